From an optimization exercise on the open Yosys and OpenROAD flow, aimed at small area; shortcuts taken in it are not production practice.
At most, simulation tests tie the RTL to the original design; equivalence was not proved.
Runs are listed by start time; runs that overlapped did not see each other's results, and the first one shown may already differ from the original design.
Some runs may be left out. An edit can pass the tests and still lose a function that they never use.
No functional check of the RTL was part of runs 5 and 6.
The clock port is modelled as an ideal driver; clocking choices that lean on that would not hold on a real chip.
No activity file was given, so power comes from the tool's default toggle rates.

==> flow/design.v <==
module lfsr(R, clk, rst_n, seed);
input clk, rst_n, seed;
reg out;
output reg [7:0]R;
reg [4:0]clk_count;
always @ (posedge clk)
begin
	if(!rst_n)
	begin
		out <= 1'b0;
		clk_count <= 5'd0;
		R <= 8'd0;
	end
	else
	begin
	if(clk_count <= 10) 
	begin	
		out <= seed;
		clk_count <= clk_count + 1'b1;
	end
	else out <= R[7] + R[6];
	R[0]<=out;
	R[1]<=R[0];
	R[2]<=R[1];
	R[3]<=R[2];
	R[4]<=R[3];
	R[5]<=R[4];
	R[6]<=R[5];
	R[7]<=R[6];
	end
end
endmodule 
module cmp(
	input [7:0]datain,
	input [7:0]random_number,
	input random_btn,
	input clk,
	input rst_n,
	output big,
	output smal,
	output match_n,
	output [7:0]xx
);
reg [7:0] key;
reg btn_q;
always @ (posedge clk)
begin
	if(!rst_n)
	begin
		key<=8'b10101010;
		btn_q<=1'b0;
	end
	else
	begin
		btn_q<=random_btn;
		if(random_btn && !btn_q)
			key<=random_number;
	end
end
assign xx=key;
assign smal=(datain<key);
assign big=(datain>key);
assign match_n=~(datain==key);
endmodule
module time_counter(
    rst_n,
    clk,        
    min_h,      
    min_l,
    sec_h,      
    sec_l,
    display_flag
    );
    parameter   CLK_CYCLE = 20;                                        
    parameter   T0        = 40;                                 
    parameter   T0_VAL    = T0/CLK_CYCLE-1;                            
    input                   rst_n;                                     
    input                   clk;                                       
    output reg  [2:0]       min_h;                   
    output reg  [3:0]       min_l;                                     
    output reg  [2:0]       sec_h;                                    
    output reg  [3:0]       sec_l;                                     
    output                  display_flag;  
    wire 					delay_1ms;                            
    reg [15:0]  cnt;
    always@(posedge clk)
    begin
        if(rst_n == 1'b0)
            cnt <= (0);
        else if(cnt < T0_VAL)
            cnt <= cnt + 1'b1;
        else
            cnt <= (0);
    end
    assign  delay_1ms = (cnt == T0_VAL);                              
    assign  display_flag = delay_1ms;                                 
    reg         [9:0]       mse;
    always@(posedge clk)
    begin
        if(rst_n == 1'b0)
            mse <= (0);
        else
        begin
            if(delay_1ms == 1'b1)
            begin
                if(mse < 10'd999)
                    mse <= mse + 1'b1;
                else
                    mse <= (0);
            end
        end
    end
    wire    sec_l_flag = ((mse == 10'd999) && (delay_1ms == 1'b1));      
    always@(posedge clk)
    begin
        if(rst_n == 1'b0)
            sec_l <= 0;
        else
        begin
            if(sec_l_flag == 1'b1)
            begin
                if(sec_l < 4'd9)
                    sec_l <= sec_l + 1'b1;
                else
                    sec_l <= 0;
            end
        end
    end
    wire    sec_h_flag = ((sec_l == 4'd9) && (sec_l_flag == 1'b1));  
    always@(posedge clk)
    begin
        if(rst_n == 1'b0)
            sec_h <= 0;
        else
        begin
            if(sec_h_flag == 1'b1)
            begin
                if(sec_h < 3'd5)
                    sec_h <= sec_h + 1'b1;
                else
                    sec_h <= 0;
                end
        end
    end
    wire    min_l_flag = ((sec_h == 3'd5) && (sec_h_flag == 1'b1));  
    always@(posedge clk)
    begin
        if(rst_n == 1'b0)
            min_l <= 0;
        else
        begin
            if(min_l_flag == 1'b1)
            begin
                if(min_l < 4'd9)
                    min_l <= min_l + 1'b1;
                else
                    min_l <= 0;
            end
        end
    end
    wire    min_h_flag = ((min_l == 4'd9) && (min_l_flag == 1'b1)); 
    always@(posedge clk)
    begin
        if(rst_n == 1'b0)
            min_h <= 0;
        else
        begin
            if(min_h_flag == 1'b1)
            begin
                if(min_h < 3'd5)
                    min_h <= min_h + 1'b1;
                else
                    min_h <= 0;
            end
        end
    end
endmodule
module display(
    rst_n,
    clk,
    min_h,      
    min_l,
    sec_h,      
    sec_l,
    display_flag,
    seg,
    sel
    );
    input                   rst_n;                                      
    input                   clk;                                        
    input       [2:0]       min_h;                                      
    input       [3:0]       min_l;                                      
    input       [2:0]       sec_h;                                      
    input       [3:0]       sec_l;                                      
    input                   display_flag;                               
    output reg  [7:0]       seg;                                        
    output reg  [3:0]       sel;                                        
    function [7:0]  seg_data;
        input   [3:0]       din;                                        
        input               dp;                                         
        begin
            case(din)
            4'd0 : seg_data = {dp,7'b0111111};
            4'd1 : seg_data = {dp,7'b0000110};
            4'd2 : seg_data = {dp,7'b1011011};
            4'd3 : seg_data = {dp,7'b1001111};
            4'd4 : seg_data = {dp,7'b1100110};
            4'd5 : seg_data = {dp,7'b1101101};
            4'd6 : seg_data = {dp,7'b1111101};
            4'd7 : seg_data = {dp,7'b0000111};
            4'd8 : seg_data = {dp,7'b1111111};
            4'd9 : seg_data = {dp,7'b1101111};
            default: seg_data = {dp,7'b0000000};
            endcase
        end
    endfunction
	wire flag;
	assign flag=(min_l>=3'b010);	 
    reg         [1:0]       cnt;                                        
    always @(posedge clk)
    begin
        if(rst_n == 1'b0)
            cnt <= (0);
        else if(display_flag == 1'b1)
            cnt <= cnt + 1'b1;
        else
            cnt <= cnt;
    end
    always @(posedge clk)
    begin
        if(rst_n == 1'b0)
        begin
            seg <= (0);
            sel <= (0);
        end
		else if(flag==1'b1)  
			begin
				case(cnt)
					2'b00 :                                                     
					begin
						seg <= {1'b1,7'b0111001};
						sel <= 4'b0111;
					end
					2'b01 :                                                     
					begin
						seg <= {1'b1,7'b1011000};
						sel <= 4'b1011;
					end
					2'b10 :                                                     
					begin
						seg <= {1'b1,7'b0111110};
						sel <= 4'b1101;
					end
					2'b11 :                                                     
					begin
						seg <= {1'b1,7'b1110001};
						sel <= 4'b1110;
					end
				endcase
			end
        else
        begin
            case(cnt)
            2'b00 :                                                     
            begin
                seg <= seg_data(sec_l,1'b1);
                sel <= 4'b0111;
            end
            2'b01 :                                                     
            begin
                seg <= seg_data({1'b0,sec_h},1'b0);
                sel <= 4'b1011;
            end
            2'b10 :                                                     
            begin
                seg <= seg_data(min_l,1'b1);
                sel <= 4'b1101;
            end
            2'b11 :                                                     
            begin
                seg <= seg_data({1'b0,min_h},1'b0);
                sel <= 4'b1110;
            end
            endcase
        end
    end
endmodule
module timera(
	clk,
	rst_n,
	seg,
	sel
);
	input clk;
	input rst_n;
	output [7:0]seg;
	output [3:0]sel;
	wire  [2:0]       min_h;
	wire  [3:0]       min_l;
	wire  [2:0]       sec_h;
	wire  [3:0]       sec_l;
	wire              display_flag;
	time_counter t(
		.clk(clk),
		.rst_n(rst_n),
		.min_h(min_h),
		.min_l(min_l),
		.sec_h(sec_h),
		.sec_l(sec_l),
		.display_flag(display_flag)
	);
	display d(
		.rst_n(rst_n),
		.clk(clk),
		.min_h(min_h),      
		.min_l(min_l),
		.sec_h(sec_h),      
		.sec_l(sec_l),
		.display_flag(display_flag),
		.seg(seg),
		.sel(sel)
	);
endmodule 
module Led_Top
(
	input clk,rst_n,
	output[3:0] ledOut
);
	wire[3:0] isStart;
	wire[55:0] SetMSTimes;
	wire[3:0] isDone;
	Led_Control Led_Control 
	(
		.clk(clk),
		.rst_n(rst_n),
		.isDone(isDone),
		.isStart(isStart),
		.SetMSTimes(SetMSTimes)
	);
	genvar gi;
	generate
		for(gi=0;gi<4;gi=gi+1) begin : g_drv
			Led_Driver Led_Driver
			(
				.clk(clk),
				.rst_n(rst_n),
				.StartSig(isStart[gi]),
				.setMSTimes(SetMSTimes),
				.DoneSig(isDone[gi]),
				.ledOut(ledOut[gi])
			);
		end
	endgenerate
endmodule
module Led_Control
(
	input clk,rst_n,
	input[3:0] isDone,
	output[3:0] isStart,
	output[55:0] SetMSTimes
);
	reg[3:0] i,j,k;
	reg[3:0] regStart;
	reg[13:0] regSetMSTimes[3:0];
	always@(posedge clk)
		if(!rst_n)    
			begin 
				i<=4'd0;
				j<=4'd0;
				k<=4'd0;
				regStart<=4'b0000;
				regSetMSTimes[0]<=14'd0;
				regSetMSTimes[1]<=14'd0;
				regSetMSTimes[2]<=14'd0;
				regSetMSTimes[3]<=14'd0;
			end
		else
			case(i)
				0:SerialLight(14'd500,14'd500,14'd500,14'd500);
				1:PipeLineLight(14'd500,14'd500,14'd500,14'd500);
				2:ParallelPipeLineLight(14'd500,14'd500,14'd500,14'd500);
				3:i<=4'd0;     
			endcase
	assign isStart=regStart;
	assign SetMSTimes={regSetMSTimes[3],regSetMSTimes[2],regSetMSTimes[1],regSetMSTimes[0]};
	task SerialLight
	(
		input[13:0] serialSetMSTimes0,serialSetMSTimes1,
						serialSetMSTimes2,serialSetMSTimes3
	);
		case(j)
				0:
					begin
						regSetMSTimes[0]<=serialSetMSTimes0;
						regSetMSTimes[1]<=serialSetMSTimes1;
						regSetMSTimes[2]<=serialSetMSTimes2;
						regSetMSTimes[3]<=serialSetMSTimes3;
						regStart[0]<=1'b1;
						j<=j+1'b1;
					end
				1:
					if(isDone[0])
						begin
							regStart[0]<=1'b0;
							regStart[1]<=regStart[0];
							j<=j+1'b1;
						end
				2:
					if(isDone[1])
						begin
							regStart[1]<=1'b0;
							regStart[2]<=regStart[1];
							j<=j+1'b1;
						end
				3:
					if(isDone[2])
						begin
							regStart[2]<=1'b0;
							regStart[3]<=regStart[2];
							j<=j+1'b1;
						end
				4:
					if(isDone[3])
						begin
							regStart[3]<=1'b0;
							k<=k+1'b1;
							if(k==4'd3)
								begin
									k<=4'd0;
									j<=j+1'b1;
								end
							else
								begin
									regStart[0]<=regStart[3];
									j<=4'd1;   
								end				
						end
				5:
					begin
						j<=4'd0;
						i<=i+1'b1;
					end
			endcase
	endtask
	task PipeLineLight
	(
		input[13:0] PipeLineSetMSTimes0,PipeLineSetMSTimes1,
						PipeLineSetMSTimes2,PipeLineSetMSTimes3
	);
		case(j)
				0:
					begin
						regSetMSTimes[0]<=PipeLineSetMSTimes0;
						regSetMSTimes[1]<=PipeLineSetMSTimes1;
						regSetMSTimes[2]<=PipeLineSetMSTimes2;
						regSetMSTimes[3]<=PipeLineSetMSTimes3;
						regStart[0]<=1'b1;
						j<=j+1'b1;
					end
				1:
					if(isDone[0])
						begin
							regStart[0]<=1'b1;
							regStart[1]<=regStart[0];
							regStart[2]<=regStart[1];
							regStart[3]<=regStart[2];
							k<=k+1'b1;
							if(k==4'd2)
								begin
									k<=4'd0;
									j<=j+1'b1;
								end
							else
								j<=j;
						end
				2:
					if(isDone[3])
						begin
							regStart[0]<=1'b0;
							regStart[1]<=regStart[0];
							regStart[2]<=regStart[1];
							regStart[3]<=regStart[2];
							k<=k+1'b1;
							if(k==4'd3)
								begin
									k<=4'd0;
									j<=j+1'b1;
								end
							else
								j<=j;
						end
				3:
					begin
						j<=4'd0;
						i<=i+1'b1;
					end
			endcase
	endtask
	task ParallelPipeLineLight
	(
		input[13:0] PipeLineSetMSTimes0,PipeLineSetMSTimes1,
						PipeLineSetMSTimes2,PipeLineSetMSTimes3
	);
		case(j)
				0:
					begin
						regSetMSTimes[0]<=PipeLineSetMSTimes0;
						regSetMSTimes[1]<=PipeLineSetMSTimes1;
						regSetMSTimes[2]<=PipeLineSetMSTimes2;
						regSetMSTimes[3]<=PipeLineSetMSTimes3;
						regStart[0]<=1'b1;
						regStart[2]<=1'b1;
						j<=j+1'b1;
					end
				1:
					if(isDone[0])
						begin
							regStart[0]<=1'b1;
							regStart[1]<=regStart[0];
							regStart[2]<=1'b1;
							regStart[3]<=regStart[2];
							k<=k+1'b1;
							if(k==4'd0)
								begin
									k<=4'd0;
									j<=j+1'b1;
								end
							else
								j<=j;
						end
				2:
					if(isDone[1])
						begin
							regStart[0]<=1'b0;
							regStart[1]<=regStart[0];
							regStart[2]<=1'b0;
							regStart[3]<=regStart[2];
							k<=k+1'b1;
							if(k==4'd1)
								begin
									k<=4'd0;
									j<=j+1'b1;
								end
							else
								j<=j;
						end
				3:
					begin
						j<=4'd0;
						i<=i+1'b1;
					end
			endcase
	endtask
endmodule
module Led_Driver
(
	input clk,rst_n,
	input StartSig,
	input[55:0] setMSTimes,
	output DoneSig,
	output ledOut
);
	wire[13:0] halrSetMSTimes;
	wire timerOut;
	Led_Driver_Control Led_Driver_Control
	(
		.clk(clk),
		.rst_n(rst_n),
		.StartSig(StartSig),
		.setMSTimes(setMSTimes),
		.timerOut(timerOut),
		.DoneSig(DoneSig),
		.halrSetMSTimes(halrSetMSTimes)
	);
	Timer Timer							   
	(										   
		.clk(clk),						   
		.rst_n(rst_n),					   
		.StartSig(StartSig),
		.setMSTimes(halrSetMSTimes),  
		.timerOut(timerOut)
	);
	Led_Interface Led_Interface
	(
		.clk(clk),
		.rst_n(rst_n),
		.StartSig(StartSig),
		.timerIn(timerOut),
		.ledOut(ledOut)
	);
endmodule
module Led_Driver_Control
(
	input clk,rst_n,
	input StartSig,
	input[13:0] setMSTimes,
	input timerOut,
	output DoneSig,
	output[13:0] halrSetMSTimes
);
	reg countTimerOut;
	always@(posedge clk)   
		if(!rst_n)
			countTimerOut<=1'b0;
		else if(StartSig)
			begin
				if(timerOut && (countTimerOut==1'b1) )
					countTimerOut<=1'b0;
				else if(timerOut)
					countTimerOut<=countTimerOut+1'b1;
			end
		else
			countTimerOut<=1'b0;
	assign DoneSig=(StartSig && timerOut && (countTimerOut==1'b1) )?1'b1:1'b0;	
	assign halrSetMSTimes=setMSTimes>>1;
endmodule
module Timer
(
	input clk,rst_n,
	input[13:0] setMSTimes,
	input StartSig,
	output timerOut
);
	wire MSOut;
	MSTimer MSTimer
	(
		.clk(clk),
		.rst_n(rst_n),
		.StartSig(StartSig),
		.MSOut(MSOut)
	);
	NMSTimer NMSTimer
	(
		.clk(clk),
		.rst_n(rst_n),
		.setMSTimes(setMSTimes),
		.StartSig(StartSig),
		.MSIn(MSOut),
		.NMSOut(timerOut)
	);
endmodule
module MSTimer
(
	input clk,rst_n,
	input StartSig,
	output MSOut
);
	reg[15:0] countMS;
	always@(posedge clk)
		if(!rst_n)
			countMS<=16'd0;
		else if(StartSig)
			begin
				if(countMS == 16'd1)
					countMS<=16'd0;
				else
					countMS<=countMS+1'b1;
			end
		else
			countMS<=16'd0;
	assign MSOut=(StartSig && (countMS == 16'd1) )?1'b1:1'b0;
endmodule
module NMSTimer
(
	input clk,rst_n,
	input MSIn,
	input StartSig,
	input[13:0] setMSTimes,
	output NMSOut
);
	reg[13:0] countNMS;   	
	always@(posedge clk) 
		if(!rst_n)
			countNMS<=14'd0;
		else if(StartSig)
			begin
				if(MSIn && (countNMS==(setMSTimes-1'd1) ) )   
					countNMS<=14'd0;								 	 
				else if(MSIn)
					countNMS<=countNMS+1'b1;
			end
		else
			countNMS<=14'd0;
	assign NMSOut=(StartSig && MSIn && (countNMS==(setMSTimes-1'd1) ) )?1'b1:1'b0;
endmodule
module Led_Interface
(
	input clk,rst_n,
	input StartSig,
	input timerIn,
	output ledOut
);
	reg regLedOut;
	always@(posedge clk)
		if(!rst_n)
			regLedOut<=1'b0;
		else if(StartSig)
			begin
				if(timerIn)
					regLedOut<=~regLedOut;
			end
		else
			regLedOut<=1'b0;
	assign ledOut=regLedOut;
endmodule 
module final_top(
	input clk,
	input rst_n,
	input [7:0] datain,
	input random_btn,
	output big,
	output smal,
	output [7:0] seg,
	output [3:0] sel,
	output [3:0] led_out,
	output [7:0]key
);
wire match_n;
wire timer_rst_n;
wire led_rst_n;
wire [7:0]random_number;
wire [7:0] xx;
assign key=xx;
lfsr r(
	.R(random_number),
	.clk(clk),
	.rst_n(rst_n),
	.seed(1'b1)
);
cmp c(
	.datain(datain),
	.big(big),
	.smal(smal),
	.rst_n(rst_n),
	.match_n(match_n),
	.random_number(random_number),
	.random_btn(random_btn),
	.clk(clk),
	.xx(xx)
);
assign timer_rst_n = rst_n & match_n;
assign led_rst_n = rst_n & ~match_n;
timera t(
	.rst_n(timer_rst_n),
	.clk(clk),
	.seg(seg),
	.sel(sel)
);
Led_Top l(clk,led_rst_n,led_out);
endmodule
==> flow/run.sh <==
#!/bin/bash
# synth_recipe.tcl (not shown) runs the flow's synth.tcl, then flattens the netlist and writes it again
# the make line also repeats each setting of config.mk as NAME=value (left out here)
make -C /OpenROAD-flow-scripts/flow DESIGN_CONFIG=/design/flow/config.mk WORK_HOME=/design/flow/orfs CLKGATE_MAP_FILE= SYNTH_SCRIPT=/design/flow/synth_recipe.tcl finish
==> flow/config.mk <==
export PLATFORM = sky130hd
export DESIGN_NAME = final_top
export DESIGN_NICKNAME = final_top
export VERILOG_FILES = /design/flow/design.v
export SDC_FILE = /design/flow/constraint.sdc
export NUM_CORES = 4
export LEC_CHECK = 0
export CAP_MARGIN = 20
export CORE_MARGIN = 2
export CORE_UTILIZATION = 40
export SLEW_MARGIN = 20
==> flow/constraint.sdc <==
create_clock -name core_clock -period 10.0 [get_ports {clk}]
set_input_delay 2.0000 -clock core_clock [delete_from_list [all_inputs] [get_ports {clk}]]
set_output_delay 2.0000 -clock core_clock [all_outputs]
set_load 0.01 [all_outputs]
==> reports/metrics.yaml, run 1 <==
run_status:
  outcome: "complete, no violations"
logic_synthesis:
  yosysMostFrequentCell: "dfxtp_1"
  syn_avg_cell_area_um2: 8.72
  yosysTopAreaCellShare: 0.418
  yosysTopAreaCell: "dfxtp_1"
  synth_common_cells: "250 x dfxtp_1, 206 x nor2_1, 119 x nand2_1"
  netlist_area_mm2: 0.0120
  yosysSeqAreaShare: 0.418
  synth_area_leaders: "dfxtp_1 42%, ha_1 8.0%, nor2_1 6.5%"
  synthDistinctLibCells: 76
  synth_warnings: 11
  synth_edf_count: 0
  synth-seq-cells: 250
  synthFlopType: "dfxtp_1"
  synthArstFlopShare: 0
  synth_cells: 1373
timing:
  clock_skew_ns: 0.0220
  worst_slew_pin_slew_ns: 0.964
  setup_viol: 0
  relSlewSlack: 0.351
  slew_viol_final: 0
  rsz0062_at_grt: "no"
  setup_tns_ns: 0
  clock.fmax_ghz: 0.158
  holdWs_ns: 0.439
  fin_crit_ns: 6.33
  min_period_over_period: 0.633
  hold_viol: 0
critical_path:
  cp.required_ns: 8.00
  ff2ff_setup_slack_ns: 6.72
  reg2reg_from: "l.Led_Control.regSetMSTimes[0][2]"
  path_common_cell: "o21a_1"
  critPathMaxStageDelay_ns: 0.47
  cp.arrival_ns: 4.33
  cp_cell_sequence: "clkdlybuf4s50_1 -> ha_1 -> nor2b_1 -> o21a_1 -> o21a_1 -> o21a_1 -> o21ai_0 -> a21oi_1 -> o21ba_2 -> clkdlybuf4s50_1"
  start_kind: "input port"
  endpoint: "big"
  crit_path_start: "datain[1]"
  reg2reg_depth: 7
  critPathCaptureType: "output port"
  r2r-end: "l.Led_Control.k[2]"
  slowest_stage: "clkdlybuf4s50_1"
  crit_fanout: 2
  critPathKind: "input port to output port"
place:
  io_buffers: 36
  dpl.cell_count: 1777
  dp_hpwl_um: 16600
  gp_congestion: 0.821
run:
  drv_cap: 0
clocking:
  tritoncts: "yes"
  hold_buffers: 0
  clock_path_buffers: 3
  cts_sinks: 250
  cts_buffers: 30
  cts.repair.resized: 0
  clk_pin_slew_ns: 0.05
  htree_levels: 1
  cts_root_buffer: "clkbuf_16"
  clock_latency_ns: 0.56
  post_cts_buffers: 0
final_layout:
  fin_cells: 1833
  fillCellCount: 2937
  area_growth_pct: 14.9
  diodes: 0
  fin_nets: 1507
  layout-drive-gt1-share: 0.0568
routing:
  wl_um: 23700
  ant_nets: 0
  drtPass1Iterations: 5
  route.detailed.drc: 0
  num_vias: 9343
  avgViaCountPerCell: 5.10
  wl_per_cell_um: 13.0
  drtIter0Drc: 552
floorplan:
  fp.dieW_um: 177
  core-area_mm2: 0.0296
  row_count: 63
  initial_utilization: 0.405
  ios: 37
  dieHeight_um: 177
  die_area_mm2: 0.0313
global_route:
  grt_max_degree: 26
  grtUsageMet1: 0.197
  met3_usage: 0.0271
  busiest_layer: "met2"
  antenna_found_initial: 0
  grt_pass1_wl_um: 40800
  grtUsageMet2: 0.260
  grt_overflow_total: 0
  grtUsageTotal: 0.153
  grt_pass1_vias: 8794
pwr:
  power_density_mw_per_mm2: 155
  leakagePower_nw: 5.06
  ir_drop_uv: 110
worst_hold_path:
  hold_path_class: "register to register"
## how the worst min path moves through the flow
stage | start | endpoint | slack [ns] | depth (start not counted)
floorplan | r.out | r.R[0] | 0.41 | 1
global placement | r.out | r.R[0] | 0.42 | 1
detailed placement | r.out | r.R[0] | 0.43 | 1
CTS | r.out | r.R[0] | 0.44 | 1
global route | r.out | r.R[0] | 0.47 | 1
finish | r.out | r.R[0] | 0.44 | 1
## per-layer routing
layer  vias up  wire [µm]
met5         -          0
met4         0        625
li1       4867          -
met2       124      10900
met3        44        919
met1      4308      11300
## kinds of logic after synthesis
logic type               share of synthesized area
other                                     0.000313
buffers and inverters                       0.0350
multiplexers                                0.0171
flip-flops                                   0.418
AND/OR/NAND/NOR                              0.252
XOR/XNOR                                    0.0885
AO/OA/AOI/OAI                                0.108
adder cells (fa/ha/maj)                     0.0805
## where the power goes
| group | total (mW) | switching (mW) | internal (mW) |
|---|---|---|---|
| Clock | 1.09 | 0.422 | 0.665 |
| Combinational | 0.0406 | 0.0204 | 0.0202 |
| Sequential | 1.01 | 0.00363 | 1.01 |
## per-stage QoR
stage	util	area, µm²	setup slack [ns]	total power, mW
floorplan	-	12000	4.69	1.05
global placement	0.431	12700	3.68	1.07
detailed placement	0.431	12700	3.66	1.07
CTS	0.465	13700	3.64	2.17
global route	0.465	13800	3.50	2.21
finish	0.465	13800	3.67	2.14
## worst max-delay path: cells and delay by family
family                     cells  cell delay [ns]
AOI/OAI and AO/OA              6             0.95
adders and majority gates      1             0.33
buffers and inverters          2             0.92
and+or+nand+nor                1             0.14
## placed cells by master, fill, tap and decap left out, types with 8 or more instances in the layout
master / instances
clkdlybuf4s50_1: 36
conb_1: 13
nor4_1: 18
xnor2_1: 53
and3_1: 26
nor4b_1: 11
o21ai_0: 45
clkbuf_1: 10
nor2_1: 206
nand4_1: 35
nand2_1: 119
and2_1: 21
clkbuf_16: 31
nor3_1: 26
or3_1: 21
dfxtp_1: 250
a211oi_1: 9
nand3_1: 56
inv_1: 67
a31oi_1: 9
a21oi_1: 45
ha_1: 77
xor2_1: 68
or2_2: 8
o211ai_1: 9
and4_1: 11
mux2i_1: 16
## layout make-up
class | count | area, µm² | area share
Clock buffer | 47 | 896 | 0.0651
Clock inverter | 9 | 105 | 0.00764
Inverter | 68 | 255 | 0.0186
Multi-Input combinational cell | 1030 | 6620 | 0.481
Sequential cell | 250 | 5000 | 0.364
Tap cell | 390 | 488 | 0.0355
Timing Repair Buffer | 39 | 383 | 0.0278
==> inputs of run 2 (changes only) <==
==> flow/design.v (replaced) <==
module final_top(
	input clk,
	input rst_n,
	input [7:0] datain,
	input random_btn,
	output big,
	output smal,
	output [7:0] seg,
	output [3:0] sel,
	output [3:0] led_out,
	output [7:0] key
);
reg [7:0] R;
reg       out;
reg       npre;
reg       e8;
always @(posedge clk)
	if (!rst_n) begin
		R <= 8'd0; out <= 1'b0; npre <= 1'b0; e8 <= 1'b0;
	end else begin
		R <= {R[6:0], out};
		out <= ~npre | (R[7] ^ R[6]);
		npre <= npre | e8;
		e8 <= R[7];
	end
reg [7:0] k;
reg       bq;
always @(posedge clk)
	if (!rst_n) begin
		k <= 8'hAA; bq <= 1'b0;
	end else begin
		bq <= random_btn;
		if (random_btn & ~bq) k <= R;
	end
assign key  = k;
assign big  = datain > k;
assign smal = datain < k;
wire match = (datain == k);
reg       rf;
reg       tc;
reg [1:0] dc;
reg [7:0] mh;
reg [3:0] sl;
reg [2:0] sh;
reg [3:0] ml;
reg [2:0] mt;
always @(posedge clk) rf <= ~rst_n | match;
wire t_ms  = tc & (dc == 2'd3);
wire c_sl  = t_ms & (mh == 8'd249);
wire c_sh  = c_sl & (sl == 4'd9);
wire c_ml  = c_sh & (sh == 3'd5);
wire c_mt  = c_ml & (ml == 4'd9);
always @(posedge clk)
	if (rf) begin
		tc <= 1'b0; dc <= 2'd0; mh <= 8'd0;
		sl <= 4'd0; sh <= 3'd0; ml <= 4'd0; mt <= 3'd0;
	end else begin
		tc <= ~tc;
		if (tc) dc <= dc + 2'd1;
		if (t_ms) mh <= (mh == 8'd249) ? 8'd0 : mh + 8'd1;
		if (c_sl) sl <= (sl == 4'd9) ? 4'd0 : sl + 4'd1;
		if (c_sh) sh <= (sh == 3'd5) ? 3'd0 : sh + 3'd1;
		if (c_ml) ml <= (ml == 4'd9) ? 4'd0 : ml + 4'd1;
		if (c_mt) mt <= (mt == 3'd5) ? 3'd0 : mt + 3'd1;
	end
reg [3:0] dig;
always @*
	case (dc)
		2'd0: dig = sl;
		2'd1: dig = {1'b0, sh};
		2'd2: dig = ml;
		default: dig = {1'b0, mt};
	endcase
wire w = dig[3], x = dig[2], y = dig[1], z = dig[0];
wire [6:0] s7;
assign s7[0] = w | y | (x & z) | (~x & ~z);
assign s7[1] = ~x | (~y & ~z) | (y & z);
assign s7[2] = x | ~y | z;
assign s7[3] = w | (~x & ~z) | (y & ~z) | (~x & y) | (x & ~y & z);
assign s7[4] = (~x & ~z) | (y & ~z);
assign s7[5] = w | (~y & ~z) | (x & ~y) | (x & ~z);
assign s7[6] = w | (x & ~y) | (~x & y) | (y & ~z);
wire bomb = ml[3] | ml[2] | ml[1];
wire [6:0] bp;
assign bp[0] = ~dc[1] ^ dc[0];
assign bp[1] = dc[1] & ~dc[0];
assign bp[2] = dc[1] & ~dc[0];
assign bp[3] = ~(dc[1] & dc[0]);
assign bp[4] = 1'b1;
assign bp[5] = ~(dc[0] & ~dc[1]);
assign bp[6] = dc[0];
wire [7:0] seg_d = bomb ? {1'b1, bp} : {~dc[0], s7};
wire [3:0] sel_d = {~(dc == 2'd3), ~(dc == 2'd2), ~(dc == 2'd1), ~(dc == 2'd0)};
assign seg = rf ? 8'd0 : seg_d;
assign sel = rf ? 4'd0 : {sel_d[0], sel_d[1], sel_d[2], sel_d[3]};
reg [4:0] s;
reg       half;
reg [8:0] sub;
wire lrun = rst_n & match;
wire sub_end = (sub == 9'd499);
always @(posedge clk)
	if (!lrun) begin
		s <= 5'd0; half <= 1'b0; sub <= 9'd511;
	end else if (sub_end) begin
		half <= ~half;
		if (half) begin
			s <= (s == 5'd25) ? 5'd0 : s + 5'd1;
			sub <= (s == 5'd15 || s == 5'd22) ? 9'd510 : (s == 5'd25) ? 9'd509 : 9'd0;
		end else
			sub <= 9'd0;
	end else
		sub <= sub + 9'd1;
reg [3:0] sv;
always @* begin
	case (s)
		5'd16: sv = 4'b0001;
		5'd17: sv = 4'b0011;
		5'd18: sv = 4'b0111;
		5'd19: sv = 4'b1111;
		5'd20: sv = 4'b1110;
		5'd21: sv = 4'b1100;
		5'd22: sv = 4'b1000;
		5'd23: sv = 4'b0101;
		5'd24: sv = 4'b1111;
		5'd25: sv = 4'b1010;
		default: sv = 4'b0001 << s[1:0];
	endcase
end
assign led_out = sv & {4{half}};
endmodule
==> reports/metrics.yaml, run 2 <==
run_status:
  outcome: "complete, no violations"
logic_synthesis:
  synth-seq-cells: 61
  synthFlopType: "dfxtp_1"
  synth_compound_gate_area_share: 0.171
  synth_simple_gate_area_share: 0.247
  yosysMostFrequentCell: "dfxtp_1"
  synth_top_family_by_area: "simple AND/OR/NAND/NOR gates"
  syn_avg_cell_area_um2: 8.49
  netlist_area_mm2: 0.00323
  yosysSeqAreaShare: 0.378
  synth_common_cells: "61 x dfxtp_1, 35 x nor2_1, 28 x nand2_1"
  synth_area_leaders: "dfxtp_1 38%, ha_1 7.4%, nor2_1 4.1%"
  synthDistinctLibCells: 52
  synth_fa_ha_area_frac: 0.0768
  synth_edf_count: 0
  synthArstFlopShare: 0
  synth_xor_area_frac: 0.0597
  synth_cells: 380
  yosysTopAreaCellShare: 0.378
  synth_warnings: 1
  synthMuxAreaShare: 0.0221
  yosysTopAreaCell: "dfxtp_1"
clocking:
  htree_levels: 3
  hold_buffers: 0
  clock_latency_ns: 0.33
  cts_buffers: 9
  clk_pin_slew_ns: 0.07
  tritoncts: "yes"
  clock_path_buffers: 2
  cts.repair.resized: 0
  post_cts_buffers: 0
  cts_root_buffer: "clkbuf_8"
  cts_sinks: 61
timing:
  setup_viol: 0
  fin_crit_ns: 5.97
  rsz0062_at_grt: "no"
  worst_slew_pin_slew_ns: 0.816
  setup_tns_ns: 0
  min_period_over_period: 0.597
  worst_slack_ns: 4.03
  clock.fmax_ghz: 0.167
  clock_skew_ns: 0.00831
  slew_viol_final: 0
  hold_viol: 0
  relSlewSlack: 0.455
final_layout:
  ff_latch_area_mm2: 0.00122
  fillCellCount: 770
  layout-drive-gt1-share: 0.0528
  diodes: 0
  area_growth_pct: 20.4
  multi_input_area_mm2: 0.00186
  layout_commonest_cell: "dfxtp_1"
  fin_nets: 442
  largest_register_ffs: 9
  finish.utilization: 0.500
  top_register: "sub"
  layout_common_cells: "61 x dfxtp_1, 36 x clkdlybuf4s50_1, 35 x nor2_1"
critical_path:
  crit_fanout: 2
  reg2reg_depth: 6
  critPathMaxStageDelay_ns: 0.53
  cp.arrival_ns: 3.97
  start_kind: "input port"
  reg2reg_from: "dc[0]"
  slowest_stage: "clkdlybuf4s50_1"
  critPathKind: "input port to output port"
  cp_cell_sequence: "clkdlybuf4s50_1 -> ha_1 -> a21o_1 -> a21o_1 -> a21oi_1 -> o21a_1 -> clkdlybuf4s50_1"
  cp_top_family: "buffers and inverters"
  crit_path_start: "datain[5]"
  ff2ff_setup_slack_ns: 7.51
  path_buf_inv: 2
  critPathCaptureType: "output port"
  cp_num_cells: 7
  cp.required_ns: 8.00
global_route:
  grt_overflow_total: 0
  grt_pass1_wl_um: 11300
  grt_max_degree: 30
  grt_pass1_vias: 2591
  antenna_found_initial: 0
  grtUsageTotal: 0.160
floorplan:
  dieHeight_um: 93.8
  initial_utilization: 0.415
  ios: 37
  die_area_mm2: 0.00880
  fp.dieW_um: 93.8
  row_count: 32
  core-area_mm2: 0.00777
routing:
  drtPass1Iterations: 4
  wl_um: 6370
  drtIter0Drc: 95
  route.detailed.drc: 0
  num_vias: 2709
  wl_per_cell_um: 12.3
  ant_nets: 0
  avgViaCountPerCell: 5.22
place:
  gp_congestion: 0.804
  dp_hpwl_um: 4540
  io_buffers: 36
  dp_slack_ns: 4.03
worst_hold_path:
  hp-start: "e8"
  holdPathStages: 1
  hold_path_class: "register to register"
pwr:
  ir_drop_uv: 80.6
  total_power_uw: 548
  leakagePower_nw: 1.44
  power_density_mw_per_mm2: 141
run:
  drv_cap: 0
## run 2: changes by cell type after synthesis, sizes merged, moves of 42 or more
| cell | change |
|---|---|
| dfxtp | -189 |
| nor2 | -171 |
| nand2 | -91 |
| ha | -58 |
| xor2 | -57 |
| inv | -46 |
| xnor2 | -42 |
## run 2: cell families after synthesis
logic type / after synthesis
compound gates: 85
xor+xnor: 22
flops: 61
simple gates: 147
fa+ha+maj: 20
buf+inv: 38
mux: 7
## run 2: layout make-up
cell class	instances	area share
well taps	102	0.0329
inverters	22	0.0213
repair buffers	37	0.0947
flip-flops and latches	61	0.314
clock inverters	3	0.0174
clock buffers	13	0.0409
multi-input cells	281	0.479
## run 2: per-layer routing
metal / GRT usage / vias to the layer above / share of wire
met5: 0 / - / 0
li1: - / 1407 / -
met4: 0.0435 / 0 / 0.011
met2: 0.263 / 38 / 0.46
met1: 0.203 / 1257 / 0.49
met3: 0.0465 / 7 / 0.037
## run 2: power breakdown
part | leakage [nW] | total, mW | switching [mW] | internal (mW)
sequential | 0.495 | 0.251 | 0.00397 | 0.247
clock | 0.110 | 0.247 | 0.0923 | 0.154
combinational | 0.836 | 0.0501 | 0.0241 | 0.0260
## run 2: path summary, 6_finish.rpt
path                 to
setup / recovery   smal
hold / removal     npre
setup reg to reg  mt[1]
hold reg to reg    npre
## run 2: stage by stage
step,cell area (µm²),hold slack (ns),instances
floorplan,3230,0.405,380
global placement,3660,0.411,503
detailed placement,3660,0.420,503
CTS,3880,0.436,519
global route,3880,0.460,519
finish,3880,0.429,519
==> inputs of run 3 (changes only) <==
--- a/flow/design.v
+++ b/flow/design.v
@@ -36,30 +36,57 @@
 assign big  = datain > k;
 assign smal = datain < k;
 wire match = (datain == k);
-reg       rf;
+reg rf, lf, p;
+wire trun = rst_n & ~match;
+wire lrun = rst_n & match;
+always @(posedge clk) begin
+	rf <= ~trun;
+	lf <= lrun;
+	p  <= rf;
+end
+wire lm = lf & p;
 reg       tc;
 reg [1:0] dc;
-reg [7:0] mh;
+reg [6:0] Y;
+reg       b;
 reg [3:0] sl;
 reg [2:0] sh;
 reg [3:0] ml;
 reg [2:0] mt;
-always @(posedge clk) rf <= ~rst_n | match;
-wire t_ms  = tc & (dc == 2'd3);
-wire c_sl  = t_ms & (mh == 8'd249);
-wire c_sh  = c_sl & (sl == 4'd9);
-wire c_ml  = c_sh & (sh == 3'd5);
-wire c_mt  = c_ml & (ml == 4'd9);
+wire t4   = tc & (dc == 2'd3);
+wire W    = t4 & (Y == 7'd124);
+wire inc  = W & (lm ^ b);
+wire s15  = (sh[1:0] == 2'd1) & (sl == 4'd5);
+wire s22  = (sh[1:0] == 2'd2) & (sl == 4'd2);
+wire s25  = (sh[1:0] == 2'd2) & (sl == 4'd5);
+wire lend = lm & W & ~b;
+wire g2   = lend & (s15 | s22);
+wire g3   = lend & s25;
+wire gap  = g2 | g3;
+wire c_sh = inc & (sl == 4'd9);
+wire c_ml = c_sh & (sh == 3'd5);
+wire c_mt = c_ml & (ml == 4'd9);
+wire keep = ~rf | (lrun & lm);
+wire l2   = lrun & lf & ~p;
 always @(posedge clk)
-	if (rf) begin
-		tc <= 1'b0; dc <= 2'd0; mh <= 8'd0;
+	if (!keep) begin
+		tc <= l2; dc <= 2'd0; Y <= 7'd0; b <= 1'b0;
 		sl <= 4'd0; sh <= 3'd0; ml <= 4'd0; mt <= 3'd0;
 	end else begin
-		tc <= ~tc;
-		if (tc) dc <= dc + 2'd1;
-		if (t_ms) mh <= (mh == 8'd249) ? 8'd0 : mh + 8'd1;
-		if (c_sl) sl <= (sl == 4'd9) ? 4'd0 : sl + 4'd1;
-		if (c_sh) sh <= (sh == 3'd5) ? 3'd0 : sh + 3'd1;
+		tc <= gap ? g3 : ~tc;
+		if (gap) dc <= {1'b1, g2};
+		else if (tc) dc <= dc + 2'd1;
+		if (gap) Y <= 7'd124;
+		else if (t4) Y <= W ? 7'd0 : Y + 7'd1;
+		if (W) b <= lm ? gap : ~b;
+		if (inc) begin
+			if (lm & s25) begin
+				sl <= 4'd0; sh <= 3'd0;
+			end else begin
+				sl <= (sl == 4'd9) ? 4'd0 : sl + 4'd1;
+				if (c_sh) sh <= (sh == 3'd5) ? 3'd0 : sh + 3'd1;
+			end
+		end
 		if (c_ml) ml <= (ml == 4'd9) ? 4'd0 : ml + 4'd1;
 		if (c_mt) mt <= (mt == 3'd5) ? 3'd0 : mt + 3'd1;
 	end
@@ -93,38 +120,11 @@
 wire [3:0] sel_d = {~(dc == 2'd3), ~(dc == 2'd2), ~(dc == 2'd1), ~(dc == 2'd0)};
 assign seg = rf ? 8'd0 : seg_d;
 assign sel = rf ? 4'd0 : {sel_d[0], sel_d[1], sel_d[2], sel_d[3]};
-reg [4:0] s;
-reg       half;
-reg [8:0] sub;
-wire lrun = rst_n & match;
-wire sub_end = (sub == 9'd499);
-always @(posedge clk)
-	if (!lrun) begin
-		s <= 5'd0; half <= 1'b0; sub <= 9'd511;
-	end else if (sub_end) begin
-		half <= ~half;
-		if (half) begin
-			s <= (s == 5'd25) ? 5'd0 : s + 5'd1;
-			sub <= (s == 5'd15 || s == 5'd22) ? 9'd510 : (s == 5'd25) ? 9'd509 : 9'd0;
-		end else
-			sub <= 9'd0;
-	end else
-		sub <= sub + 9'd1;
-reg [3:0] sv;
-always @* begin
-	case (s)
-		5'd16: sv = 4'b0001;
-		5'd17: sv = 4'b0011;
-		5'd18: sv = 4'b0111;
-		5'd19: sv = 4'b1111;
-		5'd20: sv = 4'b1110;
-		5'd21: sv = 4'b1100;
-		5'd22: sv = 4'b1000;
-		5'd23: sv = 4'b0101;
-		5'd24: sv = 4'b1111;
-		5'd25: sv = 4'b1010;
-		default: sv = 4'b0001 << s[1:0];
-	endcase
-end
-assign led_out = sv & {4{half}};
+wire [3:0] sv;
+assign sv[0] = (~sl[0] & ~sl[1] & ~sh[0] & ~sh[1]) | (sl[0] & sl[1] & sh[1]) | (~sl[0] & sl[1] & sh[0]) | (sl[1] & sl[2] & sh[0]) | (sl[3] & sh[0]) | (~sl[0] & sl[2] & sh[1]);
+assign sv[1] = (~sl[0] & ~sl[1] & sh[1]) | (sl[0] & ~sl[1] & ~sh[0] & ~sh[1]) | (sl[0] & sl[1] & sh[0]) | (sl[3] & sh[0]) | (sl[2] & sh[1]);
+assign sv[2] = (~sl[0] & sl[1] & ~sh[0] & ~sh[1]) | (~sl[0] & ~sl[1] & sh[0]) | (sl[3] & sh[0]) | (~sl[1] & ~sl[2] & sh[1]) | (sl[0] & ~sl[2] & sh[1]) | (~sl[0] & sl[2] & sh[1]);
+assign sv[3] = (~sl[1] & sh[1]) | (~sl[0] & sh[1]) | (sl[0] & sl[1] & ~sh[0] & ~sh[1]) | (sl[0] & ~sl[1] & sh[0]);
+wire half = ~b & (Y[6] | ((Y[5:1] == 5'b11111) & (Y[0] | dc[1])));
+assign led_out = sv & {4{half & lm}};
 endmodule
==> reports/metrics.yaml, run 3 <==
global_route:
  grtUsageTotal: 0.173
  grt_pass1_vias: 2240
  antenna_found_initial: 0
  grt_max_degree: 24
  grt_overflow_total: 0
  grt_pass1_wl_um: 10700
run:
  drv_cap: 0
routing:
  wl_per_cell_um: 14.0
  ant_nets: 0
  drtIter0Drc: 90
  wl_um: 6450
  route.detailed.drc: 0
  num_vias: 2399
  drtPass1Iterations: 4
  avgViaCountPerCell: 5.22
final_layout:
  layout_commonest_cell: "dfxtp_1"
  diodes: 0
  layout_common_cells: "48 x dfxtp_1, 36 x clkdlybuf4s50_1, 31 x nand2_1"
  finish.utilization: 0.496
  fin_nets: 389
  fin_area_mm2: 0.00339
  area_growth_pct: 18.8
  layout-drive-gt1-share: 0.0687
  reg.largest.list: "R x8, k x8, Y x7"
  fillCellCount: 684
logic_synthesis:
  syn_avg_cell_area_um2: 8.46
  synthDistinctLibCells: 59
  yosysSeqAreaShare: 0.337
  synth_cells: 337
  synth_edf_count: 0
  yosysTopAreaCellShare: 0.337
  yosysTopAreaCell: "dfxtp_1"
  synth_area_leaders: "dfxtp_1 34%, ha_1 6.6%, nand2_1 4.1%"
  synth_common_cells: "48 x dfxtp_1, 31 x nand2_1, 26 x nor2_1"
  synthFlopType: "dfxtp_1"
  yosysMostFrequentCell: "dfxtp_1"
  synth_warnings: 1
  netlist_area_mm2: 0.00285
  synth-seq-cells: 48
  synthArstFlopShare: 0
place:
  gp_congestion: 0.807
  place_area_mm2: 0.00325
  dp_hpwl_um: 4770
  dp_slack_ns: 4.01
  io_buffers: 36
timing:
  holdWs_ns: 0.433
  relSlewSlack: 0.447
  setup_tns_ns: 0
  setup_viol: 0
  clock_skew_ns: 0.0104
  min_period_over_period: 0.597
  clock.fmax_ghz: 0.168
  rsz0062_at_grt: "no"
  hold_viol: 0
  worst_slack_ns: 4.03
  slew_viol_final: 0
  fin_crit_ns: 5.97
  worst_slew_pin_slew_ns: 0.827
worst_hold_path:
  hold_path_class: "register to register"
clocking:
  cts_root_buffer: "clkbuf_8"
  post_cts_buffers: 0
  cts.repair.resized: 0
  htree_levels: 2
  hold_buffers: 0
  cts_sinks: 48
  clock_path_buffers: 2
  clk_pin_slew_ns: 0.09
  tritoncts: "yes"
  clock_latency_ns: 0.31
  cts_buffers: 5
pwr:
  p_seq_frac: 0.482
  switching_power_uw: 95.6
  sw_frac_of_total: 0.230
  power_density_mw_per_mm2: 123
  leakagePower_nw: 1.26
  p_comb_frac: 0.110
  pwr-share-clk: 0.408
  cell_internal_pwr_uw: 320
  ir_drop_uv: 73.6
floorplan:
  initial_utilization: 0.417
  fp.dieW_um: 88.4
  die_area_mm2: 0.00782
  ios: 37
  row_count: 30
  core-area_mm2: 0.00683
  dieHeight_um: 88.4
critical_path:
  cp.required_ns: 8.00
  cp.arrival_ns: 3.97
  critPathKind: "input port to output port"
  critPathCaptureType: "output port"
  start_kind: "input port"
  crit_fanout: 2
run_status:
  outcome: "complete, no violations"
## run 3: changes by cell type after synthesis, sizes merged, moves of 4 or more
| cell | previous run | this run |
|---|---|---|
| dfxtp | 61 | 48 |
| nor2 | 35 | 28 |
| xor2 | 11 | 5 |
| a21oi | 24 | 19 |
| or3 | 7 | 2 |
| a31oi | 3 | 7 |
| ha | 19 | 15 |
| nand3 | 16 | 12 |
| nor4 | 6 | 2 |
| xnor2 | 11 | 7 |
## run 3: worst max-delay path, stage by stage
cell and delay [ns]:
clkdlybuf4s50_1 0.40, ha_1 0.31, a21o_1 0.16, a21o_1 0.17, a21oi_1 0.23, o21a_1 0.17, clkdlybuf4s50_1 0.53
## run 3: area by class of cell
type | count | area (µm²) | area share
multi-input combinational | 250 | 1720 | 0.508
timing repair buffer | 37 | 368 | 0.109
inverter | 21 | 78.8 | 0.0233
clock buffer | 5 | 68.8 | 0.0203
tap | 96 | 120 | 0.0355
sequential | 48 | 961 | 0.284
clock inverter | 3 | 68.8 | 0.0203
## run 3: cell families after synthesis
group	synth area share
flops	0.337
xor+xnor	0.0369
buf+inv	0.0610
fa+ha+maj	0.0693
compound gates	0.215
simple gates	0.249
mux	0.0320
## run 3: per-stage QoR
| step | instances | total power [mW] |
|---|---|---|
| 6_report | 460 | 0.415 |
| 3_5_place_dp | 452 | 0.251 |
| 3_3_place_gp | 452 | 0.250 |
| 4_1_cts | 460 | 0.421 |
| 2_1_floorplan | 337 | 0.228 |
| 5_1_grt | 460 | 0.434 |
## run 3: power by group through the flow
stage	clock [mW]	sequential (mW)	combinational [mW]
2_1_floorplan	0	0.203	0.0253
3_3_place_gp	0	0.204	0.0457
3_5_place_dp	0	0.204	0.0462
4_1_cts	0.174	0.200	0.0465
5_1_grt	0.182	0.201	0.0512
6_report	0.169	0.200	0.0458
## run 3: final timing paths
kind,cells after the start,slack (ns),end,start
setup / recovery,7,4.03,smal,datain[5]
hold / removal,1,0.43,npre,e8
setup reg to reg,6,7.73,mt[2],dc[0]
hold reg to reg,1,0.43,npre,e8
## run 3: layer usage
layer | GRT usage | share of wire | wire length (µm)
met5 | 0 | 0 | 0
met4 | 0.0468 | 0.0081 | 52
met3 | 0.0317 | 0.024 | 156
met2 | 0.290 | 0.48 | 3100
met1 | 0.229 | 0.49 | 3140
==> inputs of run 4 (changes only) <==
==> flow/flow/run.sh (new file) <==
#!/bin/bash
set -o pipefail
cp standard.sh standard_copy.sh.txt 2>/dev/null
cat standard.sh > standard_sh.log
export BUFFER_PORTS_ARGS="-buffer_cell sky130_fd_sc_hd__buf_1"
export CTS_ARGS="-sink_clustering_enable -repair_clock_nets -dont_use_dummy_load"
bash standard.sh > flow_standard.log 2>&1
==> flow/standard.sh (new file) <==
#!/bin/bash
# synth_recipe.tcl (not shown) runs the flow's synth.tcl, then flattens the netlist and writes it again
# the make line also repeats each setting of config.mk as NAME=value (left out here)
make -C /OpenROAD-flow-scripts/flow DESIGN_CONFIG=/design/flow/config.mk WORK_HOME=/design/flow/orfs CLKGATE_MAP_FILE= SYNTH_SCRIPT=/design/flow/synth_recipe.tcl "${@:-finish}"
removed: flow/run.sh
==> reports/metrics.yaml, run 4 <==
logic_synthesis:
  synth_xor_area_frac: 0.0369
  synth_edf_count: 0
  synthDistinctLibCells: 59
  yosysTopAreaCell: "dfxtp_1"
  synthMuxAreaShare: 0.0320
  synth_simple_gate_area_share: 0.249
  synth-seq-cells: 48
  synth_cells: 337
  yosysTopAreaCellShare: 0.337
  synth_warnings: 1
  synth_fa_ha_area_frac: 0.0693
  synthFlopType: "dfxtp_1"
  yosysSeqAreaShare: 0.337
  synth_top_family_by_area: "simple AND/OR/NAND/NOR gates"
  synth_area_leaders: "dfxtp_1 34%, ha_1 6.6%, nand2_1 4.1%"
  synth_compound_gate_area_share: 0.215
  synth_common_cells: "48 x dfxtp_1, 31 x nand2_1, 26 x nor2_1"
  yosysMostFrequentCell: "dfxtp_1"
  synthArstFlopShare: 0
  netlist_area_mm2: 0.00285
  syn_avg_cell_area_um2: 8.46
final_layout:
  fin_nets: 389
  layout_commonest_cell: "dfxtp_1"
  finish.utilization: 0.453
  layout-drive-gt1-share: 0.0609
  layout_common_cells: "48 x dfxtp_1, 36 x buf_1, 31 x nand2_1"
  reg.largest.list: "R x8, k x8, Y x7"
  area_growth_pct: 8.51
  diodes: 0
clocking:
  clock_latency_ns: 0.30
  cts_buffers: 5
  tritoncts: "yes"
  cts_sinks: 48
  clock_path_buffers: 2
  htree_levels: 2
  cts_root_buffer: "clkbuf_8"
  post_cts_buffers: 0
  cts.repair.resized: 0
  clk_pin_slew_ns: 0.09
  hold_buffers: 0
timing:
  worst_slew_pin_slew_ns: 0.755
  fin_crit_ns: 5.24
  relSlewSlack: 0.495
  rsz0062_at_grt: "no"
  slew_viol_final: 0
  setup_tns_ns: 0
  clock_skew_ns: 0.0186
  clock.fmax_ghz: 0.191
  setup_viol: 0
  min_period_over_period: 0.524
  holdWs_ns: 0.432
  hold_viol: 0
critical_path:
  cp_cell_sequence: "buf_1 -> ha_1 -> a21o_1 -> a21o_1 -> a21oi_1 -> o21a_1 -> buf_1"
  critPathCaptureType: "output port"
  cp.required_ns: 8.00
  slowest_stage: "ha_1"
  critPathKind: "input port to output port"
  critPathMaxStageDelay_ns: 0.30
  crit_fanout: 2
  start_kind: "input port"
  cp.arrival_ns: 3.24
floorplan:
  initial_utilization: 0.417
  dieHeight_um: 88.4
  fp.dieW_um: 88.4
  row_count: 30
  core-area_mm2: 0.00683
  die_area_mm2: 0.00782
  ios: 37
pwr:
  power_density_mw_per_mm2: 109
  ir_drop_uv: 57.5
  leakagePower_nw: 1.14
routing:
  drtPass1Iterations: 4
  num_vias: 2422
  drtIter0Drc: 121
  wl_um: 6030
  wl_per_cell_um: 13.2
  avgViaCountPerCell: 5.30
  ant_nets: 0
  route.detailed.drc: 0
global_route:
  grt_pass1_wl_um: 10300
  grt_overflow_total: 0
  grt_max_degree: 23
  antenna_found_initial: 0
  grt_pass1_vias: 2199
  grtUsageTotal: 0.164
place:
  dp_hpwl_um: 4520
  gp_congestion: 0.810
  io_buffers: 36
run_status:
  outcome: "complete, no violations"
run:
  drv_cap: 0
worst_hold_path:
  hold_path_class: "register to register"
## run 4: path summary, 6_finish.rpt
kind	slack, ns	to	cells past startpoint	startpoint
max	4.76	smal	7	datain[5]
min	0.43	npre	1	e8
max reg2reg	7.70	dc[0]	8	k[7]
min reg2reg	0.43	npre	1	e8
## run 4: cell type report
| type | instances | area, µm² |
|---|---|---|
| timing repair buffer | 37 | 143 |
| sequential | 48 | 961 |
| inverter | 21 | 78.8 |
| fill | 698 | 3740 |
| multi-input combinational | 250 | 1720 |
| tap | 96 | 120 |
| clock buffer | 5 | 68.8 |
## run 4: cell families (layout without fill, tap and decap cells)
| kind of cell | Yosys count | count (layout) |
|---|---|---|
| AND/OR/NAND/NOR | 127 | 127 |
| AO/OA/AOI/OAI | 86 | 86 |
| flip-flops | 48 | 48 |
| buffers and inverters | 39 | 63 |
| adder cells (fa/ha/maj) | 16 | 16 |
| XOR/XNOR | 12 | 12 |
| multiplexers | 9 | 9 |
## run 4: report_power, final
part           switching, mW  internal [mW]
Sequential           0.00480          0.195
Combinational         0.0214         0.0138
Clock                 0.0580         0.0452
## run 4: worst max-delay path, delay by kind of cell
kind / cells / cell delay [ns]
buffers and inverters: 2 / 0.22
adders and majority gates: 1 / 0.30
AOI/OAI and AO/OA: 4 / 0.73
## run 4: routing by layer
| metal | part of all wire | vias up | track usage |
|---|---|---|---|
| li1 | - | 1241 | - |
| met1 | 0.48 | 1115 | 0.227 |
| met2 | 0.48 | 59 | 0.265 |
| met3 | 0.034 | 7 | 0.0289 |
| met4 | 0.0073 | 0 | 0.0441 |
| met5 | 0 | - | 0 |
## run 4: metrics by stage
step                cell area (µm²)  total power, mW  setup WS, ns  cells
floorplan                      2850            0.228          5.06    337
global placement               3030            0.240          4.73    452
detailed placement             3030            0.240          4.74    452
CTS                            3090            0.344          4.73    457
global route                   3090            0.358          4.63    457
finish                         3090            0.338          4.76    457
==> inputs of run 5 (changes only) <==
==> flow/design.v (replaced) <==
module final_top(
	input clk,
	input rst_n,
	input [7:0] datain,
	input random_btn,
	output big,
	output smal,
	output [7:0] seg,
	output [3:0] sel,
	output [3:0] led_out,
	output [7:0] key
);
reg [7:0] R;
reg       out;
reg       npre;
reg       e8;
always @(posedge clk)
	if (!rst_n) begin
		R <= 8'd0; out <= 1'b0; npre <= 1'b0; e8 <= 1'b0;
	end else begin
		R <= {R[6:0], out};
		out <= ~npre | (R[7] ^ R[6]);
		npre <= npre | e8;
		e8 <= R[7];
	end
reg [7:0] k;
reg       bq;
always @(posedge clk)
	if (!rst_n) begin
		k <= 8'hAA; bq <= 1'b0;
	end else begin
		bq <= random_btn;
		if (random_btn & ~bq) k <= R;
	end
assign key  = k;
assign big  = datain > k;
assign smal = datain < k;
wire match = (datain == k);
reg rf, lf;
always @(posedge clk) begin
	rf <= ~rst_n | match;
	lf <= rst_n & match;
end
reg       tc;
reg [1:0] dc;
reg [6:0] Y;
reg       b;
reg [3:0] sl;
reg [2:0] sh;
reg [3:0] ml;
reg [2:0] mt;
reg [3:0] dig;
always @*
	case (dc)
		2'd0: dig = sl;
		2'd1: dig = {1'b0, sh};
		2'd2: dig = ml;
		default: dig = {1'b0, mt};
	endcase
wire [3:0] sl_n, ml_n; wire [2:0] sh_n, mt_n;
assign sl_n[0] = (~sl[0]);
assign sl_n[1] = (sl[0] & ~sl[1] & ~sl[3]) | (~sl[0] & sl[1]);
assign sl_n[2] = (sl[0] & sl[1] & ~sl[2]) | (~sl[1] & sl[2]) | (~sl[0] & sl[2]);
assign sl_n[3] = (~sl[0] & sl[3]) | (sl[0] & sl[1] & sl[2]);
assign ml_n[0] = (~ml[0]);
assign ml_n[1] = (ml[0] & ~ml[1] & ~ml[3]) | (~ml[0] & ml[1]);
assign ml_n[2] = (ml[0] & ml[1] & ~ml[2]) | (~ml[1] & ml[2]) | (~ml[0] & ml[2]);
assign ml_n[3] = (~ml[0] & ml[3]) | (ml[0] & ml[1] & ml[2]);
assign sh_n[0] = (~sh[0]);
assign sh_n[1] = (sh[0] & ~sh[1] & ~sh[2]) | (~sh[0] & sh[1]);
assign sh_n[2] = (sh[0] & sh[1]) | (~sh[0] & sh[2]);
assign mt_n[0] = (~mt[0]);
assign mt_n[1] = (mt[0] & ~mt[1] & ~mt[2]) | (~mt[0] & mt[1]);
assign mt_n[2] = (mt[0] & mt[1]) | (~mt[0] & mt[2]);
wire sl9 = (sl[0] & sl[3]);
wire ml9 = (ml[0] & ml[3]);
wire sh5 = (sh[0] & sh[2]);
wire s15 = (sl[0] & ~sl[1] & sl[2] & sh[0]);
wire s22 = (~sl[0] & sl[1] & sh[1]);
wire s25 = (sl[0] & sl[2] & sh[1]);
wire [3:0] sv;
assign sv[0] = (~sl[0] & ~sl[1] & ~sh[0] & ~sh[1]) | (sl[0] & sl[1] & sh[1]) | (~sl[0] & sl[1] & sh[0]) | (sl[1] & sl[2] & sh[0]) | (sl[3] & sh[0]) | (~sl[0] & sl[2] & sh[1]);
assign sv[1] = (~sl[0] & ~sl[1] & sh[1]) | (sl[0] & ~sl[1] & ~sh[0] & ~sh[1]) | (sl[0] & sl[1] & sh[0]) | (sl[3] & sh[0]) | (sl[2] & sh[1]);
assign sv[2] = (~sl[0] & sl[1] & ~sh[0] & ~sh[1]) | (~sl[0] & ~sl[1] & sh[0]) | (sl[3] & sh[0]) | (~sl[0] & ~sl[1] & sh[1]) | (sl[0] & ~sl[2] & sh[1]);
assign sv[3] = (~sl[1] & sh[1]) | (~sl[0] & sh[1]) | (sl[0] & sl[1] & ~sh[0] & ~sh[1]) | (sl[0] & ~sl[1] & sh[0]);
wire bomb = (ml[1]) | (ml[2]) | (ml[3]);
wire [6:0] s7;
assign s7[0] = (~dig[0] & ~dig[2]) | (dig[1]) | (dig[0] & dig[2]) | (dig[3]);
assign s7[1] = (~dig[2]) | (~dig[0] & ~dig[1]) | (dig[0] & dig[1]);
assign s7[2] = (~dig[1]) | (dig[0]) | (dig[2]);
assign s7[3] = (~dig[0] & ~dig[2]) | (dig[1] & ~dig[2]) | (dig[0] & ~dig[1] & dig[2]) | (~dig[0] & dig[1]) | (dig[3]);
assign s7[4] = (~dig[0] & ~dig[2]) | (~dig[0] & dig[1]);
assign s7[5] = (~dig[0] & ~dig[1]) | (~dig[1] & dig[2]) | (~dig[0] & dig[2]) | (dig[3]);
assign s7[6] = (dig[1] & ~dig[2]) | (~dig[1] & dig[2]) | (dig[3]) | (~dig[0] & dig[1]);
wire t4   = tc & (dc == 2'd3);
wire W    = t4 & (Y == 7'd124);
wire inc  = W & (lf ^ b);
wire lend = lf & W & ~b;
wire g2   = lend & (s15 | s22);
wire g3   = lend & s25;
wire gap  = g2 | g3;
wire c_sh = inc & sl9;
wire c_ml = c_sh & sh5;
wire c_mt = c_ml & ml9;
wire keep = rst_n & (match ? lf : ~rf);
always @(posedge clk)
	if (!keep) begin
		tc <= 1'b0; dc <= 2'd0; Y <= 7'd0; b <= 1'b0;
		sl <= 4'd0; sh <= 3'd0; ml <= 4'd0; mt <= 3'd0;
	end else begin
		tc <= gap ? g3 : ~tc;
		if (gap) dc <= {1'b1, g2};
		else if (tc) dc <= dc + 2'd1;
		if (gap) Y <= 7'd124;
		else if (t4) Y <= W ? 7'd0 : Y + 7'd1;
		if (W) b <= lf ? gap : ~b;
		if (inc) begin
			if (lf & s25) begin
				sl <= 4'd0; sh <= 3'd0;
			end else begin
				sl <= sl_n;
				if (c_sh) sh <= sh_n;
			end
		end
		if (c_ml) ml <= ml_n;
		if (c_mt) mt <= mt_n;
	end
wire [6:0] bp;
assign bp[0] = ~dc[1] ^ dc[0];
assign bp[1] = dc[1] & ~dc[0];
assign bp[2] = dc[1] & ~dc[0];
assign bp[3] = ~(dc[1] & dc[0]);
assign bp[4] = 1'b1;
assign bp[5] = ~(dc[0] & ~dc[1]);
assign bp[6] = dc[0];
wire [7:0] seg_d = bomb ? {1'b1, bp} : {~dc[0], s7};
wire [3:0] sel_d = {~(dc == 2'd0), ~(dc == 2'd1), ~(dc == 2'd2), ~(dc == 2'd3)};
assign seg = rf ? 8'd0 : seg_d;
assign sel = rf ? 4'd0 : sel_d;
wire half = ~b & (Y[6] | ((Y[5:1] == 5'b11111) & (Y[0] | dc[1])));
assign led_out = sv & {4{half & lf}};
endmodule
==> flow/flow/run.sh (replaced) <==
#!/bin/bash
export BUFFER_PORTS_ARGS="-buffer_cell sky130_fd_sc_hd__buf_1"
export CTS_ARGS="-sink_clustering_enable -sink_clustering_size 50 -sink_clustering_max_diameter 300 -repair_clock_nets -dont_use_dummy_load -buf_list sky130_fd_sc_hd__clkbuf_8"
bash standard.sh > flow_standard.log 2>&1
==> reports/metrics.yaml, run 5 <==
timing:
  worst_slack_ns: 4.75
  holdWs_ns: 0.445
  worst_slew_pin_slew_ns: 0.746
  clock.fmax_ghz: 0.191
  setup_viol: 0
  slew_viol_final: 0
  hold_viol: 0
  relSlewSlack: 0.501
  fin_crit_ns: 5.25
  clock_skew_ns: 0.0207
  min_period_over_period: 0.525
  setup_tns_ns: 0
  rsz0062_at_grt: "no"
logic_synthesis:
  synthArstFlopShare: 0
  synthFlopType: "dfxtp_1"
  syn_avg_cell_area_um2: 8.21
  netlist_area_mm2: 0.00265
  synth_common_cells: "47 x dfxtp_1, 39 x nand2_1, 25 x nor2_1"
  synth_area_leaders: "dfxtp_1 35%, ha_1 8.0%, nand2_1 5.5%"
  synth_warnings: 1
  synth-seq-cells: 47
  yosysTopAreaCellShare: 0.355
  yosysSeqAreaShare: 0.355
  synthDistinctLibCells: 49
  synth_edf_count: 0
  synth_cells: 323
  yosysTopAreaCell: "dfxtp_1"
  yosysMostFrequentCell: "dfxtp_1"
global_route:
  antenna_found_initial: 0
  grt_max_degree: 26
  grt_overflow_total: 0
  grt_pass1_wl_um: 9460
  grt_pass1_vias: 2115
  grtUsageTotal: 0.160
final_layout:
  area_growth_pct: 9.91
  layout-drive-gt1-share: 0.0456
  layout_commonest_cell: "dfxtp_1"
  diodes: 0
  fillCellCount: 659
  ff_latch_area_um2: 941
  multi_input_area_mm2: 0.00160
  fin_nets: 381
  fin_cells: 428
  fin_area_mm2: 0.00292
  reg.largest.list: "R x8, k x8, Y x7"
  layout_common_cells: "47 x dfxtp_1, 39 x nand2_1, 36 x buf_1"
place:
  dpl.cell_count: 423
  place_area_mm2: 0.00285
  gp_congestion: 0.760
  io_buffers: 36
  dp_hpwl_um: 4130
  dp_slack_ns: 4.75
floorplan:
  ios: 37
  row_count: 29
  dieHeight_um: 85.4
  fp.dieW_um: 85.4
  initial_utilization: 0.415
  core-area_mm2: 0.00639
  die_area_mm2: 0.00730
critical_path:
  critPathCaptureType: "output port"
  reg2reg_depth: 6
  cp.arrival_ns: 3.25
  critPathKind: "input port to output port"
  crit_fanout: 2
  start_kind: "input port"
  r2r-end: "mt[1]"
  ff2ff_setup_slack_ns: 7.64
  cp.required_ns: 8.00
  reg2reg_from: "dc[0]"
routing:
  route.detailed.drc: 0
  wl_per_cell_um: 13.1
  wl_um: 5600
  ant_nets: 0
  avgViaCountPerCell: 5.33
  drtPass1Iterations: 5
  num_vias: 2281
  drtIter0Drc: 106
pwr:
  ir_drop_uv: 72.6
  power_density_mw_per_mm2: 111
  leakagePower_nw: 1.07
clocking:
  hold_buffers: 0
  htree_levels: 2
  cts_root_buffer: "clkbuf_8"
  cts_sinks: 47
  clock_latency_ns: 0.31
  cts.repair.resized: 0
  cts_buffers: 5
  tritoncts: "yes"
  clk_pin_slew_ns: 0.09
  post_cts_buffers: 0
  clock_path_buffers: 2
run:
  drv_cap: 0
worst_hold_path:
  hold_path_class: "register to register"
  holdPathStages: 1
  min_to: "npre"
  hp-start: "e8"
run_status:
  outcome: "complete, no violations"
==> run 5: area by class of cell <==
class,instances,share of cell area
Tap cell,77,0.0330
Clock buffer,5,0.0236
Inverter,19,0.0245
Timing Repair Buffer,37,0.0489
Multi-Input combinational cell,243,0.547
Sequential cell,47,0.323
==> run 5: per-layer routing <==
layer / vias up / global-route usage / share of wire
met3: 5 / 0.0331 / 0.040
met4: 0 / 0.0491 / 0.011
li1: 1190 / - / -
met1: 1046 / 0.206 / 0.48
met2: 40 / 0.269 / 0.47
met5: - / 0 / 0
==> run 5: worst max path at each step <==
stage	cells after the start	from	to	slack [ns]
2_1_floorplan	5	datain[5]	smal	5.06
3_3_place_gp	7	datain[5]	smal	4.76
3_5_place_dp	7	datain[5]	smal	4.75
4_1_cts	7	datain[5]	smal	4.75
5_1_grt	7	datain[5]	smal	4.68
6_report	7	datain[5]	smal	4.75
==> run 5: through the flow <==
stage                      util  power, mW
after floorplan               -      0.215
after global placement    0.446      0.224
after detailed placement  0.446      0.225
after CTS                 0.457      0.328
after global routing      0.457      0.341
final                     0.457      0.323
==> run 5: power by group <==
part	switching (mW)	internal, mW
logic	0.0162	0.0106
registers	0.00281	0.190
clock network	0.0582	0.0452
==> run 5: worst max-delay path, cell delays in order <==
cell and delay [ns]:
buf_1 0.07, ha_1 0.30, a21o_1 0.16, a21o_1 0.17, a21oi_1 0.25, o21a_1 0.16
buf_1 0.14
==> run 5: cell families (layout without fill, tap and decap cells) <==
kind of cell,Yosys count,count (layout),synth area share
mux,8,8,0.0307
compound gates,76,76,0.183
fa+ha+maj,17,17,0.0802
xor+xnor,13,13,0.0458
flops,47,47,0.355
buf+inv,33,61,0.0467
simple gates,129,129,0.258
==> inputs of run 6 (changes only) <==
==> flow/flow/run.sh (replaced) <==
#!/bin/bash
export BUFFER_PORTS_ARGS="-buffer_cell sky130_fd_sc_hd__buf_1"
export CTS_ARGS="-sink_clustering_enable -sink_clustering_size 50 -sink_clustering_max_diameter 300 -repair_clock_nets -dont_use_dummy_load -buf_list sky130_fd_sc_hd__clkbuf_16 -root_buf sky130_fd_sc_hd__clkbuf_16"
bash standard.sh > flow_standard.log 2>&1
==> reports/metrics.yaml, run 6 <==
place:
  dp_hpwl_um: 4130
  gp_congestion: 0.760
  io_buffers: 36
clocking:
  htree_levels: 2
  cts_buffers: 5
  tritoncts: "yes"
  cts_root_buffer: "clkbuf_16"
  post_cts_buffers: 0
  clock_path_buffers: 2
  clock_latency_ns: 0.29
  cts.repair.resized: 0
  cts_sinks: 47
  hold_buffers: 0
  clk_pin_slew_ns: 0.07
critical_path:
  reg2reg_from: "dc[0]"
  cp.arrival_ns: 3.25
  cp.required_ns: 8.00
  r2r-end: "mt[1]"
  critPathCaptureType: "output port"
  critPathKind: "input port to output port"
  start_kind: "input port"
  crit_fanout: 2
  reg2reg_depth: 6
  ff2ff_setup_slack_ns: 7.64
global_route:
  grt_pass1_vias: 2101
  grt_max_degree: 26
  grt_overflow_total: 0
  antenna_found_initial: 0
  grt_pass1_wl_um: 9460
  grtUsageTotal: 0.160
timing:
  hold_viol: 0
  rsz0062_at_grt: "no"
  fin_crit_ns: 5.25
  setup_viol: 0
  clock.fmax_ghz: 0.191
  slew_viol_final: 0
  setup_tns_ns: 0
  relSlewSlack: 0.505
  worst_slew_pin_slew_ns: 0.741
  clock_skew_ns: 0.0160
  min_period_over_period: 0.525
run_status:
  outcome: "complete, no violations"
worst_hold_path:
  hold_path_class: "register to register"
  min_to: "npre"
  hp-start: "e8"
  holdPathStages: 1
pwr:
  leakagePower_nw: 1.10
  pwr-share-clk: 0.406
  cell_internal_pwr_uw: 289
  switching_power_uw: 81.3
  p_comb_frac: 0.072
  ir_drop_uv: 96.8
  power_density_mw_per_mm2: 125
  sw_frac_of_total: 0.219
  total_power_uw: 371
  p_seq_frac: 0.521
final_layout:
  area_growth_pct: 12.0
  reg.largest.list: "R x8, k x8, Y x7"
  fillCellCount: 651
  diodes: 0
  layout_commonest_cell: "dfxtp_1"
  layout_common_cells: "47 x dfxtp_1, 39 x nand2_1, 36 x buf_1"
  layout-drive-gt1-share: 0.0456
  fin_nets: 381
routing:
  drtIter0Drc: 94
  route.detailed.drc: 0
  drtPass1Iterations: 4
  ant_nets: 0
  avgViaCountPerCell: 5.29
  num_vias: 2263
  wl_per_cell_um: 13.0
  wl_um: 5560
logic_synthesis:
  syn_avg_cell_area_um2: 8.21
  yosysTopAreaCell: "dfxtp_1"
  synth_cells: 323
  synth_warnings: 1
  yosysTopAreaCellShare: 0.355
  synthArstFlopShare: 0
  synthFlopType: "dfxtp_1"
  synth-seq-cells: 47
  synthDistinctLibCells: 49
  synth_edf_count: 0
  yosysMostFrequentCell: "dfxtp_1"
  yosysSeqAreaShare: 0.355
  synth_area_leaders: "dfxtp_1 35%, ha_1 8.0%, nand2_1 5.5%"
  netlist_area_mm2: 0.00265
  synth_common_cells: "47 x dfxtp_1, 39 x nand2_1, 25 x nor2_1"
floorplan:
  die_area_mm2: 0.00730
  ios: 37
  fp.dieW_um: 85.4
  dieHeight_um: 85.4
  initial_utilization: 0.415
  row_count: 29
  core-area_mm2: 0.00639
run:
  drv_cap: 0
## run 6: kinds of logic after synthesis
family | share of synthesized area
adder cells (fa/ha/maj) | 0.0802
flip-flops | 0.355
multiplexers | 0.0307
buffers and inverters | 0.0467
AO/OA/AOI/OAI | 0.183
AND/OR/NAND/NOR | 0.258
XOR/XNOR | 0.0458
## run 6: how the worst max path moves through the flow
stage / startpoint / to / slack, ns / cells after the start
floorplan: datain[5] / smal / 5.06 / 5
global placement: datain[5] / smal / 4.76 / 7
detailed placement: datain[5] / smal / 4.75 / 7
CTS: datain[5] / smal / 4.75 / 7
global route: datain[5] / smal / 4.68 / 7
finish: datain[5] / smal / 4.75 / 7
## run 6: final cells by class
cell class              instances  area [µm²]  share of cell area
clock buffers                   5         125              0.0421
inverters                      19        71.3              0.0240
multi-input cells             243        1600               0.537
flip-flops and latches         47         941               0.317
well taps                      77        96.3              0.0324
repair buffers                 37         143              0.0480
## run 6: critical path, stage by stage
cell and delay, ns:
buf_1 0.07, ha_1 0.30, a21o_1 0.16, a21o_1 0.17, a21oi_1 0.25, o21a_1 0.16, buf_1 0.14
## run 6: layer usage
metal | global-route usage | routed length [µm]
met1 | 0.208 | 2720
met2 | 0.268 | 2590
met3 | 0.0360 | 178
met4 | 0.0447 | 65
met5 | 0 | 0
## run 6: power by group through the flow
stage	Clock [mW]	Sequential (mW)	Combinational (mW)
2_1_floorplan	0	0.197	0.0179
3_3_place_gp	0	0.197	0.0269
3_5_place_dp	0	0.197	0.0272
4_1_cts	0.156	0.193	0.0272
5_1_grt	0.167	0.194	0.0304
6_report	0.151	0.193	0.0267
## run 6: per-stage QoR
stage          setup WS [ns]  cell area [µm²]  std cells   util  hold WS, ns
2_1_floorplan           5.06             2650        323      -        0.405
3_3_place_gp            4.76             2850        423  0.446        0.412
3_5_place_dp            4.75             2850        423  0.446        0.421
4_1_cts                 4.75             2970        428  0.465        0.444
5_1_grt                 4.68             2970        428  0.465        0.460
6_report                4.75             2970        428  0.465        0.438
==> inputs of run 7 (changes only) <==
--- a/flow/design.v
+++ b/flow/design.v
@@ -10,15 +10,16 @@
 	output [3:0] led_out,
 	output [7:0] key
 );
-reg [7:0] R;
+reg [7:0] Rx;
+wire [7:0] R = Rx ^ 8'h55;
 reg       out;
 reg       npre;
 reg       e8;
 always @(posedge clk)
 	if (!rst_n) begin
-		R <= 8'd0; out <= 1'b0; npre <= 1'b0; e8 <= 1'b0;
+		Rx <= 8'h55; out <= 1'b0; npre <= 1'b0; e8 <= 1'b0;
 	end else begin
-		R <= {R[6:0], out};
+		Rx <= {R[6:0], out} ^ 8'h55;
 		out <= ~npre | (R[7] ^ R[6]);
 		npre <= npre | e8;
 		e8 <= R[7];
@@ -92,10 +93,11 @@
 assign s7[4] = (~dig[0] & ~dig[2]) | (~dig[0] & dig[1]);
 assign s7[5] = (~dig[0] & ~dig[1]) | (~dig[1] & dig[2]) | (~dig[0] & dig[2]) | (dig[3]);
 assign s7[6] = (dig[1] & ~dig[2]) | (~dig[1] & dig[2]) | (dig[3]) | (~dig[0] & dig[1]);
-wire t4   = tc & (dc == 2'd3);
-wire W    = t4 & (Y == 7'd124);
-wire inc  = W & (lf ^ b);
-wire lend = lf & W & ~b;
+wire tick = tc | lf;
+wire t4   = tick & (dc == 2'd3);
+wire W    = t4 & (Y == 7'd80);
+wire inc  = W & b & ~(lf & tc);
+wire lend = lf & inc;
 wire g2   = lend & (s15 | s22);
 wire g3   = lend & s25;
 wire gap  = g2 | g3;
@@ -108,12 +110,12 @@
 		tc <= 1'b0; dc <= 2'd0; Y <= 7'd0; b <= 1'b0;
 		sl <= 4'd0; sh <= 3'd0; ml <= 4'd0; mt <= 3'd0;
 	end else begin
-		tc <= gap ? g3 : ~tc;
-		if (gap) dc <= {1'b1, g2};
-		else if (tc) dc <= dc + 2'd1;
-		if (gap) Y <= 7'd124;
-		else if (t4) Y <= W ? 7'd0 : Y + 7'd1;
-		if (W) b <= lf ? gap : ~b;
+		tc <= lf ? (gap | (tc & ~W)) : ~tc;
+		if (gap) dc <= {g2, g3};
+		else if (tick) dc <= dc + 2'd1;
+		if (gap) Y <= 7'd80;
+		else if (t4) Y <= W ? 7'd0 : {Y[5:0], ~(Y[6] ^ Y[5])};
+		if (W) b <= ~b | gap;
 		if (inc) begin
 			if (lf & s25) begin
 				sl <= 4'd0; sh <= 3'd0;
@@ -123,7 +125,7 @@
 			end
 		end
 		if (c_ml) ml <= ml_n;
-		if (c_mt) mt <= mt_n;
+		if (c_mt) mt <= (mt == 3'd5) ? 3'd0 : mt + 3'd1;
 	end
 wire [6:0] bp;
 assign bp[0] = ~dc[1] ^ dc[0];
@@ -137,6 +139,5 @@
 wire [3:0] sel_d = {~(dc == 2'd0), ~(dc == 2'd1), ~(dc == 2'd2), ~(dc == 2'd3)};
 assign seg = rf ? 8'd0 : seg_d;
 assign sel = rf ? 4'd0 : sel_d;
-wire half = ~b & (Y[6] | ((Y[5:1] == 5'b11111) & (Y[0] | dc[1])));
-assign led_out = sv & {4{half & lf}};
+assign led_out = sv & {4{b & ~tc & lf}};
 endmodule
==> flow/flow/run.sh (replaced) <==
#!/bin/bash
# Layout flow: the standard flow (standard.sh, ORFS) with these changes:
#  - synthesis: the same script (synth_recipe.tcl), but the final ABC mapping
#    is area-oriented (flow/area_abc.tcl: the smallest result of the ABC
#    scripts flow/abc_*.script) instead of the speed script with buffering
#    and sizing, and adders are left to ABC instead of half/full-adder cells.
#    The registers (mapped by dfflibmap before ABC) are untouched; the flow
#    checks that they match the standard synthesis's (names and cell types)
#    and falls back to the standard synthesis if they do not.
#  - port buffers are buf_1 cells;
set -e
here=$(pwd)
{
  head -1 synth_recipe.tcl
  echo "source $here/flow/area_abc.tcl"
  tail -n +2 synth_recipe.tcl
} > area_synth.tcl
export AREA_ABC_SCRIPTS="$(ls $here/flow/abc_*.script | tr '\n' ' ')"
export BUFFER_PORTS_ARGS="-buffer_cell sky130_fd_sc_hd__buf_1"
export MANUAL_CTS_DIR="$here/flow"
export PRE_CTS_TCL="$here/flow/pre_cts.tcl"

# reference: the standard synthesis, for its registers
sed -e "s|WORK_HOME=[^ ]*|WORK_HOME=$here/orfs_ref|" standard.sh > ref_standard.sh
bash ref_standard.sh synth > flow_ref_synth.log 2>&1
sed -e "s|SYNTH_SCRIPT=[^ ]*|SYNTH_SCRIPT=$here/area_synth.tcl ADDER_MAP_FILE=|" standard.sh > area_standard.sh
bash area_standard.sh synth > flow_synth.log 2>&1
regs() { grep -E '^ *sky130_fd_sc_hd__(df|edf|sdf)[a-z0-9_]* ' "$1" | sort; }
res=orfs/results/sky130hd/final_top/base
if ! diff <(regs orfs_ref/results/sky130hd/final_top/base/1_2_yosys.v) <(regs $res/1_2_yosys.v) > flow_regs_diff.log; then
  echo "registers differ from the standard synthesis: using the standard synthesis" | tee -a flow_synth.log
  cp orfs_ref/results/sky130hd/final_top/base/1_2_yosys.v $res/1_2_yosys.v
  touch $res/1_2_yosys.v
fi
bash area_standard.sh > flow_standard.log 2>&1
==> flow/flow/abc_b1.script (new file) <==
strash
&get -n
&fraig -x
&put
scorr
dc2
strash
&get -n
&dch -f
&nf -R 1000
&put
==> flow/flow/abc_b2.script (new file) <==
strash
&get -n
&fraig -x
&put
scorr
dc2
strash
dch -f
map -a
==> flow/flow/abc_b3.script (new file) <==
strash
&get -n
&fraig -x
&put
scorr
dc2
strash
&get -n
&syn2
&synch2
&dch -f
&nf -R 1000
&put
==> flow/flow/abc_c1.script (new file) <==
strash
&get -n
&fraig -x
&put
scorr
dc2
strash
&get -n
&syn2
&dch -f
&nf -R 1000
&put
==> flow/flow/abc_c2.script (new file) <==
strash
&get -n
&fraig -x
&put
scorr
dc2
strash
&get -n
&synch2
&dch -f
&nf -R 1000
&put
==> flow/flow/abc_c4.script (new file) <==
strash
&get -n
&fraig -x
&put
scorr
dc2
strash
&get -n
&syn2
&synch2
&dch -f
&nf -R 1000
&put
&get -n
&syn2
&synch2
&dch -f
&nf -R 1000
&put
==> flow/flow/abc_c5.script (new file) <==
strash
&get -n
&fraig -x
&put
scorr
dc2
strash
dch -f
amap
==> flow/flow/abc_c8.script (new file) <==
strash
&get -n
&fraig -x
&put
scorr
dc2
strash
&get -n
&syn2
&synch2
&put
dch -f
amap
==> flow/flow/abc_c9.script (new file) <==
strash
&get -n
&fraig -x
&put
scorr
dc2
strash
dch -f
amap
strash
dch -f
amap
==> flow/flow/area_abc.tcl (new file) <==
# Sourced by the synthesis script after its first line: replaces ORFS's final
# ABC mapping (speed script, with buffering and gate sizing for a 10 ps
# target) by area-oriented mapping.  ABC is run with each script listed in
# AREA_ABC_SCRIPTS on the same netlist and the smallest result is kept.  Only
# combinational logic changes: the registers were mapped before this step.
proc abc {args} {
  foreach opt {-script -D -constr} {
    set i [lsearch -exact $args $opt]
    if { $i >= 0 } { set args [lreplace $args $i [expr {$i + 1}]] }
  }
  set i [lsearch -exact $args -liberty]
  set lib [lindex $args [expr {$i + 1}]]
  yosys design -save area_abc_in
  set best_area ""
  set best_script ""
  foreach script $::env(AREA_ABC_SCRIPTS) {
    yosys design -load area_abc_in
    yosys abc -script $script -D 10000 {*}$args
    set rpt $::env(OBJECTS_DIR)/area_abc_stat.txt
    yosys tee -q -o $rpt stat -liberty $lib
    set fp [open $rpt r]
    set txt [read $fp]
    close $fp
    if { ![regexp {Chip area for module[^:]*:\s*([0-9.]+)} $txt -> area] } { continue }
    puts "area_abc: [file tail $script] $area"
    if { $best_area eq "" || $area < $best_area } {
      set best_area $area
      set best_script $script
      yosys design -save area_abc_best
    }
  }
  puts "area_abc: kept [file tail $best_script] ($best_area)"
  yosys design -load area_abc_best
}
==> flow/flow/manual_cts.tcl (new file) <==
# Manual clock tree: the clock port drives (through an optional root buffer)
# ngroups leaf buffers, each driving a group of registers (groups
# are stripes of equal size along the longer side of the sinks' bounding box).
proc manual_cts {ngroups leaf_cell root_cell} {
  set block [ord::get_db_block]
  set db [ord::get_db]
  set net [$block findNet clk]
  set sinks {}
  foreach iterm [$net getITerms] {
    set bb [[$iterm getInst] getBBox]
    lappend sinks [list $iterm [expr {([$bb xMin] + [$bb xMax]) / 2}] [expr {([$bb yMin] + [$bb yMax]) / 2}]]
  }
  set xs [lmap s $sinks {lindex $s 1}]
  set ys [lmap s $sinks {lindex $s 2}]
  set w [expr {[tcl::mathfunc::max {*}$xs] - [tcl::mathfunc::min {*}$xs]}]
  set h [expr {[tcl::mathfunc::max {*}$ys] - [tcl::mathfunc::min {*}$ys]}]
  set key [expr {$w >= $h ? 1 : 2}]
  set sinks [lsort -integer -index $key $sinks]
  set n [llength $sinks]
  if { $root_cell ne "" } {
    set root [odb::dbInst_create $block [$db findMaster $root_cell] clkbuf_root]
    set rootnet [odb::dbNet_create $block clknet_root]
    $rootnet setSigType CLOCK
    [$root findITerm A] connect $net
    [$root findITerm X] connect $rootnet
    set skip [list clk clknet_root]
  } else {
    set rootnet $net
    set skip [list clk]
  }
  set rx 0; set ry 0
  for {set g 0} {$g < $ngroups} {incr g} {
    set lo [expr {$g * $n / $ngroups}]
    set hi [expr {($g + 1) * $n / $ngroups - 1}]
    set buf [odb::dbInst_create $block [$db findMaster $leaf_cell] clkbuf_leaf_$g]
    set lnet [odb::dbNet_create $block clknet_leaf_$g]
    $lnet setSigType CLOCK
    set sx 0; set sy 0; set m 0
    foreach s [lrange $sinks $lo $hi] {
      set it [lindex $s 0]
      $it disconnect
      $it connect $lnet
      set sx [expr {$sx + [lindex $s 1]}]; set sy [expr {$sy + [lindex $s 2]}]; incr m
    }
    [$buf findITerm A] connect $rootnet
    [$buf findITerm X] connect $lnet
    set cx [expr {$sx / $m}]; set cy [expr {$sy / $m}]
    $buf setLocation $cx $cy
    $buf setPlacementStatus PLACED
    set rx [expr {$rx + $cx}]; set ry [expr {$ry + $cy}]
    lappend skip clknet_leaf_$g
  }
  if { $root_cell ne "" } {
    $root setLocation [expr {$rx / $ngroups}] [expr {$ry / $ngroups}]
    $root setPlacementStatus PLACED
  }
  puts "manual clock tree: clk -> $root_cell -> $ngroups x $leaf_cell -> $n registers"
  set_cts_config -skip_nets $skip
}
==> flow/flow/pre_cts.tcl (new file) <==
# Sourced by ORFS's cts.tcl before clock_tree_synthesis (PRE_CTS_TCL).
source $::env(MANUAL_CTS_DIR)/manual_cts.tcl
manual_cts 3 sky130_fd_sc_hd__clkbuf_8 ""
==> reports/metrics.yaml, run 7 <==
run_status:
  outcome: "complete, no violations"
logic_synthesis:
  synth_common_cells: "69 x nor2_1, 47 x dfxtp_1, 43 x clkinv_1"
  syn_avg_cell_area_um2: 7.45
  synthFlopType: "dfxtp_1"
  synth_warnings: 1
  synth_cells: 286
  netlist_area_mm2: 0.00213
  yosysSeqAreaShare: 0.442
  synth_edf_count: 0
  synthDistinctLibCells: 29
  synth_area_leaders: "dfxtp_1 44%, nor2_1 12%, clkinv_1 7.6%"
  yosysTopAreaCellShare: 0.442
  yosysMostFrequentCell: "nor2_1"
  synthArstFlopShare: 0
  yosysTopAreaCell: "dfxtp_1"
  synth-seq-cells: 47
place:
  dp_slack_ns: 4.76
  place_area_mm2: 0.00236
  io_buffers: 36
  dpl.cell_count: 393
  gp_congestion: 0.841
  dp_hpwl_um: 3650
global_route:
  grt_max_degree: 22
  antenna_found_initial: 0
  grt_pass1_wl_um: 8270
  grtUsageTotal: 0.159
  grt_pass1_vias: 1856
  grt_overflow_total: 0
timing:
  slew_viol_final: 0
  worst_slack_ns: 4.75
  setup_viol: 0
  clock_skew_ns: 0.00223
  rsz0062_at_grt: "no"
  holdWs_ns: 0.385
  worst_slew_pin_slew_ns: 0.773
  min_period_over_period: 0.525
  hold_viol: 0
  relSlewSlack: 0.483
  setup_tns_ns: 0
  fin_crit_ns: 5.25
  clock.fmax_ghz: 0.190
routing:
  num_vias: 2084
  route.detailed.drc: 0
  drtIter0Drc: 79
  drtPass1Iterations: 4
  wl_um: 4830
  wl_per_cell_um: 12.2
  ant_nets: 0
  avgViaCountPerCell: 5.26
critical_path:
  critPathMaxStageDelay_ns: 0.30
  slowest_stage: "a311oi_1"
  reg2reg_from: "dc[0]"
  critPathCaptureType: "output port"
  cp.arrival_ns: 3.25
  start_kind: "input port"
  ff2ff_setup_slack_ns: 6.11
  path_common_cell: "buf_1"
  reg2reg_depth: 15
  r2r-end: "mt[2]"
  critPathKind: "input port to output port"
  cp_cell_sequence: "buf_1 -> clkinv_1 -> a22oi_1 -> o22ai_1 -> a311oi_1 -> a211o_1 -> a21oi_1 -> nor2b_1 -> buf_1"
  cp.required_ns: 8.00
  crit_fanout: 2
floorplan:
  row_count: 26
  initial_utilization: 0.415
  dieHeight_um: 77.0
  fp.dieW_um: 77.0
  ios: 37
  die_area_mm2: 0.00593
  core-area_mm2: 0.00514
final_layout:
  layout-drive-gt1-share: 0.0123
  fin_nets: 339
  area_growth_pct: 12.7
  finish.utilization: 0.467
  fin_cells: 396
  layout_commonest_cell: "nor2_1"
  reg.largest.list: "Rx x8, k x8, Y x7"
  fin_area_mm2: 0.00240
  diodes: 0
  layout_common_cells: "69 x nor2_1, 47 x dfxtp_1, 43 x clkinv_1"
pwr:
  power_density_mw_per_mm2: 126
  total_power_uw: 302
  leakagePower_nw: 0.740
  ir_drop_uv: 61.6
worst_hold_path:
  hp-start: "out"
  hold_path_class: "register to register"
  min_to: "Rx[0]"
  holdPathStages: 1
run:
  drv_cap: 0
clocking:
  post_cts_buffers: 0
  clock_latency_ns: 0.15
  clk_pin_slew_ns: 0.09
  cts.repair.resized: 0
  hold_buffers: 0
-- run 7: cell types whose count changed in the layout (fill, tap and decap cells not counted), sizes merged, moves of 7 or more --
cell    delta
nand4      -9
inv       -19
o22ai      +7
ha        -17
a21oi     -10
nand2     -18
xnor2      -7
and2      -14
clkinv    +43
nor2      +44
nand3      -9
mux2i      -7
-- run 7: worst max-delay path by stage --
stage	end	slack, ns	startpoint	depth (start not counted)
after floorplan	big	4.96	datain[1]	7
after global placement	big	4.78	datain[1]	9
after detailed placement	big	4.76	datain[1]	9
after CTS	big	4.75	datain[1]	9
after global routing	big	4.61	datain[1]	9
final	big	4.75	datain[1]	9
-- run 7: per-layer routing --
layer | up-vias | GRT usage | part of all wire
met5 | - | 0 | 0
met4 | 0 | 0.0250 | 0.018
met3 | 8 | 0.0106 | 0.037
met2 | 42 | 0.271 | 0.43
met1 | 931 | 0.226 | 0.51
li1 | 1103 | - | -
-- run 7: critical path, delay by kind of cell --
kind	cells	cell delay [ns]
compound gates	5	0.81
buf+inv	3	0.30
simple gates	1	0.13
-- run 7: power breakdown --
part | switching, mW | total, mW | internal, mW | leakage (nW)
registers | 0.00361 | 0.195 | 0.191 | 0.382
logic | 0.0211 | 0.0326 | 0.0116 | 0.336
clock network | 0.0472 | 0.0751 | 0.0278 | 0.0216
total | 0.0719 | 0.302 | 0.230 | 0.740
-- run 7: cell type report --
class | count | area [µm²]
fillers | 554 | 2740
multi-input cells | 196 | 1030
flip-flops and latches | 47 | 941
inverters | 43 | 161
repair buffers | 37 | 143
well taps | 70 | 87.6
plain buffers | 3 | 41.3
-- run 7: cells by family after synthesis --
| family | synth area share |
|---|---|
| and+or+nand+nor | 0.223 |
| buffers and inverters | 0.0757 |
| AOI/OAI and AO/OA | 0.260 |
| DFF | 0.442 |
==> inputs of run 8 (changes only) <==
==> flow/flow/pre_cts.tcl (replaced) <==
# Sourced by ORFS's cts.tcl before clock_tree_synthesis (PRE_CTS_TCL).
source $::env(MANUAL_CTS_DIR)/manual_cts.tcl
manual_cts 4 sky130_fd_sc_hd__clkbuf_4 ""
--- a/flow/config.mk
+++ b/flow/config.mk
@@ -7,5 +7,6 @@
 export LEC_CHECK = 0
 export CAP_MARGIN = 20
 export CORE_MARGIN = 2
-export CORE_UTILIZATION = 40
+export CORE_UTILIZATION = 65
+export PLACE_DENSITY = 0.8
 export SLEW_MARGIN = 20
==> reports/metrics.yaml, run 8 <==
critical_path:
  cp.arrival_ns: 3.25
  cp_cell_sequence: "buf_1 -> clkinv_1 -> a22oi_1 -> o22ai_1 -> a311oi_1 -> a211o_1 -> a21oi_1 -> nor2b_1 -> buf_1"
  critPathMaxStageDelay_ns: 0.29
  reg2reg_depth: 15
  cp.required_ns: 8.00
  crit_fanout: 2
  reg2reg_from: "dc[0]"
  r2r-end: "mt[1]"
  path_common_cell: "buf_1"
  critPathCaptureType: "output port"
  critPathKind: "input port to output port"
  cp_top_family: "compound AO/OA/AOI/OAI gates"
  ff2ff_setup_slack_ns: 6.14
  slowest_stage: "a311oi_1"
  path_buf_inv: 3
  start_kind: "input port"
pwr:
  ir_drop_uv: 93.6
  leakagePower_nw: 0.737
  power_density_mw_per_mm2: 123
logic_synthesis:
  synthFlopType: "dfxtp_1"
  netlist_area_mm2: 0.00213
  synth_common_cells: "69 x nor2_1, 47 x dfxtp_1, 43 x clkinv_1"
  synthMuxAreaShare: 0
  synthDistinctLibCells: 29
  synth-seq-cells: 47
  synth_edf_count: 0
  yosysTopAreaCell: "dfxtp_1"
  syn_avg_cell_area_um2: 7.45
  yosysMostFrequentCell: "nor2_1"
  synth_warnings: 1
  synthArstFlopShare: 0
  synth_simple_gate_area_share: 0.223
  synth_top_family_by_area: "compound AO/OA/AOI/OAI gates"
  synth_compound_gate_area_share: 0.260
  yosysSeqAreaShare: 0.442
  synth_area_leaders: "dfxtp_1 44%, nor2_1 12%, clkinv_1 7.6%"
  synth_xor_area_frac: 0
  synth_cells: 286
  synth_fa_ha_area_frac: 0
  yosysTopAreaCellShare: 0.442
timing:
  clock_skew_ns: 0.0160
  setup_tns_ns: 0
  slew_viol_final: 0
  fin_crit_ns: 5.25
  min_period_over_period: 0.525
  hold_viol: 0
  worst_slew_pin_slew_ns: 0.700
  worst_slack_ns: 4.75
  rsz0062_at_grt: "no"
  relSlewSlack: 0.532
  setup_viol: 0
  clock.fmax_ghz: 0.191
  holdWs_ns: 0.375
run_status:
  outcome: "complete, no violations"
global_route:
  grtUsageTotal: 0.253
  grt_overflow_total: 0
  grt_pass1_wl_um: 7550
  antenna_found_initial: 0
  grt_max_degree: 22
  grt_pass1_vias: 1810
routing:
  drtPass1Iterations: 4
  route.detailed.drc: 0
  num_vias: 2151
  drtIter0Drc: 214
  ant_nets: 0
  wl_um: 4490
  wl_per_cell_um: 12.1
  avgViaCountPerCell: 5.80
clocking:
  cts.repair.resized: 0
  hold_buffers: 0
  clk_pin_slew_ns: 0.12
  post_cts_buffers: 0
  clock_latency_ns: 0.18
floorplan:
  die_area_mm2: 0.00375
  ios: 37
  dieHeight_um: 61.3
  row_count: 20
  initial_utilization: 0.692
  core-area_mm2: 0.00308
  fp.dieW_um: 61.3
final_layout:
  fin_area_mm2: 0.00236
  layout_common_cells: "69 x nor2_1, 47 x dfxtp_1, 43 x clkinv_1"
  fillCellCount: 267
  layout-drive-gt1-share: 0.0153
  diodes: 0
  fin_nets: 340
  area_growth_pct: 10.7
  reg.largest.list: "Rx x8, k x8, Y x7"
  layout_commonest_cell: "nor2_1"
worst_hold_path:
  hp-start: "Rx[3]"
  holdPathStages: 1
  hold_path_class: "register to register"
  min_to: "Rx[4]"
place:
  dp_hpwl_um: 3480
  io_buffers: 36
  gp_congestion: 0.902
  dp_slack_ns: 4.76
  place_area_mm2: 0.00233
run:
  drv_cap: 0
[run 8: kinds of logic (layout without fill, tap and decap cells)]
logic type             count (synthesis)  after routing
flip-flops                            47             47
AO/OA/AOI/OAI                         82             82
buffers and inverters                 43             84
AND/OR/NAND/NOR                      114            114
[run 8: worst max-delay path by stage]
stage / from / end / slack (ns) / depth (start not counted)
floorplan: datain[1] / big / 4.96 / 7
global placement: datain[1] / big / 4.78 / 9
detailed placement: datain[1] / big / 4.76 / 9
CTS: datain[1] / big / 4.75 / 9
global route: datain[1] / big / 4.63 / 9
finish: datain[1] / big / 4.75 / 9
[run 8: where the power goes]
part	switching (mW)	total (mW)	internal (mW)
clock network	0.0446	0.0639	0.0193
registers	0.00354	0.195	0.191
logic	0.0209	0.0325	0.0116
[run 8: metrics by stage]
step | power, mW | cells | util
after floorplan | 0.220 | 286 | -
after global placement | 0.231 | 367 | 0.757
after detailed placement | 0.231 | 367 | 0.757
after CTS | 0.279 | 371 | 0.766
after global routing | 0.304 | 371 | 0.766
final | 0.291 | 371 | 0.766
[run 8: worst register-to-register path: cells and delay by family, from the launching register on]
kind	cells	cell delay (ns)
AND/OR/NAND/NOR	9	1.94
buffers and inverters	4	0.79
AO/OA/AOI/OAI	2	0.61
flip-flops	1	0.42
[run 8: area by class of cell]
class | instances | area [µm²] | share of cell area
multi-input combinational | 196 | 1030 | 0.436
inverter | 43 | 161 | 0.0684
timing repair buffer | 37 | 143 | 0.0605
sequential | 47 | 941 | 0.399
tap | 44 | 55.1 | 0.0233
buffer | 4 | 30.0 | 0.0127
[run 8: per-layer routing]
metal / vias up / GRT usage / routed length, µm / part of all wire
li1: 1105 / - / - / -
met1: 964 / 0.353 / 2110 / 0.47
met2: 73 / 0.442 / 2080 / 0.46
met3: 9 / 0.0105 / 219 / 0.049
met4: 0 / 0.0466 / 84 / 0.019
met5: - / 0 / 0 / 0
==> inputs of run 9 (changes only) <==
==> flow/flow/abc_d1.script (new file) <==
strash
&get -n
&fraig -x
&put
scorr
dc2
strash
&get -n
&deepsyn -T 20
&put
dch -f
amap
==> flow/flow/abc_e1.script (new file) <==
strash
&get -n
&fraig -x
&put
scorr
dc2
strash
&get -n
&deepsyn -T 60
&put
dch -f
amap
==> flow/flow/abc_e2.script (new file) <==
strash
&get -n
&fraig -x
&put
scorr
dc2
strash
&get -n
&deepsyn -T 20 -S 7
&put
dch -f
amap
==> flow/flow/abc_e3.script (new file) <==
strash
&get -n
&fraig -x
&put
scorr
dc2
strash
&get -n
&deepsyn -T 20 -S 42
&put
dch -f
amap
==> flow/flow/pre_cts.tcl (replaced) <==
# Sourced by ORFS's cts.tcl before clock_tree_synthesis (PRE_CTS_TCL).
source $::env(MANUAL_CTS_DIR)/manual_cts.tcl
manual_cts 3 sky130_fd_sc_hd__clkbuf_8 ""
--- a/flow/config.mk
+++ b/flow/config.mk
@@ -7,6 +7,5 @@
 export LEC_CHECK = 0
 export CAP_MARGIN = 20
 export CORE_MARGIN = 2
-export CORE_UTILIZATION = 65
-export PLACE_DENSITY = 0.8
+export CORE_UTILIZATION = 40
 export SLEW_MARGIN = 20
==> reports/metrics.yaml, run 9 <==
floorplan:
  fp.dieW_um: 75.2
  dieHeight_um: 75.2
  die_area_mm2: 0.00565
  ios: 37
  row_count: 25
  core-area_mm2: 0.00482
  initial_utilization: 0.421
global_route:
  grt_overflow_total: 0
  grt_max_degree: 17
  grtUsageTotal: 0.163
  grt_pass1_wl_um: 7560
  grt_pass1_vias: 1698
  antenna_found_initial: 0
place:
  place_area_mm2: 0.00224
  dp_hpwl_um: 3590
  gp_congestion: 0.866
  io_buffers: 36
  dpl.cell_count: 368
logic_synthesis:
  synth_cells: 265
  synth_edf_count: 0
  synthDistinctLibCells: 29
  synthFlopType: "dfxtp_1"
  synth_common_cells: "49 x nor2_1, 47 x dfxtp_1, 44 x clkinv_1"
  synth_area_leaders: "dfxtp_1 46%, nor2_1 9.1%, clkinv_1 8.2%"
  netlist_area_mm2: 0.00203
  synth-seq-cells: 47
  yosysSeqAreaShare: 0.464
  syn_avg_cell_area_um2: 7.64
  yosysTopAreaCell: "dfxtp_1"
  synthArstFlopShare: 0
  yosysTopAreaCellShare: 0.464
  yosysMostFrequentCell: "nor2_1"
  synth_warnings: 1
timing:
  min_period_over_period: 0.512
  hold_viol: 0
  relSlewSlack: 0.522
  clock.fmax_ghz: 0.195
  setup_viol: 0
  holdWs_ns: 0.372
  worst_slew_pin_slew_ns: 0.711
  rsz0062_at_grt: "no"
  slew_viol_final: 0
  clock_skew_ns: 0.0120
  setup_tns_ns: 0
  fin_crit_ns: 5.12
final_layout:
  ff_latch_area_um2: 941
  layout_commonest_cell: "nor2_1"
  layout-drive-gt1-share: 0.00987
  fin_nets: 317
  fillCellCount: 497
  area_growth_pct: 12.8
  fin_cells: 371
  multi_input_area_um2: 920
  reg.largest.list: "Rx x8, k x8, Y x7"
  layout_common_cells: "49 x nor2_1, 47 x dfxtp_1, 44 x clkinv_1"
  diodes: 0
  fin_area_mm2: 0.00229
critical_path:
  crit_fanout: 2
  start_kind: "input port"
  cp.arrival_ns: 3.12
  critPathKind: "input port to output port"
  reg2reg_depth: 17
  cp.required_ns: 8.00
  critPathCaptureType: "output port"
clocking:
  clock_latency_ns: 0.16
  hold_buffers: 0
  clk_pin_slew_ns: 0.10
  post_cts_buffers: 0
  cts.repair.resized: 0
routing:
  drtIter0Drc: 84
  wl_per_cell_um: 12.4
  route.detailed.drc: 0
  ant_nets: 0
  drtPass1Iterations: 4
  wl_um: 4610
  avgViaCountPerCell: 5.18
  num_vias: 1922
pwr:
  power_density_mw_per_mm2: 130
  total_power_uw: 296
  leakagePower_nw: 0.726
  ir_drop_uv: 69.7
worst_hold_path:
  holdPathStages: 1
  hold_path_class: "register to register"
run_status:
  outcome: "complete, no violations"
run:
  drv_cap: 0
-- run 9: cell types whose count changed after synthesis, moves of 3 or more --
cell,delta
a211oi_1,-3
o22a_1,+3
a311oi_1,-3
o21a_1,+3
a22oi_1,-4
or2_0,+3
a22o_1,+3
nor2_1,-20
-- run 9: report_power, final --
part	switching, mW	internal, mW
Clock	0.0479	0.0278
Combinational	0.0169	0.00925
Sequential	0.00351	0.191
Total	0.0684	0.228
-- run 9: final cells by class --
type                    instances  share of cell area
plain buffers                   3              0.0181
well taps                      67              0.0367
repair buffers                 36              0.0591
inverters                      44              0.0722
flip-flops and latches         47               0.412
multi-input cells             174               0.402
-- run 9: cells by family (layout without fill, tap and decap cells) --
kind of cell | after synthesis | after routing | synth area share
and+or+nand+nor | 99 | 99 | 0.208
AOI/OAI and AO/OA | 75 | 75 | 0.246
DFF | 47 | 47 | 0.464
buffers and inverters | 44 | 83 | 0.0815
-- run 9: worst paths after layout --
check / slack [ns] / from / end
max: 4.88 / datain[2] / big
min: 0.37 / out / Rx[0]
max reg2reg: 6.66 / dc[0] / mt[1]
min reg2reg: 0.37 / out / Rx[0]
-- run 9: layer usage --
metal / GRT usage / part of all wire / up-vias / routed length (µm)
met5: 0 / 0 / - / 0
met4: 0.0351 / 0.012 / 0 / 55
met3: 0.0107 / 0.028 / 6 / 129
met2: 0.265 / 0.46 / 37 / 2110
met1: 0.238 / 0.50 / 868 / 2310
li1: - / - / 1011 / -
-- run 9: through the flow --
step           worst slack (ns)   util
6_report                   4.88  0.475
3_5_place_dp               4.92  0.466
5_1_grt                    4.71  0.475
4_1_cts                    4.91  0.475
2_1_floorplan              5.00      -
3_3_place_gp               4.95  0.466
-- run 9: worst max-delay path: stages --
cell	delay (ns)
buf_1	0.08
a22o_1	0.24
o21ai_0	0.25
clkinv_1	0.09
o21ai_0	0.24
nor2_1	0.07
buf_1	0.14
==> inputs of run 10 (changes only) <==
==> flow/flow/abc_ds11.script (new file) <==
strash
&get -n
&fraig -x
&put
scorr
dc2
strash
&get -n
&deepsyn -T 25 -S 11
&put
dch -f
amap -F 3 -A 10
==> flow/flow/abc_ds23.script (new file) <==
strash
&get -n
&fraig -x
&put
scorr
dc2
strash
&get -n
&deepsyn -T 25 -S 23
&put
dch -f
amap -F 3 -A 10
==> flow/flow/abc_ds37.script (new file) <==
strash
&get -n
&fraig -x
&put
scorr
dc2
strash
&get -n
&deepsyn -T 25 -S 37
&put
dch -f
amap -F 3 -A 10
==> flow/flow/abc_ds53.script (new file) <==
strash
&get -n
&fraig -x
&put
scorr
dc2
strash
&get -n
&deepsyn -T 25 -S 53
&put
dch -f
amap -F 3 -A 10
==> flow/flow/abc_ds71.script (new file) <==
strash
&get -n
&fraig -x
&put
scorr
dc2
strash
&get -n
&deepsyn -T 25 -S 71
&put
dch -f
amap -F 3 -A 10
==> flow/flow/abc_ds89.script (new file) <==
strash
&get -n
&fraig -x
&put
scorr
dc2
strash
&get -n
&deepsyn -T 25 -S 89
&put
dch -f
amap -F 3 -A 10
==> reports/metrics.yaml, run 10 <==
final_layout:
  fin_nets: 317
  fin_area_mm2: 0.00228
  layout_commonest_cell: "nor2_1"
  diodes: 0
  fin_cells: 371
  area_growth_pct: 12.9
  layout_common_cells: "58 x nor2_1, 49 x clkinv_1, 47 x dfxtp_1"
  reg.largest.list: "Rx x8, k x8, Y x7"
  layout-drive-gt1-share: 0.00987
logic_synthesis:
  synth_area_leaders: "dfxtp_1 47%, nor2_1 11%, clkinv_1 9.1%"
  synth_cells: 265
  synth-seq-cells: 47
  synth_warnings: 1
  synth_edf_count: 0
  synthFlopType: "dfxtp_1"
  yosysTopAreaCellShare: 0.466
  synth_common_cells: "58 x nor2_1, 49 x clkinv_1, 47 x dfxtp_1"
  yosysMostFrequentCell: "nor2_1"
  synthDistinctLibCells: 29
  synthArstFlopShare: 0
  netlist_area_mm2: 0.00202
  yosysSeqAreaShare: 0.466
  yosysTopAreaCell: "dfxtp_1"
  syn_avg_cell_area_um2: 7.63
pwr:
  power_density_mw_per_mm2: 129
  total_power_uw: 294
  ir_drop_uv: 82.3
  leakagePower_nw: 0.729
critical_path:
  reg2reg_depth: 16
  crit_path_start: "datain[7]"
  start_kind: "input port"
  critPathKind: "input port to output port"
  critPathCaptureType: "output port"
  r2r-end: "mt[1]"
  crit_fanout: 2
  ff2ff_setup_slack_ns: 6.23
  reg2reg_from: "dc[0]"
  cp_top_family: "compound AO/OA/AOI/OAI gates"
  cp_cell_sequence: "buf_1 -> nand2_1 -> o21ai_0 -> a211oi_1 -> nand2_1 -> a221oi_1 -> nor2_1 -> buf_1"
  critPathMaxStageDelay_ns: 0.32
  slowest_stage: "a211oi_1"
  cp.arrival_ns: 3.16
  path_buf_inv: 2
  cp.required_ns: 8.00
timing:
  fin_crit_ns: 5.16
  clock.fmax_ghz: 0.194
  hold_viol: 0
  clock_skew_ns: 0.00820
  slew_viol_final: 0
  relSlewSlack: 0.651
  worst_slew_pin_slew_ns: 0.524
  holdWs_ns: 0.391
  setup_viol: 0
  rsz0062_at_grt: "no"
  min_period_over_period: 0.516
  setup_tns_ns: 0
global_route:
  grt_overflow_total: 0
  grt_pass1_vias: 1698
  grt_pass1_wl_um: 7440
  grt_max_degree: 17
  grtUsageTotal: 0.162
  antenna_found_initial: 0
routing:
  drtIter0Drc: 74
  wl_um: 4420
  drtPass1Iterations: 4
  num_vias: 1932
  route.detailed.drc: 0
  wl_per_cell_um: 11.9
  avgViaCountPerCell: 5.21
  ant_nets: 0
clocking:
  post_cts_buffers: 0
  hold_buffers: 0
  clock_latency_ns: 0.16
  clk_pin_slew_ns: 0.09
  cts.repair.resized: 0
run:
  drv_cap: 0
worst_hold_path:
  hp-start: "out"
  holdPathStages: 1
  hold_path_class: "register to register"
  min_to: "Rx[0]"
floorplan:
  fp.dieW_um: 75.1
  dieHeight_um: 75.1
  initial_utilization: 0.422
  die_area_mm2: 0.00564
  core-area_mm2: 0.00479
  row_count: 25
  ios: 37
place:
  io_buffers: 36
  place_area_mm2: 0.00224
  gp_congestion: 0.887
  dpl.cell_count: 368
  dp_hpwl_um: 3500
run_status:
  outcome: "complete, no violations"
run 10: power by group:
part	internal [mW]	leakage (nW)	total (mW)	switching (mW)
Sequential	0.191	0.382	0.194	0.00334
Clock	0.0278	0.0216	0.0732	0.0454
Combinational	0.00949	0.326	0.0272	0.0177
run 10: stage by stage:
step | setup WS, ns | util
floorplan | 5.12 | -
global placement | 5.00 | 0.468
detailed placement | 4.75 | 0.468
CTS | 4.74 | 0.477
global route | 4.67 | 0.477
finish | 4.84 | 0.477
run 10: worst max path at each step:
stage | endpoint | slack (ns) | depth (start not counted)
6_report | big | 4.84 | 8
3_3_place_gp | big | 5.00 | 8
4_1_cts | sh[1] | 4.74 | 13
2_1_floorplan | big | 5.12 | 6
3_5_place_dp | sh[1] | 4.75 | 13
5_1_grt | sh[1] | 4.67 | 13
run 10: area by class of cell:
class / count / area, µm²
buffer: 3 / 41.3
multi-input combinational: 169 / 896
inverter: 49 / 184
tap: 67 / 83.8
fill: 508 / 2500
sequential: 47 / 941
timing repair buffer: 36 / 135
run 10: kinds of logic (layout without fill, tap and decap cells):
group,count (synthesis),count (layout),synth area share
AND/OR/NAND/NOR,98,98,0.200
AO/OA/AOI/OAI,71,71,0.243
flip-flops,47,47,0.466
buffers and inverters,49,88,0.0910
run 10: worst register-to-register path, delay by kind of cell, from the launching register on:
family / cells / cell delay (ns)
AND/OR/NAND/NOR: 9 / 2.01
buffers and inverters: 5 / 0.70
AO/OA/AOI/OAI: 2 / 0.55
flip-flops: 1 / 0.42
run 10: routing by layer:
metal | share of wire | track usage | up-vias
met2 | 0.47 | 0.298 | 69
met1 | 0.45 | 0.211 | 859
met4 | 0.012 | 0.0218 | 0
li1 | - | - | 1000
met5 | 0 | 0 | -
met3 | 0.064 | 0.0134 | 4
==> inputs of run 11 (changes only) <==
==> flow/flow/abc_dt17.script (new file) <==
strash
&get -n
&fraig -x
&put
scorr
dc2
strash
&get -n
&deepsyn -T 40 -S 17
&put
dch -f
amap -F 3 -A 10
==> flow/flow/abc_dt29.script (new file) <==
strash
&get -n
&fraig -x
&put
scorr
dc2
strash
&get -n
&deepsyn -T 40 -S 29
&put
dch -f
amap -F 3 -A 10
==> flow/flow/abc_dt3.script (new file) <==
strash
&get -n
&fraig -x
&put
scorr
dc2
strash
&get -n
&deepsyn -T 40 -S 3
&put
dch -f
amap -F 3 -A 10
==> flow/flow/abc_dt41.script (new file) <==
strash
&get -n
&fraig -x
&put
scorr
dc2
strash
&get -n
&deepsyn -T 40 -S 41
&put
dch -f
amap -F 3 -A 10
==> flow/flow/abc_dt61.script (new file) <==
strash
&get -n
&fraig -x
&put
scorr
dc2
strash
&get -n
&deepsyn -T 40 -S 61
&put
dch -f
amap -F 3 -A 10
==> flow/flow/abc_dt97.script (new file) <==
strash
&get -n
&fraig -x
&put
scorr
dc2
strash
&get -n
&deepsyn -T 40 -S 97
&put
dch -f
amap -F 3 -A 10
removed: flow/flow/abc_b1.script
removed: flow/flow/abc_b2.script
removed: flow/flow/abc_b3.script
removed: flow/flow/abc_c1.script
removed: flow/flow/abc_c2.script
removed: flow/flow/abc_c4.script
==> reports/metrics.yaml, run 11 <==
clocking:
  clk_pin_slew_ns: 0.10
  hold_buffers: 0
  cts.repair.resized: 0
  post_cts_buffers: 0
  clock_latency_ns: 0.16
floorplan:
  core-area_mm2: 0.00479
  dieHeight_um: 75.1
  row_count: 25
  ios: 37
  initial_utilization: 0.422
  die_area_mm2: 0.00563
  fp.dieW_um: 75.1
critical_path:
  path_buf_inv: 2
  critPathKind: "input port to output port"
  crit_fanout: 3
  critPathMaxStageDelay_ns: 0.42
  cp_top_family: "compound AO/OA/AOI/OAI gates"
  critPathCaptureType: "output port"
  cp.required_ns: 8.00
  cp_num_cells: 7
  slowest_stage: "a222oi_1"
  path_common_cell: "buf_1"
  reg2reg_depth: 16
  reg2reg_from: "dc[0]"
  ff2ff_setup_slack_ns: 6.28
  cp_cell_sequence: "buf_1 -> nor2_1 -> a21oi_1 -> a222oi_1 -> o2111ai_1 -> nor2b_1 -> buf_1"
  start_kind: "input port"
  cp.arrival_ns: 3.16
  r2r-end: "mt[1]"
logic_synthesis:
  synthArstFlopShare: 0
  synth_cells: 266
  yosysSeqAreaShare: 0.466
  synth_edf_count: 0
  synthDistinctLibCells: 27
  yosysTopAreaCell: "dfxtp_1"
  synth_area_leaders: "dfxtp_1 47%, nor2_1 11%, clkinv_1 8.4%"
  yosysMostFrequentCell: "nor2_1"
  yosysTopAreaCellShare: 0.466
  synth_common_cells: "58 x nor2_1, 47 x dfxtp_1, 45 x clkinv_1"
  synth_warnings: 1
  synth-seq-cells: 47
  syn_avg_cell_area_um2: 7.59
  netlist_area_mm2: 0.00202
  synthFlopType: "dfxtp_1"
routing:
  wl_per_cell_um: 11.2
  drtPass1Iterations: 4
  drtIter0Drc: 121
  wl_um: 4180
  route.detailed.drc: 0
  avgViaCountPerCell: 5.06
  ant_nets: 0
  num_vias: 1883
final_layout:
  layout_common_cells: "58 x nor2_1, 47 x dfxtp_1, 45 x clkinv_1"
  fillCellCount: 524
  reg.largest.list: "Rx x8, k x8, Y x7"
  diodes: 0
  layout-drive-gt1-share: 0.00984
  layout_commonest_cell: "nor2_1"
  area_growth_pct: 12.9
  fin_nets: 318
global_route:
  grt_overflow_total: 0
  antenna_found_initial: 0
  grtUsageTotal: 0.158
  grt_max_degree: 17
  grt_pass1_wl_um: 7370
  grt_pass1_vias: 1699
pwr:
  power_density_mw_per_mm2: 129
  leakagePower_nw: 0.733
  sw_frac_of_total: 0.227
  p_seq_frac: 0.658
  p_comb_frac: 0.088
  switching_power_uw: 66.9
  pwr-share-clk: 0.254
  cell_internal_pwr_uw: 228
  ir_drop_uv: 62.4
worst_hold_path:
  hp-start: "out"
  min_to: "Rx[0]"
  hold_path_class: "register to register"
  holdPathStages: 1
place:
  dp_slack_ns: 4.84
  io_buffers: 36
  dp_hpwl_um: 3300
  gp_congestion: 0.866
timing:
  worst_slew_pin_slew_ns: 0.681
  clock_skew_ns: 0.00692
  hold_viol: 0
  setup_viol: 0
  fin_crit_ns: 5.16
  slew_viol_final: 0
  worst_slack_ns: 4.84
  rsz0062_at_grt: "no"
  clock.fmax_ghz: 0.194
  setup_tns_ns: 0
  relSlewSlack: 0.541
  min_period_over_period: 0.516
run:
  drv_cap: 0
run_status:
  outcome: "complete, no violations"
## run 11: per-stage QoR
| stage | hold slack [ns] | total power [mW] | util | std cells | area (µm²) |
|---|---|---|---|---|---|
| floorplan | 0.343 | 0.215 | - | 266 | 2020 |
| global placement | 0.376 | 0.224 | 0.468 | 369 | 2240 |
| detailed placement | 0.376 | 0.224 | 0.468 | 369 | 2240 |
| CTS | 0.376 | 0.280 | 0.476 | 372 | 2280 |
| global route | 0.407 | 0.309 | 0.476 | 372 | 2280 |
| finish | 0.386 | 0.295 | 0.476 | 372 | 2280 |
## run 11: worst reg2reg max path, delay by kind of cell, from the launching register on
kind | cells | cell delay [ns]
compound gates | 2 | 0.50
simple gates | 10 | 2.17
flops | 1 | 0.41
buf+inv | 4 | 0.54
## run 11: worst max path at each step
stage                          from  endpoint  slack, ns
after global routing      datain[6]       big       4.65
after floorplan           datain[6]       big       5.14
final                     datain[6]       big       4.84
after global placement    datain[6]       big       4.89
after detailed placement  datain[6]       big       4.84
after CTS                 datain[6]       big       4.83
## run 11: final cells by class
cell class / instances / area [µm²] / area share
plain buffers: 3 / 41.3 / 0.0181
inverters: 45 / 169 / 0.0741
multi-input cells: 174 / 910 / 0.399
flip-flops and latches: 47 / 941 / 0.413
well taps: 67 / 83.8 / 0.0368
repair buffers: 36 / 135 / 0.0593
## run 11: cell families after synthesis
family / after synthesis / share of synthesized area
AO/OA/AOI/OAI: 80 / 0.261
buffers and inverters: 45 / 0.0836
flip-flops: 47 / 0.466
AND/OR/NAND/NOR: 94 / 0.190
## run 11: power groups by stage
stage          Clock [mW]  Sequential, mW  Combinational (mW)
6_report           0.0748           0.194              0.0259
5_1_grt            0.0841           0.195              0.0299
4_1_cts            0.0559           0.198              0.0262
3_5_place_dp            0           0.198              0.0261
3_3_place_gp            0           0.198              0.0260
2_1_floorplan           0           0.198              0.0163
## run 11: metal layers
metal | share of wire | up-vias | GRT usage
met5 | 0 | - | 0
met4 | 0.0050 | 0 | 0.0218
met3 | 0.041 | 2 | 0.00937
met2 | 0.47 | 39 | 0.283
met1 | 0.48 | 834 | 0.215
li1 | - | 1008 | -
==> inputs of run 12 (changes only) <==
--- a/flow/design.v
+++ b/flow/design.v
@@ -96,7 +96,7 @@
 wire tick = tc | lf;
 wire t4   = tick & (dc == 2'd3);
 wire W    = t4 & (Y == 7'd80);
-wire inc  = W & b & ~(lf & tc);
+wire inc  = W & b;
 wire lend = lf & inc;
 wire g2   = lend & (s15 | s22);
 wire g3   = lend & s25;
@@ -110,12 +110,12 @@
 		tc <= 1'b0; dc <= 2'd0; Y <= 7'd0; b <= 1'b0;
 		sl <= 4'd0; sh <= 3'd0; ml <= 4'd0; mt <= 3'd0;
 	end else begin
-		tc <= lf ? (gap | (tc & ~W)) : ~tc;
+		tc <= ~tc;
 		if (gap) dc <= {g2, g3};
 		else if (tick) dc <= dc + 2'd1;
-		if (gap) Y <= 7'd80;
+		if (gap) Y <= 7'd64;
 		else if (t4) Y <= W ? 7'd0 : {Y[5:0], ~(Y[6] ^ Y[5])};
-		if (W) b <= ~b | gap;
+		if (W) b <= ~b;
 		if (inc) begin
 			if (lf & s25) begin
 				sl <= 4'd0; sh <= 3'd0;
@@ -139,5 +139,5 @@
 wire [3:0] sel_d = {~(dc == 2'd0), ~(dc == 2'd1), ~(dc == 2'd2), ~(dc == 2'd3)};
 assign seg = rf ? 8'd0 : seg_d;
 assign sel = rf ? 4'd0 : sel_d;
-assign led_out = sv & {4{b & ~tc & lf}};
+assign led_out = sv & {4{b & lf}};
 endmodule
==> reports/metrics.yaml, run 12 <==
pwr:
  p_seq_frac: 0.656
  ir_drop_uv: 56.0
  p_comb_frac: 0.086
  power_density_mw_per_mm2: 132
  cell_internal_pwr_uw: 228
  switching_power_uw: 68.7
  sw_frac_of_total: 0.232
  leakagePower_nw: 0.743
  pwr-share-clk: 0.258
timing:
  worst_slack_ns: 4.64
  worst_slew_pin_slew_ns: 0.580
  min_period_over_period: 0.536
  slew_viol_final: 0
  setup_tns_ns: 0
  clock_skew_ns: 0.0108
  hold_viol: 0
  rsz0062_at_grt: "no"
  clock.fmax_ghz: 0.187
  relSlewSlack: 0.603
  fin_crit_ns: 5.36
  setup_viol: 0
place:
  dp_hpwl_um: 3230
  place_area_mm2: 0.00220
  io_buffers: 36
  dp_slack_ns: 4.64
  gp_congestion: 0.924
clocking:
  clk_pin_slew_ns: 0.10
  hold_buffers: 0
  clock_latency_ns: 0.16
  post_cts_buffers: 0
  cts.repair.resized: 0
final_layout:
  layout-drive-gt1-share: 0.00993
  layout_commonest_cell: "nor2_1"
  layout_common_cells: "56 x nor2_1, 47 x dfxtp_1, 47 x clkinv_1"
  ff_latch_area_um2: 941
  fin_nets: 315
  fillCellCount: 523
  multi_input_area_um2: 865
  fin_area_mm2: 0.00224
  area_growth_pct: 13.1
  diodes: 0
  reg.largest.list: "Rx x8, k x8, Y x7"
logic_synthesis:
  synth_area_leaders: "dfxtp_1 47%, nor2_1 11%, clkinv_1 8.9%"
  synth_cells: 263
  synth_warnings: 1
  synth-seq-cells: 47
  yosysSeqAreaShare: 0.475
  synthDistinctLibCells: 27
  yosysTopAreaCellShare: 0.475
  synth_common_cells: "56 x nor2_1, 47 x clkinv_1, 47 x dfxtp_1"
  yosysMostFrequentCell: "nor2_1"
  synth_edf_count: 0
  synthArstFlopShare: 0
  yosysTopAreaCell: "dfxtp_1"
  syn_avg_cell_area_um2: 7.54
  synthFlopType: "dfxtp_1"
  netlist_area_mm2: 0.00198
global_route:
  met3_usage: 0.00949
  grtUsageMet2: 0.252
  grtUsageMet1: 0.240
  grt_pass1_wl_um: 7220
  busiest_layer: "met2"
  antenna_found_initial: 0
  grt_overflow_total: 0
  grt_pass1_vias: 1604
  grtUsageTotal: 0.156
  grt_max_degree: 17
routing:
  num_vias: 1857
  drtPass1Iterations: 4
  wl_um: 4230
  wl_per_cell_um: 11.5
  route.detailed.drc: 0
  avgViaCountPerCell: 5.03
  ant_nets: 0
  drtIter0Drc: 94
critical_path:
  crit_path_start: "datain[1]"
  cp.arrival_ns: 3.36
  critPathKind: "input port to output port"
  reg2reg_from: "dc[0]"
  cp.required_ns: 8.00
  crit_fanout: 2
  critPathCaptureType: "output port"
  start_kind: "input port"
worst_hold_path:
  hp-start: "out"
  hold_path_class: "register to register"
run_status:
  outcome: "complete, no violations"
floorplan:
  fp.dieW_um: 74.4
  row_count: 25
  ios: 37
  dieHeight_um: 74.4
  initial_utilization: 0.417
  die_area_mm2: 0.00553
  core-area_mm2: 0.00475
run:
  drv_cap: 0
==> run 12: cell count changes after synthesis, sizes merged, moves of 2 or more <==
cell	before	now
o21a	6	2
o32ai	3	1
clkinv	45	47
a222oi	2	4
a31oi	5	1
nand3	1	4
nor2	58	56
nor3	9	12
a221oi	3	1
==> run 12: worst paths after layout <==
path | end | slack [ns] | cells after the start
worst max register to register | ml[2] | 6.73 | 15
worst min-delay path | Rx[0] | 0.37 | 1
worst max-delay path | big | 4.64 | 10
worst min register to register | Rx[0] | 0.37 | 1
==> run 12: kinds of logic (layout without fill, tap and decap cells) <==
logic type	Yosys count	count (layout)	share of synthesized area
simple gates	98	98	0.205
compound gates	71	71	0.232
flops	47	47	0.475
buf+inv	47	86	0.0890
==> run 12: cell type report <==
type,instances,area share
Inverter,47,0.0787
Tap cell,67,0.0374
Sequential cell,47,0.420
Timing Repair Buffer,36,0.0603
Multi-Input combinational cell,169,0.386
Buffer,3,0.0184
==> run 12: metrics by stage <==
stage	total power [mW]	util	hold WS (ns)	cells
2_1_floorplan	0.214	-	0.343	263
3_3_place_gp	0.224	0.463	0.347	366
3_5_place_dp	0.224	0.463	0.352	366
4_1_cts	0.280	0.472	0.352	369
5_1_grt	0.309	0.472	0.393	369
6_report	0.296	0.472	0.374	369
==> run 12: metal layers <==
metal  part of all wire  routed length, µm
met3              0.025                107
met5                  0                  0
met4              0.011                 48
met2               0.42               1770
met1               0.55               2310
==> run 12: critical path: stages <==
cell and delay (ns):
buf_1 0.10, clkinv_1 0.08, o21ai_0 0.14, o221ai_1 0.12
a222oi_1 0.28, nor2_1 0.07, a211oi_1 0.23, nor2_1 0.09
nor2_1 0.09, buf_1 0.15
==> run 12: power by group through the flow <==
stage / registers (mW) / logic (mW) / clock network, mW
4_1_cts: 0.199 / 0.0259 / 0.0559
2_1_floorplan: 0.199 / 0.0156 / 0
3_3_place_gp: 0.199 / 0.0255 / 0
6_report: 0.194 / 0.0256 / 0.0764
3_5_place_dp: 0.199 / 0.0256 / 0
5_1_grt: 0.195 / 0.0291 / 0.0851
==> inputs of run 13 (changes only) <==
--- a/flow/flow/run.sh
+++ b/flow/flow/run.sh
@@ -4,6 +4,7 @@
 #    is area-oriented (flow/area_abc.tcl: the smallest result of the ABC
 #    scripts flow/abc_*.script) instead of the speed script with buffering
 #    and sizing, and adders are left to ABC instead of half/full-adder cells.
+#    The deepsyn scripts are made from flow/abc_deepsyn.template, one per seed.
 #    The registers (mapped by dfflibmap before ABC) are untouched; the flow
 #    checks that they match the standard synthesis's (names and cell types)
 #    and falls back to the standard synthesis if they do not.
@@ -15,7 +16,13 @@
   echo "source $here/flow/area_abc.tcl"
   tail -n +2 synth_recipe.tcl
 } > area_synth.tcl
-export AREA_ABC_SCRIPTS="$(ls $here/flow/abc_*.script | tr '\n' ' ')"
+# deepsyn runs with several random seeds, from flow/abc_deepsyn.template
+mkdir -p abc_scripts
+for s in 3 5 11 13 17 23 29 31 37 41 47 53 59 61 67 71 79 83 89 93 97 100; do
+  t=25; case $s in 3|17|29|41|61|97) t=40;; esac
+  sed -e "s/@T@/$t/" -e "s/@S@/$s/" flow/abc_deepsyn.template > abc_scripts/abc_deepsyn_$s.script
+done
+export AREA_ABC_SCRIPTS="$(ls $here/flow/abc_*.script $here/abc_scripts/abc_*.script | tr '\n' ' ')"
 export BUFFER_PORTS_ARGS="-buffer_cell sky130_fd_sc_hd__buf_1"
 export MANUAL_CTS_DIR="$here/flow"
 export PRE_CTS_TCL="$here/flow/pre_cts.tcl"
==> flow/flow/abc_deepsyn.template (new file) <==
strash
&get -n
&fraig -x
&put
scorr
dc2
strash
&get -n
&deepsyn -T @T@ -S @S@
&put
dch -f
amap -F 3 -A 10
removed: flow/flow/abc_ds11.script
removed: flow/flow/abc_ds23.script
removed: flow/flow/abc_ds37.script
removed: flow/flow/abc_ds53.script
removed: flow/flow/abc_ds71.script
removed: flow/flow/abc_ds89.script
removed: flow/flow/abc_dt17.script
removed: flow/flow/abc_dt29.script
removed: flow/flow/abc_dt3.script
removed: flow/flow/abc_dt41.script
removed: flow/flow/abc_dt61.script
removed: flow/flow/abc_dt97.script
==> reports/metrics.yaml, run 13 <==
logic_synthesis:
  yosysSeqAreaShare: 0.478
  yosysTopAreaCell: "dfxtp_1"
  netlist_area_mm2: 0.00197
  yosysMostFrequentCell: "dfxtp_1"
  yosysTopAreaCellShare: 0.478
  synth_common_cells: "47 x dfxtp_1, 44 x nor2_1, 42 x clkinv_1"
  synthFlopType: "dfxtp_1"
  syn_avg_cell_area_um2: 7.85
  synthDistinctLibCells: 29
  synthArstFlopShare: 0
  synth_area_leaders: "dfxtp_1 48%, nor2_1 8.4%, clkinv_1 8.0%"
  synth_warnings: 1
  synth_cells: 251
  synth_edf_count: 0
  synth-seq-cells: 47
pwr:
  switching_power_uw: 66.5
  ir_drop_uv: 107
  p_seq_frac: 0.659
  cell_internal_pwr_uw: 228
  p_comb_frac: 0.091
  leakagePower_nw: 0.724
  pwr-share-clk: 0.250
  sw_frac_of_total: 0.226
  power_density_mw_per_mm2: 132
critical_path:
  start_kind: "input port"
  cp.arrival_ns: 3.34
  cp_top_family: "compound AO/OA/AOI/OAI gates"
  slowest_stage: "a221oi_1"
  cp.required_ns: 8.00
  critPathCaptureType: "output port"
  cp_cell_sequence: "buf_1 -> a22o_1 -> a221oi_1 -> o2111ai_1 -> nor3_1 -> nor2_1 -> buf_1"
  path_buf_inv: 2
  critPathMaxStageDelay_ns: 0.32
  path_common_cell: "buf_1"
  crit_fanout: 3
  critPathKind: "input port to output port"
worst_hold_path:
  hold_path_class: "register to register"
final_layout:
  layout-drive-gt1-share: 0.0103
  multi_input_area_um2: 871
  layout_common_cells: "47 x dfxtp_1, 44 x nor2_1, 42 x clkinv_1"
  fin_nets: 303
  finish.utilization: 0.472
  fin_cells: 357
  fin_area_mm2: 0.00223
  diodes: 0
  layout_commonest_cell: "dfxtp_1"
  fillCellCount: 476
  reg.largest.list: "Rx x8, k x8, Y x7"
  ff_latch_area_um2: 941
  area_growth_pct: 13.2
routing:
  drtPass1Iterations: 4
  route.detailed.drc: 0
  num_vias: 1790
  ant_nets: 0
  wl_um: 4160
  wl_per_cell_um: 11.7
  avgViaCountPerCell: 5.01
  drtIter0Drc: 57
timing:
  clock.fmax_ghz: 0.187
  clock_skew_ns: 0.00799
  setup_viol: 0
  hold_viol: 0
  worst_slew_pin_slew_ns: 0.623
  slew_viol_final: 0
  holdWs_ns: 0.376
  fin_crit_ns: 5.34
  relSlewSlack: 0.581
  min_period_over_period: 0.534
  rsz0062_at_grt: "no"
  setup_tns_ns: 0
clocking:
  post_cts_buffers: 0
  clk_pin_slew_ns: 0.09
  hold_buffers: 0
  clock_latency_ns: 0.16
  cts.repair.resized: 0
place:
  io_buffers: 36
  place_area_mm2: 0.00219
  gp_congestion: 0.823
  dp_hpwl_um: 3290
  dpl.cell_count: 354
global_route:
  grt_overflow_total: 0
  antenna_found_initial: 0
  grt_max_degree: 17
  grt_pass1_wl_um: 7130
  grt_pass1_vias: 1590
  grtUsageTotal: 0.157
floorplan:
  core-area_mm2: 0.00472
  initial_utilization: 0.417
  fp.dieW_um: 74.2
  ios: 37
  die_area_mm2: 0.00550
  dieHeight_um: 74.2
  row_count: 25
run_status:
  outcome: "complete, no violations"
run:
  drv_cap: 0
run 13: path summary, 6_finish.rpt:
kind	end	startpoint	slack, ns	depth (start not counted)
worst max register to register	mt[1]	dc[0]	6.48	15
worst max-delay path	big	datain[6]	4.66	7
worst min register to register	Rx[0]	out	0.38	1
worst min-delay path	Rx[0]	out	0.38	1
run 13: metrics by stage:
stage	setup WS, ns	total power [mW]
2_1_floorplan	5.00	0.215
3_3_place_gp	4.70	0.225
3_5_place_dp	4.66	0.225
4_1_cts	4.64	0.281
5_1_grt	4.46	0.309
6_report	4.66	0.295
run 13: cell families (layout without fill, tap and decap cells):
group	Yosys count	in the layout	share of synthesized area
AOI/OAI and AO/OA	80	80	0.266
and+or+nand+nor	82	82	0.176
buffers and inverters	42	81	0.0801
DFF	47	47	0.478
run 13: power by group through the flow:
| stage | Combinational, mW | Clock, mW | Sequential (mW) |
|---|---|---|---|
| 6_report | 0.0269 | 0.0737 | 0.194 |
| 5_1_grt | 0.0303 | 0.0841 | 0.195 |
| 4_1_cts | 0.0271 | 0.0559 | 0.198 |
| 3_5_place_dp | 0.0270 | 0 | 0.198 |
| 3_3_place_gp | 0.0271 | 0 | 0.198 |
| 2_1_floorplan | 0.0164 | 0 | 0.198 |
run 13: metal layers:
layer,up-vias,GRT usage,share of wire,wire length (µm)
li1,969,-,-,-
met1,795,0.254,0.55,2300
met2,22,0.236,0.41,1710
met3,4,0.0108,0.026,107
met4,0,0.0162,0.012,50
met5,-,0,0,0
run 13: layout make-up:
| type | instances | share of cell area |
|---|---|---|
| inverters | 42 | 0.0707 |
| repair buffers | 36 | 0.0606 |
| well taps | 67 | 0.0376 |
| plain buffers | 3 | 0.0185 |
| flip-flops and latches | 47 | 0.422 |
| multi-input cells | 162 | 0.391 |

port drivers added, routing unchanged:
The results above use ideal ports. As a check the final layouts listed here were re-extracted and re-timed, cells and wires unchanged.
Step 1, drivers: a clkbuf_16 drives clk and a buf_2 each remaining input, both assumed.
Step 2 times the ports against the registers' clock, not the clock port: input delays grow and output delays shrink by t, the midpoint of the rising clock arrivals with the driver on.
Slacks: no drivers / after step 1 / after step 2; pairs: no drivers / after step 1.
run | shift t [ns] | setup WS [ns] | latest minus earliest clock arrival (ns) | slew at the worst register clock pin (ns) | cell pins on the clock port's net
run 1 | 0.599 | 3.666 / 3.628 / 3.628 | 0.023 / 0.023 | 0.06 / 0.06 | 1
run 2 | 0.356 | 4.030 / 3.999 / 3.999 | 0.008 / 0.009 | 0.07 / 0.07 | 1
run 3 | 0.329 | 4.032 / 4.001 / 4.001 | 0.010 / 0.011 | 0.10 / 0.10 | 1
run 4 | 0.312 | 4.757 / 4.736 / 4.736 | 0.019 / 0.019 | 0.09 / 0.09 | 1
run 5 | 0.325 | 4.753 / 4.732 / 4.732 | 0.020 / 0.021 | 0.09 / 0.09 | 1
run 6 | 0.315 | 4.754 / 4.732 / 4.732 | 0.016 / 0.016 | 0.07 / 0.07 | 1
run 7 | 0.196 | 4.748 / 4.725 / 4.725 | 0.002 / 0.002 | 0.10 / 0.10 | 3
run 8 | 0.208 | 4.754 / 4.733 / 4.733 | 0.016 / 0.016 | 0.12 / 0.12 | 4
run 9 | 0.195 | 4.875 / 4.852 / 4.852 | 0.012 / 0.012 | 0.10 / 0.10 | 3
run 10 | 0.196 | 4.843 / 4.823 / 4.732 | 0.009 / 0.008 | 0.10 / 0.10 | 3
run 11 | 0.192 | 4.843 / 4.823 / 4.823 | 0.007 / 0.007 | 0.10 / 0.10 | 3
run 12 | 0.197 | 4.643 / 4.621 / 4.621 | 0.010 / 0.010 | 0.10 / 0.10 | 3
run 13 | 0.199 | 4.659 / 4.638 / 4.638 | 0.008 / 0.008 | 0.10 / 0.10 | 3
After both steps every run listed still meets setup and hold. For run 10, which loses most, drivers alone change the setup slack by -0.020 ns; drivers and shift together by -0.111 ns.
